Background: an optimization exercise with open tools, aiming at a short achievable clock period and few clock cycles. Do not read the settings as production practice. At most, simulation tests tie the RTL to the original design; equivalence was not proved. The runs stand in the order in which they began. Some may have run side by side, so a run need not build on the results above it, and the first need not be the original design. The series may have gaps, and a smaller design here may also do less where the tests do not look. The RTL of runs 1, 4 and 6 was laid out without a check of its function. Power is estimated from default activity; no workload was simulated.

==> design.v <==
module riscv_top #(
  parameter PC_INIT = 32'h8000_0000
) (
  input wire clk,
  input wire rst_n,
  output wire [31:0] imem_addr,
  input wire [31:0] imem_rdata,
  output wire [31:0] dmem_addr,
  input wire [31:0] dmem_rdata,
  output wire dmem_we,
  output wire [31:0] dmem_wdata,
  output wire [31:0] reg4
);
  logic [31:0] pc_f;
  logic        d_valid;
  logic [31:0] d_ir;
  logic [31:0] d_pc;
  logic        e_valid;
  logic [31:0] e_pc;
  logic [31:0] e_a, e_b;         
  logic        e_fwd_a, e_fwd_b;  
  logic [31:0] e_sd;             
  logic        e_fwd_sd;
  logic [2:0]  e_f3;
  logic        e_sub, e_sra;
  logic        e_we;
  logic [4:0]  e_rd;
  logic        e_early;           
  logic [31:0] e_early_val;
  logic        e_alu, e_load, e_store, e_br, e_csr, e_ecall, e_csr_imm;
  logic [4:0]  e_csr_sel;         
  logic [4:0]  e_zimm;
  logic        e_pred;            
  logic [31:0] e_alt;             
  logic        e_alt_ok;          
  logic [31:0] e_addr;            
  logic        w_valid;
  logic        w_we;
  logic [4:0]  w_rd;
  logic [31:0] w_result;
  logic [31:0] dm_addr_q, dm_wdata_q;
  logic        dm_we_q;
  logic [31:0] regs [1:31];
  logic [31:0] mstatus, mtvec, mscratch, mepc, mcause;
  assign imem_addr = pc_f;
  assign dmem_addr = dm_addr_q;
  assign dmem_we = dm_we_q;
  assign dmem_wdata = dm_wdata_q;
  assign reg4 = regs[4];
  wire [6:0] d_op = d_ir[6:0];
  wire [2:0] d_f3 = d_ir[14:12];
  wire [4:0] d_rs1 = d_ir[19:15];
  wire [4:0] d_rs2 = d_ir[24:20];
  wire [4:0] d_rd = d_ir[11:7];
  wire d_lui   = d_op == 7'b0110111;
  wire d_auipc = d_op == 7'b0010111;
  wire d_jal   = d_op == 7'b1101111;
  wire d_jalr  = d_op == 7'b1100111;
  wire d_br    = d_op == 7'b1100011;
  wire d_load  = d_op == 7'b0000011;
  wire d_store = d_op == 7'b0100011;
  wire d_opimm = d_op == 7'b0010011;
  wire d_opr   = d_op == 7'b0110011;
  wire d_sys   = d_op == 7'b1110011;
  wire d_csr   = d_sys && d_f3 != 3'b000 && d_f3 != 3'b100;
  wire d_ecall = d_sys && d_f3 == 3'b000 && d_ir[31:20] == 12'h000;
  wire d_narrow = d_store && d_f3[1:0] != 2'b10;
  wire [31:0] imm_i = {{20{d_ir[31]}}, d_ir[31:20]};
  wire [31:0] imm_s = {{20{d_ir[31]}}, d_ir[31:25], d_ir[11:7]};
  wire [31:0] imm_b = {{19{d_ir[31]}}, d_ir[31], d_ir[7], d_ir[30:25], d_ir[11:8], 1'b0};
  wire [31:0] imm_j = {{11{d_ir[31]}}, d_ir[31], d_ir[19:12], d_ir[20], d_ir[30:21], 1'b0};
  wire [31:0] imm_u = {d_ir[31:12], 12'b0};
  wire w_hit1 = w_valid && w_we && w_rd == d_rs1;
  wire w_hit2 = w_valid && w_we && w_rd == d_rs2;
  wire [31:0] rf1 = d_rs1 == 5'd0 ? 32'd0 : regs[d_rs1];
  wire [31:0] rf2 = d_rs2 == 5'd0 ? 32'd0 : regs[d_rs2];
  wire [31:0] rv1 = w_hit1 ? w_result : rf1;
  wire [31:0] rv2 = w_hit2 ? w_result : rf2;
  wire e_hit1 = e_valid && e_we && e_rd == d_rs1;
  wire e_hit2 = e_valid && e_we && e_rd == d_rs2;
  wire [31:0] base = e_hit1 ? e_early_val : rv1;
  wire [31:0] agu = base + (d_store ? imm_s : imm_i);
  wire [31:0] d_pc4 = d_pc + 32'd4;
  wire [31:0] bj_target = d_pc + (d_jal ? imm_j : imm_b);
  wire [31:0] auipc_val = {d_pc[31:12] + d_ir[31:12], d_pc[11:0]};
  wire d_need_base = d_load || d_store || d_jalr;
  wire d_stall = d_valid && (
      (d_need_base && e_hit1 && !e_early) ||
      ((d_load || d_narrow) && e_valid && e_store) ||
      (d_ecall && e_valid && e_csr));
  wire d_pred = d_br && d_ir[31];
  wire d_redirect = d_valid && (d_jal || d_jalr || d_ecall || d_pred);
  wire [31:0] d_target = d_jalr ? agu : d_ecall ? mtvec : bj_target;
  wire d_we = d_rd != 5'd0 && (d_lui || d_auipc || d_jal || d_jalr || d_opimm ||
                               d_opr || d_load || d_csr);
  wire [31:0] a = e_fwd_a ? w_result : e_a;
  wire [31:0] b = e_fwd_b ? w_result : e_b;
  wire [31:0] sd = e_fwd_sd ? w_result : e_sd;
  wire [32:0] diff = {1'b0, a} - {1'b0, b};
  wire ltu = diff[32];
  wire lt = (a[31] ^ b[31]) ? a[31] : diff[32];
  wire eq = a == b;
  wire [31:0] sra_out = $signed(a) >>> b[4:0];
  logic [31:0] alu_out;
  always_comb begin
    case (e_f3)
      3'b000: alu_out = e_sub ? diff[31:0] : a + b;
      3'b001: alu_out = a << b[4:0];
      3'b010: alu_out = {31'd0, lt};
      3'b011: alu_out = {31'd0, ltu};
      3'b100: alu_out = a ^ b;
      3'b101: alu_out = e_sra ? sra_out : a >> b[4:0];
      3'b110: alu_out = a | b;
      default: alu_out = a & b;
    endcase
  end
  logic br_taken;
  always_comb begin
    case (e_f3)
      3'b000: br_taken = eq;
      3'b001: br_taken = !eq;
      3'b100: br_taken = lt;
      3'b101: br_taken = !lt;
      3'b110: br_taken = ltu;
      3'b111: br_taken = !ltu;
      default: br_taken = 1'b0;
    endcase
  end
  wire e_redirect = e_valid && e_br && (br_taken != e_pred);
  wire [31:0] csr_old = ({32{e_csr_sel[0]}} & mstatus) | ({32{e_csr_sel[1]}} & mtvec) |
                        ({32{e_csr_sel[2]}} & mscratch) | ({32{e_csr_sel[3]}} & mepc) |
                        ({32{e_csr_sel[4]}} & mcause);
  wire [31:0] csr_v = e_csr_imm ? {27'd0, e_zimm} : a;
  logic [31:0] csr_new;
  always_comb begin
    case (e_f3[1:0])
      2'b01: csr_new = csr_v;
      2'b10: csr_new = csr_old | csr_v;
      default: csr_new = csr_old & ~csr_v;
    endcase
  end
  wire csr_wr = e_valid && e_csr;
  logic [31:0] load_val;
  always_comb begin
    case (e_f3)
      3'b000: load_val = {{24{dmem_rdata[7]}}, dmem_rdata[7:0]};
      3'b001: load_val = {{16{dmem_rdata[15]}}, dmem_rdata[15:0]};
      3'b100: load_val = {24'd0, dmem_rdata[7:0]};
      3'b101: load_val = {16'd0, dmem_rdata[15:0]};
      default: load_val = dmem_rdata;
    endcase
  end
  wire [31:0] e_result = e_load ? load_val :
                         e_early ? e_early_val :
                         e_csr ? csr_old : alu_out;
  logic [31:0] st_val;
  always_comb begin
    case (e_f3[1:0])
      2'b00: st_val = {dmem_rdata[31:8], sd[7:0]};
      2'b01: st_val = {dmem_rdata[31:16], sd[15:0]};
      default: st_val = sd;
    endcase
  end
  wire d_adv = d_valid && !d_stall;
  always_ff @(posedge clk or negedge rst_n) begin
    if (!rst_n) begin
      pc_f <= PC_INIT;
      d_valid <= 1'b0;
      e_valid <= 1'b0;
      w_valid <= 1'b0;
      dm_we_q <= 1'b0;
    end else begin
      if (e_redirect) begin
        if (e_alt_ok) begin
          pc_f <= e_alt + 32'd4;
          d_valid <= 1'b1;
        end else begin
          pc_f <= e_alt;
          d_valid <= 1'b0;
        end
      end else if (d_stall) begin
      end else if (d_redirect) begin
        pc_f <= d_target;
        d_valid <= 1'b0;
      end else begin
        pc_f <= pc_f + 32'd4;
        d_valid <= 1'b1;
      end
      e_valid <= d_adv && !e_redirect;
      w_valid <= e_valid;
      dm_we_q <= e_valid && e_store;
    end
  end
  always_ff @(posedge clk) begin
    if (e_redirect) begin
      d_ir <= dmem_rdata;
      d_pc <= e_alt;
    end else if (!d_stall) begin
      d_ir <= imem_rdata;
      d_pc <= pc_f;
    end
  end
  always_ff @(posedge clk) begin
    e_pc <= d_pc;
    e_a <= rv1;
    e_fwd_a <= e_hit1 && d_rs1 != 5'd0;
    e_b <= (d_opimm) ? imm_i : rv2;
    e_fwd_b <= !d_opimm && e_hit2 && d_rs2 != 5'd0;
    e_sd <= rv2;
    e_fwd_sd <= e_hit2 && d_rs2 != 5'd0;
    e_f3 <= d_f3;
    e_sub <= d_opr && d_ir[30];
    e_sra <= d_ir[30];
    e_we <= d_we;
    e_rd <= d_rd;
    e_early <= d_lui || d_auipc || d_jal || d_jalr;
    e_early_val <= d_lui ? imm_u : d_auipc ? auipc_val : d_pc4;
    e_alu <= d_opimm || d_opr;
    e_load <= d_load;
    e_store <= d_store;
    e_br <= d_br;
    e_csr <= d_csr;
    e_ecall <= d_ecall;
    e_csr_imm <= d_f3[2];
    e_csr_sel <= {d_ir[31:20] == 12'h342, d_ir[31:20] == 12'h341, d_ir[31:20] == 12'h340,
                  d_ir[31:20] == 12'h305, d_ir[31:20] == 12'h300};
    e_zimm <= d_rs1;
    e_pred <= d_pred;
    e_alt <= d_pred ? d_pc4 : bj_target;
    e_alt_ok <= !(e_valid && e_store);
    e_addr <= agu;
  end
  always_ff @(posedge clk) begin
    if (e_valid && e_store)
      dm_addr_q <= e_addr;
    else if (d_valid && (d_load || d_narrow))
      dm_addr_q <= agu;
    else if (d_valid && d_br)
      dm_addr_q <= d_pred ? d_pc4 : bj_target;
    dm_wdata_q <= st_val;
  end
  always_ff @(posedge clk) begin
    w_we <= e_we;
    w_rd <= e_rd;
    w_result <= e_result;
  end
  always_ff @(posedge clk) begin
    if (w_valid && w_we)
      regs[w_rd] <= w_result;
  end
  always_ff @(posedge clk or negedge rst_n) begin
    if (!rst_n) begin
      mstatus <= 32'h0;
      mtvec <= 32'h0;
      mscratch <= 32'h0;
      mepc <= 32'h0;
      mcause <= 32'h0;
    end else if (e_valid) begin
      if (e_ecall) begin
        mepc <= e_pc;
        mcause <= 32'd11;
      end
      if (e_csr) begin
        if (e_csr_sel[0]) mstatus <= csr_new;
        if (e_csr_sel[1]) mtvec <= csr_new;
        if (e_csr_sel[2]) mscratch <= csr_new;
        if (e_csr_sel[3]) mepc <= csr_new;
        if (e_csr_sel[4]) mcause <= csr_new;
      end
    end
  end
endmodule
==> run.sh <==
#!/bin/bash
# synth_recipe.tcl (not shown) runs the flow's synth.tcl, then flattens the netlist and writes it again
# the make line also repeats each setting of config.mk as NAME=value (left out here)
make -C /OpenROAD-flow-scripts/flow DESIGN_CONFIG=/design/flow/config.mk WORK_HOME=/design/flow/orfs CLKGATE_MAP_FILE= SYNTH_SCRIPT=/design/flow/synth_recipe.tcl finish
==> constraint.sdc <==
create_clock -name core_clock -period 16.0 [get_ports {clk}]
set_input_delay 3.2000 -clock core_clock [delete_from_list [all_inputs] [get_ports {clk}]]
set_output_delay 3.2000 -clock core_clock [all_outputs]
set_load 0.01 [all_outputs]
==> config.mk <==
export PLATFORM = sky130hd
export DESIGN_NAME = riscv_top
export DESIGN_NICKNAME = riscv_top
export VERILOG_FILES = /design/flow/design.v
export SDC_FILE = /design/flow/constraint.sdc
export NUM_CORES = 4
export LEC_CHECK = 0
export CAP_MARGIN = 20
export CELL_PAD_IN_SITES_DETAIL_PLACEMENT = 2
export CELL_PAD_IN_SITES_GLOBAL_PLACEMENT = 2
export CORE_MARGIN = 2
export CORE_UTILIZATION = 25
export SLEW_MARGIN = 20
==> results_dict.tcl, run 1 <==
set metrics [dict create \
    htreeDepth 4 \
    gp_congestion 0.971 \
    p_switching_w 0.00483 \
    critPathCaptureType "register" \
    p_per_area_nw_per_um2 138 \
    worstPathArrival_ns 8.76 \
    rows 214 \
    dieArea_um2 346000 \
    ctsLongestPathBuffers 4 \
    rsz0062_at_grt "no" \
    hold_violations 0 \
    cts_tree "done" \
    critPathKind "register to register" \
    dr.first_iter.drc_count 6938 \
    start_kind "register" \
    tns_ns 0 \
    p_sw_share_pct 34.9 \
    start_util_pct 25.1 \
    layout_setup_ws_ns 7.82 \
    hold_path_class "register to register" \
    period_share_pct 51.1 \
    synth_area_um2 85300 \
    vias 64482 \
    p_int_w 0.00901 \
    synth-edff-count 1088 \
    tightest_slew_ns 1.44 \
    yosysWarnings 1 \
    ioPinCount 195 \
    die_h_um 588 \
    max_cap_viol_count 0 \
    max_freq_mhz 122 \
    leakagePower_nw 34.9 \
    grt_overflow_total 0 \
    drive_gt1_share_pct 17.8 \
    seq_area_frac_synth_pct 51.9 \
    cts-hold-fix-buffers 0 \
    ant_nets 0 \
    dp_hpwl_mm 281 \
    port_buffers 194 \
    crit_fanout 54 \
    power_w 0.0138 \
    post_cts_buffers 0 \
    dp_slack_ns 7.95 \
    worstPathRequired_ns 16.58 \
    drv_slew 0 \
    vdd_drop_max_uv 87.8 \
    die_x_um 588 \
    dr.pass1.iters 6 \
    skew_ns 0.108 \
    grt_max_degree 137 \
    syn2layout_area_growth_pct 17.3 \
    cts.repair.resized 0 \
    setup_viol 0 \
    slew-limit-headroom_pct 2.97 \
    n_fill_cell 35735 \
    grtUsageTotal_pct 23.0 \
    antenna_found_initial 50 \
    grt_pass1_wl_mm 565 \
    status "no timing/DRC/antenna violations" \
    cts_sinks 1619 \
    grt_pass1_vias 67495 \
    async_reset_ff_share_pct 12.1 \
    clk_pin_slew_worst_paths_ns 0.06 \
    ys_ff_latch 1619 \
    cts_inserted_buffers 190 \
    num-nets-final 7158 \
    ys_types 87 \
    viasPerCell 5.54 \
    pwr-share-seq_pct 39.9 \
    clockPowerShare_pct 34.1 \
    fin_crit_ns 8.18 \
    p_comb_share_pct 26.0 \
    core_area_um2 340000 \
    syn_avg_cell_area_um2 12.6 \
    utilization_pct 29.5 \
    root_buffer "clkbuf_16" \
    routed_wl_mm 408 \
    clk_latency_ns 0.92 \
    synthFlopType "edfxtp_1" \
    drc_errors 0 \
    synth_cells 6779 \
    routedWlPerCell_um 35.1 \
]
## sequential cells by signal, summed over array words and instances (netlist names), 31 cells and up, named ones only
register     count
d_ir            32
d_pc            32
dm_addr_q       32
dm_wdata_q      32
e_a             32
e_addr          32
e_alt           32
e_b             32
e_early_val     32
e_pc            31
e_sd            32
mcause          32
mepc            32
mscratch        32
mstatus         32
mtvec           32
pc_f            32
regs           992
w_result        32
## layout by cell type, fill, tap and decap left out, drive strengths merged, types with 76 or more instances in the layout
cell type and n:
mux2i 397, clkdlybuf4s50 193, ha 184, xnor2 90
mux4 562, o21ai 478, dfrtp 195, buf 225
nand3 97, mux2 144, nor3 76, edfxtp 1088
a211oi 120, clkbuf 253, inv 140, xor2 81
a21oi 412, dfxtp 335, nand2 611, nor2 484
## critical path: stages, from the launching register on
cell	delay, ns
dfxtp_2	0.32
buf_4	0.54
mux2i_4	0.36
clkinv_1	0.13
buf_4	0.32
ha_1	0.33
fa_1	0.46
nor3_1	0.27
a211o_1	0.22
a211oi_2	0.14
or4b_4	0.58
nand4_2	0.19
a311oi_2	0.17
a221oi_2	0.31
mux2i_1	0.11
a31oi_1	0.44
mux2i_4	0.67
buf_4	0.37
buf_4	0.54
buf_4	0.84
mux2_1	0.39
## per-layer routing
| layer | up-vias | wire [um] | global-route usage (%) |
|---|---|---|---|
| met5 | - | 42 | 0 |
| met4 | 8 | 20400 | 10.7 |
| met3 | 626 | 26200 | 3.75 |
| met2 | 2548 | 190000 | 36.9 |
| met1 | 34763 | 171000 | 30.4 |
| li1 | 26537 | - | - |
## logic make-up after synthesis
group,Yosys count,synth area share (%)
XOR/XNOR,171,1.76
AND/OR/NAND/NOR,1500,7.64
flip-flops,1619,51.9
AO/OA/AOI/OAI,1576,11.6
adder cells (fa/ha/maj),189,2.82
buffers and inverters,621,2.87
multiplexers,1103,21.4
## area by class of cell
type	count	area, um^2	area share [%]
flip-flops and latches	1619	44300	44.3
multi-input cells	4539	39100	39.0
well taps	4536	5680	5.67
inverters	135	507	0.506
diodes	56	140	0.140
repair buffers	418	3710	3.71
clock buffers	253	5410	5.40
clock inverters	91	1250	1.25
## cell usage after synthesis (43+ instances only)
cell type  instances  share of area [%]
a211oi_1         119                1.0
a21o_1            69               0.61
a21oi_1          412                2.4
a22oi_1           43               0.38
buf_1             96               0.42
clkbuf_1         356                1.6
dfrtp_1          195                5.7
dfxtp_1          335                7.9
edfxtp_1        1088                 38
ha_1             184                2.7
inv_1            128               0.56
mux2_1            84                1.1
mux2_2            60               0.79
mux2i_1          397                4.7
mux4_2           562                 15
nand2_1          611                2.7
nand3_1           97               0.57
nor2_1           484                2.1
nor3_1            76               0.45
o211ai_1          67               0.59
o21ai_0          475                2.8
xnor2_1           90               0.92
xor2_1            81               0.83
## worst paths after layout
kind	from	endpoint	slack, ns	depth (start not counted)
hold reg to reg	e_we	w_we	0.38	0
max in group asynchronous	rst_n	dm_we_q	11.43	3
hold / removal	e_we	w_we	0.38	0
setup / recovery	e_fwd_b	d_ir[19]	7.82	20
min in group asynchronous	rst_n	mstatus[14]	2.41	1
setup reg to reg	e_fwd_b	d_ir[19]	7.82	20
## per-stage QoR
| step | hold slack, ns | cells | cell area, um^2 |
|---|---|---|---|
| 2_1_floorplan | 0.331 | 6779 | 85300 |
| 3_3_place_gp | 0.374 | 11243 | 93200 |
| 3_5_place_dp | 0.375 | 11245 | 93200 |
| 4_1_cts | 0.382 | 11589 | 99900 |
| 5_1_grt | 0.387 | 11636 | 100000 |
| 6_report | 0.378 | 11647 | 100000 |
## power by group through the flow
| stage | clock network (W) | logic [W] | registers, W |
|---|---|---|---|
| CTS | 0.00480 | 0.00356 | 0.00551 |
| global route | 0.00495 | 0.00382 | 0.00554 |
| floorplan | 0 | 0.00193 | 0.00538 |
| global placement | 0 | 0.00346 | 0.00559 |
| finish | 0.00472 | 0.00361 | 0.00552 |
| detailed placement | 0 | 0.00354 | 0.00559 |
==> run 2, diff against run 1 <==
--- a/design.v
+++ b/design.v
@@ -102,3 +102,5 @@
   wire eq = a == b;
-  wire [31:0] sra_out = $signed(a) >>> b[4:0];
+  wire signed [31:0] a_s = a;
+  wire signed [31:0] sra_s = a_s >>> b[4:0];
+  wire [31:0] sra_out = sra_s;
   logic [31:0] alu_out;
==> results_dict.tcl, run 2 <==
set metrics [dict create \
    p_per_area_nw_per_um2 138 \
    dr.pass1.iters 6 \
    grt_pass1_wl_mm 565 \
    reg2reg_depth 20 \
    crit_fanout 54 \
    die_h_um 588 \
    min_from "e_we" \
    largest_reg_flops 992 \
    layout_setup_ws_ns 7.82 \
    root_buffer "clkbuf_16" \
    syn_avg_cell_area_um2 12.6 \
    gp_congestion 0.971 \
    synth-simple-area-share_pct 7.64 \
    critical_path.top_delay_family "buffers and inverters" \
    max_freq_mhz 122 \
    fin_crit_ns 8.18 \
    cpMostUsedCell "buf_4" \
    cts.repair.resized 0 \
    ant_nets 0 \
    tns_ns 0 \
    drive_gt1_share_pct 17.8 \
    slew-limit-headroom_pct 2.97 \
    yosysWarnings 1 \
    core_area_um2 340000 \
    start_util_pct 25.1 \
    routed_wl_mm 408 \
    routedWlPerCell_um 35.1 \
    synth_xor_area_share_pct 1.76 \
    rr_startpoint "e_fwd_b" \
    post-synth-top-count-cell "edfxtp_1" \
    regMostFlops "regs" \
    critPathCaptureType "register" \
    period_share_pct 51.1 \
    multi_input_area_um2 39100 \
    n_fill_cell 35735 \
    register_area_um2 44300 \
    post_cts_buffers 0 \
    num-nets-final 7158 \
    synth_top_family_by_area "multiplexers" \
    grt_pass1_vias 67495 \
    rsz0062_at_grt "no" \
    start_kind "register" \
    whs_endpoint "w_we" \
    hold_path_class "register to register" \
    final_common_cell "edfxtp_1" \
    dieArea_um2 346000 \
    worstPathRequired_ns 16.58 \
    r2r-end "d_ir[19]" \
    vdd_drop_max_uv 87.8 \
    synth_cells 6779 \
    cts-hold-fix-buffers 0 \
    cts_tree "done" \
    synthTopCellsByArea "edfxtp_1 (38%), mux4_2 (15%), dfxtp_1 (7.9%)" \
    whs_ns 0.378 \
    synthFlopType "edfxtp_1" \
    ioPinCount 195 \
    clk_pin_slew_worst_paths_ns 0.06 \
    rows 214 \
    yosysTopAreaCell "edfxtp_1" \
    ctsLongestPathBuffers 4 \
    viasPerCell 5.54 \
    crit_chain "buf_4, mux2i_4, clkinv_1, buf_4, ha_1, fa_1, nor3_1, a211o_1, a211oi_2, or4b_4, nand4_2, a311oi_2, a221oi_2, mux2i_1, a31oi_1, mux2i_4, buf_4, buf_4, buf_4, mux2_1" \
    critPathMaxStageDelay_ns 0.84 \
    synth_area_um2 85300 \
    async_reset_ff_share_pct 12.1 \
    grt_overflow_total 0 \
    synth_top_area_share_pct 38.3 \
    ys_ff_latch 1619 \
    dp_slack_ns 7.95 \
    dp_hpwl_mm 281 \
    setup_viol 0 \
    grtUsageTotal_pct 23.0 \
    dr.first_iter.drc_count 6938 \
    synthAdderAreaFrac_pct 2.82 \
    seq_area_frac_synth_pct 51.9 \
    critPathKind "register to register" \
    grt_max_degree 137 \
    synth-edff-count 1088 \
    leakagePower_nw 34.9 \
    worstPathArrival_ns 8.76 \
    drv_slew 0 \
    ys_types 87 \
    muxShareOfSynthArea_pct 21.4 \
    htreeDepth 4 \
    synth-compound-area-share_pct 11.6 \
    reg2reg_slack_ns 7.82 \
    cts_sinks 1619 \
    die_x_um 588 \
    status "no timing/DRC/antenna violations" \
    skew_ns 0.108 \
    syn2layout_area_growth_pct 17.3 \
    clk_latency_ns 0.92 \
    slowest_stage "buf_4" \
    antenna_found_initial 50 \
    max_cap_viol_count 0 \
    hold_path_depth 0 \
    drc_errors 0 \
    cts_inserted_buffers 190 \
    hold_violations 0 \
    synth_common_cells "edfxtp_1 (1,088), nand2_1 (611), mux4_2 (562), nor2_1 (484), o21ai_0 (475)" \
    tightest_slew_ns 1.44 \
    vias 64482 \
    cp_num_buf_inv 6 \
    layout_common_cells "edfxtp_1 (1,088), nand2_1 (609), mux4_2 (562)" \
    port_buffers 194 \
]
run 2: cells by family after synthesis:
family	count (synthesis)
adder cells (fa/ha/maj)	189
flip-flops	1619
buffers and inverters	621
XOR/XNOR	171
AO/OA/AOI/OAI	1576
AND/OR/NAND/NOR	1500
multiplexers	1103
run 2: routing by layer:
metal | global-route usage (%) | wire length, um | vias up | share of wire, %
li1 | - | - | 26537 | -
met1 | 30.4 | 171000 | 34763 | 42
met2 | 36.9 | 190000 | 2548 | 47
met3 | 3.75 | 26200 | 626 | 6.4
met4 | 10.7 | 20400 | 8 | 5.0
met5 | 0 | 42 | - | 0.010
run 2: layout make-up:
class,count,area share (%)
well taps,4536,5.67
repair buffers,418,3.71
multi-input cells,4539,39.0
diodes,56,0.140
clock inverters,91,1.25
inverters,135,0.506
clock buffers,253,5.40
flip-flops and latches,1619,44.3
run 2: stage by stage:
step                total power [W]  cell area [um^2]  utilization (%)  instances
detailed placement          0.00913             93200             27.4      11245
global route                 0.0143            100000             29.4      11636
floorplan                   0.00731             85300                -       6779
finish                       0.0138            100000             29.5      11647
CTS                          0.0139             99900             29.4      11589
global placement            0.00904             93200             27.4      11243
run 2: worst max-delay path by stage:
stage / end / slack, ns / cells past startpoint / startpoint
2_1_floorplan: d_ir[0] / 9.00 / 20 / w_result[0]
3_3_place_gp: pc_f[30] / 7.98 / 15 / register
3_5_place_dp: d_ir[16] / 7.95 / 20 / e_fwd_b
4_1_cts: d_pc[5] / 7.92 / 20 / e_fwd_b
5_1_grt: d_ir[16] / 7.64 / 20 / e_fwd_b
6_report: d_ir[19] / 7.82 / 20 / e_fwd_b
run 2: where the power goes:
part           switching (W)  internal, W
clock                0.00192      0.00280
combinational        0.00239      0.00122
sequential          0.000524      0.00500
total                0.00483      0.00901
Testbench counts for the RTL of run 2, summed over its fixed seeds: cycles 95,510.
==> run 3, diff against run 2 <==
--- a/design.v
+++ b/design.v
@@ -17,2 +17,3 @@
   logic [31:0] d_pc;
+  logic        d_fred;           
   logic        e_valid;
@@ -91,3 +92,3 @@
   wire d_pred = d_br && d_ir[31];
-  wire d_redirect = d_valid && (d_jal || d_jalr || d_ecall || d_pred);
+  wire d_redirect = d_valid && !d_fred && (d_jal || d_jalr || d_ecall || d_pred);
   wire [31:0] d_target = d_jalr ? agu : d_ecall ? mtvec : bj_target;
@@ -165,2 +166,17 @@
   end
+  wire [31:0] fi = imem_rdata;
+  wire [6:0] f_op = fi[6:0];
+  wire f_jal = f_op == 7'b1101111;
+  wire f_bwd = f_op == 7'b1100011 && fi[31];
+  wire f_jalr = f_op == 7'b1100111 && d_valid && d_auipc && d_rd != 5'd0 &&
+                d_rd == fi[19:15];
+  wire f_ecall = f_op == 7'b1110011 && fi[14:12] == 3'b000 && fi[31:20] == 12'h000 &&
+                 !(d_valid && d_csr) && !(e_valid && e_csr);
+  wire f_redirect = f_jal || f_bwd || f_jalr || f_ecall;
+  wire [31:0] f_imm = f_jal ? {{11{fi[31]}}, fi[31], fi[19:12], fi[20], fi[30:21], 1'b0} :
+                      f_jalr ? {{20{fi[31]}}, fi[31:20]} :
+                      {{19{fi[31]}}, fi[31], fi[7], fi[30:25], fi[11:8], 1'b0};
+  wire [31:0] f_base = f_jalr ? auipc_val : pc_f;
+  wire [31:0] f_sum = f_base + f_imm;
+  wire [31:0] f_target = f_ecall ? mtvec : f_sum;
   wire d_adv = d_valid && !d_stall;
@@ -186,2 +202,5 @@
         d_valid <= 1'b0;
+      end else if (f_redirect) begin
+        pc_f <= f_target;
+        d_valid <= 1'b1;
       end else begin
@@ -199,2 +218,3 @@
       d_pc <= e_alt;
+      d_fred <= 1'b0;
     end else if (!d_stall) begin
@@ -202,2 +222,3 @@
       d_pc <= pc_f;
+      d_fred <= f_redirect;
     end
==> flow/run.sh (new file) <==
#!/bin/bash
# Standard layout (the standard flow's own synthesis and ORFS steps), with timing repair
# aimed below the clock period: repair_timing treats paths with less than
# SETUP_SLACK_MARGIN of slack as violating. The SDC is the standard flow's, unchanged.
set -uo pipefail
bash standard.sh SETUP_SLACK_MARGIN=11.5 finish > standard_flow.log 2>&1
status=$?
cp -r orfs/logs . 2>/dev/null || true
exit $status
==> standard.sh (new file) <==
#!/bin/bash
# synth_recipe.tcl (not shown) runs the flow's synth.tcl, then flattens the netlist and writes it again
# the make line also repeats each setting of config.mk as NAME=value (left out here)
make -C /OpenROAD-flow-scripts/flow DESIGN_CONFIG=/design/flow/config.mk WORK_HOME=/design/flow/orfs CLKGATE_MAP_FILE= SYNTH_SCRIPT=/design/flow/synth_recipe.tcl "${@:-finish}"
--- a/config.mk
+++ b/config.mk
@@ -7,7 +7,8 @@
 export LEC_CHECK = 0
+export ABC_CLOCK_PERIOD_IN_PS = 4500
 export CAP_MARGIN = 20
-export CELL_PAD_IN_SITES_DETAIL_PLACEMENT = 2
-export CELL_PAD_IN_SITES_GLOBAL_PLACEMENT = 2
+export CELL_PAD_IN_SITES_DETAIL_PLACEMENT = 1
+export CELL_PAD_IN_SITES_GLOBAL_PLACEMENT = 1
 export CORE_MARGIN = 2
-export CORE_UTILIZATION = 25
+export CORE_UTILIZATION = 40
 export SLEW_MARGIN = 20
removed: run.sh
==> results_dict.tcl, run 3 <==
set metrics [dict create \
    status "no timing/DRC/antenna violations" \
    max_freq_mhz 149 \
    r2r-end "pc_f[29]" \
    rr_startpoint "d_pc[12]" \
    power_w 0.0154 \
    period_share_pct 41.8 \
    dr.pass1.iters 6 \
    dp_slack_ns 7.49 \
    clk_pin_slew_worst_paths_ns 0.06 \
    die_x_um 473 \
    worstPathArrival_ns 7.41 \
    synthTopCellsByArea "edfxtp_1 (37%), mux4_2 (14%), dfxtp_1 (7.7%)" \
    synth_top_area_share_pct 37.2 \
    viasPerCell 6.53 \
    grt_overflow_total 0 \
    drc_errors 0 \
    whs_ns 0.411 \
    p_per_area_nw_per_um2 140 \
    hold_path_depth 0 \
    start_kind "input port" \
    die_h_um 473 \
    critPathKind "input port to register" \
    cts_tree "done" \
    drv_slew 0 \
    synth_cells 7253 \
    ctsLongestPathBuffers 3 \
    drive_gt1_share_pct 31.0 \
    n_fill_cell 21919 \
    grtUsageTotal_pct 36.4 \
    syn2layout_area_growth_pct 25.8 \
    dp_hpwl_mm 270 \
    reg2reg_depth 23 \
    routed_wl_mm 419 \
    syn_avg_cell_area_um2 12.1 \
    seq_area_frac_synth_pct 50.4 \
    rsz0062_at_grt "yes" \
    skew_ns 0.0766 \
    dr.first_iter.drc_count 8688 \
    rows 172 \
    muxShareOfSynthArea_pct 20.0 \
    synth_xor_area_share_pct 2.33 \
    synth-edff-count 1088 \
    synth_area_um2 87800 \
    setup_viol 0 \
    crit_fanout 7 \
    hold_path_class "register to register" \
    clk_latency_ns 0.89 \
    hold_violations 0 \
    yosysTopAreaCell "edfxtp_1" \
    dieArea_um2 223000 \
    port_buffers 194 \
    tightest_slew_ns 1.20 \
    core_area_um2 219000 \
    yosysWarnings 1 \
    tns_ns 0 \
    final_common_cell "edfxtp_1" \
    routedWlPerCell_um 38.6 \
    cts_inserted_buffers 180 \
    cts-hold-fix-buffers 0 \
    critPathCaptureType "register" \
    reg2reg_slack_ns 9.55 \
    grt_pass1_wl_mm 571 \
    worstPathRequired_ns 16.72 \
    start_util_pct 40.1 \
    synth-simple-area-share_pct 8.62 \
    regMostFlops "regs" \
    largest_reg_flops 992 \
    cts_sinks 1620 \
    slew-limit-headroom_pct 20.0 \
    gp_congestion 0.963 \
    max_cap_viol_count 0 \
    layout_common_cells "edfxtp_1 (1,088), nand2_1 (699), mux4_2 (562)" \
    ioPinCount 195 \
    async_reset_ff_share_pct 12.1 \
    synth-compound-area-share_pct 12.5 \
    min_from "e_rd[2]" \
    multi_input_area_um2 45600 \
    root_buffer "clkbuf_16" \
    grt_pass1_vias 70178 \
    vias 70869 \
    vdd_drop_max_uv 152 \
    antenna_found_initial 33 \
    synth_common_cells "edfxtp_1 (1,088), nand2_1 (748), nor2_1 (567), mux4_2 (562), o21ai_0 (482)" \
    grt_max_degree 149 \
    layout_setup_ws_ns 9.31 \
    synthAdderAreaFrac_pct 3.24 \
    num-nets-final 8113 \
    ant_nets 0 \
    ys_ff_latch 1620 \
    leakagePower_nw 40.5 \
    post-synth-top-count-cell "edfxtp_1" \
    whs_endpoint "w_rd[2]" \
    register_area_um2 44400 \
    ys_types 89 \
    synthFlopType "edfxtp_1" \
    synth_top_family_by_area "multiplexers" \
    fin_crit_ns 6.69 \
    htreeDepth 4 \
]
run 3: worst max-delay path by stage:
stage	start	end	slack, ns	cells past startpoint
after global placement	imem_rdata[6]	pc_f[27]	7.59	19
after CTS	imem_rdata[17]	pc_f[27]	9.50	21
after global routing	imem_rdata[16]	pc_f[26]	9.20	22
final	imem_rdata[6]	pc_f[30]	9.31	19
after floorplan	imem_rdata[17]	pc_f[28]	9.17	19
after detailed placement	imem_rdata[6]	pc_f[27]	7.49	19
run 3: routing by layer:
metal	wire length (um)	vias to the layer above	GRT usage [%]
met2	188000	3694	55.8
met4	27800	10	19.2
met1	167000	37193	48.9
li1	-	29098	-
met3	36600	874	7.24
met5	62	-	0
run 3: cells by family (layout without fill, tap and decap cells):
| family | after synthesis | count (layout) |
|---|---|---|
| AOI/OAI and AO/OA | 1731 | 1732 |
| buffers and inverters | 655 | 1373 |
| xor gates and xnor gates | 233 | 233 |
| DFF | 1620 | 1620 |
| other | 0 | 13 |
| and+or+nand+nor | 1751 | 1755 |
| adders and majority gates | 224 | 224 |
| muxes | 1039 | 1039 |
run 3: where the power goes:
part / total [W] / internal (W) / switching, W
clock network: 0.00450 / 0.00260 / 0.00190
logic: 0.00541 / 0.00205 / 0.00337
registers: 0.00553 / 0.00501 / 0.000518
run 3: metrics by stage:
stage	util (%)	instances	area, um^2
after CTS	49.0	10708	107000
after detailed placement	42.9	10050	93900
final	50.4	10860	110000
after floorplan	-	7253	88600
after global routing	50.4	10849	110000
after global placement	42.9	10050	93900
run 3: critical path, stage by stage:
cell and delay (ns):
buf_2 0.33, nand4_1 0.30, nor2_2 0.25, nor4bb_4 0.31, buf_12 0.19, nor2_4 0.06
mux2_2 0.31, ha_4 0.29, a21o_1 0.15, a41oi_2 0.15, nand3_2 0.13, a31oi_4 0.11
a211o_1 0.35, a211oi_2 0.36, o21ai_2 0.13, a21oi_2 0.16, mux2i_1 0.25, o21ai_1 0.12
a31o_1 0.23
run 3: layout make-up:
type | instances | share of cell area (%)
Multi-Input combinational cell | 4983 | 41.3
Sequential cell | 1620 | 40.2
Timing Repair Buffer | 887 | 8.95
Clock buffer | 222 | 4.32
Tap cell | 2871 | 3.25
Clock inverter | 113 | 1.44
Inverter | 151 | 0.537
Antenna cell | 13 | 0.0294
run 3: what timing repair did:
action                                  in CTS  in global routing
gates resized for setup                   1431                396
pin swaps                                  161                192
cloned                                      51                 12
buffers inserted                           272                126
endpoints found under the setup margin     448                389
Testbench counts for the RTL of run 3, summed over its fixed seeds: cycles 87,197.
==> run 4, diff against run 3 <==
--- a/design.v
+++ b/design.v
@@ -14,2 +14,3 @@
   logic [31:0] pc_f;
+  logic [31:0] pc_o;             
   logic        d_valid;
@@ -18,2 +19,11 @@
   logic        d_fred;           
+  logic        d_auok;           
+  logic [31:0] d_rs1_pre;        
+  logic [31:0] d_rs2_pre;
+  logic        d_alt_ok;         
+  logic        e_res;            
+  logic        d_wsel1, d_wsel2;  
+  logic        d_ehit1, d_ehit2;  
+  logic        d_esel1, d_esel2;  
+  logic [31:0] reg4_q;
   logic        e_valid;
@@ -45,3 +55,3 @@
   logic [31:0] mstatus, mtvec, mscratch, mepc, mcause;
-  assign imem_addr = pc_f;
+  assign imem_addr = pc_o;
   assign dmem_addr = dm_addr_q;
@@ -49,3 +59,3 @@
   assign dmem_wdata = dm_wdata_q;
-  assign reg4 = regs[4];
+  assign reg4 = reg4_q;
   wire [6:0] d_op = d_ir[6:0];
@@ -73,21 +83,34 @@
   wire [31:0] imm_u = {d_ir[31:12], 12'b0};
-  wire w_hit1 = w_valid && w_we && w_rd == d_rs1;
-  wire w_hit2 = w_valid && w_we && w_rd == d_rs2;
-  wire [31:0] rf1 = d_rs1 == 5'd0 ? 32'd0 : regs[d_rs1];
-  wire [31:0] rf2 = d_rs2 == 5'd0 ? 32'd0 : regs[d_rs2];
-  wire [31:0] rv1 = w_hit1 ? w_result : rf1;
-  wire [31:0] rv2 = w_hit2 ? w_result : rf2;
-  wire e_hit1 = e_valid && e_we && e_rd == d_rs1;
-  wire e_hit2 = e_valid && e_we && e_rd == d_rs2;
-  wire [31:0] base = e_hit1 ? e_early_val : rv1;
-  wire [31:0] agu = base + (d_store ? imm_s : imm_i);
+  wire [31:0] rv1 = ({32{d_esel1}} & e_early_val) | ({32{!d_esel1 && d_wsel1}} & w_result) |
+                    ({32{!d_esel1 && !d_wsel1}} & d_rs1_pre);
+  wire [31:0] rv2 = ({32{d_esel2}} & e_early_val) | ({32{!d_esel2 && d_wsel2}} & w_result) |
+                    ({32{!d_esel2 && !d_wsel2}} & d_rs2_pre);
+  wire e_hit1 = d_ehit1 && !d_esel1;   
+  wire e_hit2 = d_ehit2 && !d_esel2;
+  wire [32:0] agu_s;
+  add_w #(32) agu_add(.a(rv1), .b(d_store ? imm_s : imm_i), .cin(1'b0), .s(agu_s));
+  wire [31:0] agu = agu_s[31:0];
   wire [31:0] d_pc4 = d_pc + 32'd4;
   wire [31:0] bj_target = d_pc + (d_jal ? imm_j : imm_b);
-  wire [31:0] auipc_val = {d_pc[31:12] + d_ir[31:12], d_pc[11:0]};
-  wire d_need_base = d_load || d_store || d_jalr;
+  wire [20:0] au_s, au_sp, au_sm;
+  add_w #(20) au_add(.a(d_pc[31:12]), .b(d_ir[31:12]), .cin(1'b0), .s(au_s));
+  add_w #(20) au_addp(.a(d_pc[31:12]), .b(d_ir[31:12]), .cin(1'b1), .s(au_sp));
+  add_w #(20) au_addm(.a(~(d_pc[31:12] ^ d_ir[31:12])),
+                      .b({d_pc[30:12] | d_ir[30:12], 1'b0}), .cin(1'b0), .s(au_sm));
+  wire [19:0] au_hi = au_s[19:0];
+  wire [31:0] auipc_val = {au_hi, d_pc[11:0]};
+  wire [19:0] au_hi_p = au_sp[19:0];
+  wire [19:0] au_hi_m = au_sm[19:0];
+  wire d_need_base = d_load || d_store || (d_jalr && !d_fred);
   wire d_stall = d_valid && (
-      (d_need_base && e_hit1 && !e_early) ||
+      (d_need_base && e_hit1) ||
       ((d_load || d_narrow) && e_valid && e_store) ||
-      (d_ecall && e_valid && e_csr));
+      (d_ecall && e_valid && e_csr && e_csr_sel[1]));
   wire d_pred = d_br && d_ir[31];
+  wire [31:0] d_alt = d_pred ? d_pc4 : bj_target;
+  wire d_res = d_valid && d_br && d_alt_ok && !e_hit1 && !e_hit2;
+  wire d_mis, d_mis_ir, d_mis_op;
+  br_dec d_dec0(.a(rv1), .b(rv2), .f3(d_f3), .pred(d_pred), .res(d_res), .mis(d_mis));
+  br_dec d_dec1(.a(rv1), .b(rv2), .f3(d_f3), .pred(d_pred), .res(d_res), .mis(d_mis_ir));
+  br_dec d_dec2(.a(rv1), .b(rv2), .f3(d_f3), .pred(d_pred), .res(d_res), .mis(d_mis_op));
   wire d_redirect = d_valid && !d_fred && (d_jal || d_jalr || d_ecall || d_pred);
@@ -96,2 +119,13 @@
                                d_opr || d_load || d_csr);
+  wire d_addi = d_opimm && d_f3 == 3'b000;
+  wire d_csr_early = d_csr && !(e_valid && e_csr);
+  wire [31:0] mepc_d = (e_valid && e_ecall) ? e_pc : mepc;
+  wire [31:0] mcause_d = (e_valid && e_ecall) ? 32'd11 : mcause;
+  wire [11:0] d_ca = d_ir[31:20];
+  wire [31:0] csr_d = ({32{d_ca == 12'h300}} & mstatus) | ({32{d_ca == 12'h305}} & mtvec) |
+                      ({32{d_ca == 12'h340}} & mscratch) | ({32{d_ca == 12'h341}} & mepc_d) |
+                      ({32{d_ca == 12'h342}} & mcause_d);
+  wire d_early = d_lui || d_auipc || d_jal || d_jalr || (d_addi && !e_hit1) || d_csr_early;
+  wire [31:0] d_early_val = d_lui ? imm_u : d_auipc ? auipc_val : (d_jal || d_jalr) ? d_pc4 :
+                            d_addi ? agu : csr_d;
   wire [31:0] a = e_fwd_a ? w_result : e_a;
@@ -102,3 +136,15 @@
   wire lt = (a[31] ^ b[31]) ? a[31] : diff[32];
-  wire eq = a == b;
+  wire eq00, lt00, ltu00, eq10, lt10, ltu10, eq01, lt01, ltu01;
+  cmp_w e_cmp00(.a(e_a), .b(e_b), .eq(eq00), .lt(lt00), .ltu(ltu00));
+  cmp_w e_cmp10(.a(w_result), .b(e_b), .eq(eq10), .lt(lt10), .ltu(ltu10));
+  cmp_w e_cmp01(.a(e_a), .b(w_result), .eq(eq01), .lt(lt01), .ltu(ltu01));
+  logic beq, blt, bltu;
+  always_comb begin
+    case ({e_fwd_a, e_fwd_b})
+      2'b00: begin beq = eq00; blt = lt00; bltu = ltu00; end
+      2'b10: begin beq = eq10; blt = lt10; bltu = ltu10; end
+      2'b01: begin beq = eq01; blt = lt01; bltu = ltu01; end
+      default: begin beq = 1'b1; blt = 1'b0; bltu = 1'b0; end
+    endcase
+  end
   wire signed [31:0] a_s = a;
@@ -122,8 +168,8 @@
     case (e_f3)
-      3'b000: br_taken = eq;
-      3'b001: br_taken = !eq;
-      3'b100: br_taken = lt;
-      3'b101: br_taken = !lt;
-      3'b110: br_taken = ltu;
-      3'b111: br_taken = !ltu;
+      3'b000: br_taken = beq;
+      3'b001: br_taken = !beq;
+      3'b100: br_taken = blt;
+      3'b101: br_taken = !blt;
+      3'b110: br_taken = bltu;
+      3'b111: br_taken = !bltu;
       default: br_taken = 1'b0;
@@ -131,3 +177,3 @@
   end
-  wire e_redirect = e_valid && e_br && (br_taken != e_pred);
+  wire e_redirect = e_valid && e_br && !e_res && (br_taken != e_pred);
   wire [31:0] csr_old = ({32{e_csr_sel[0]}} & mstatus) | ({32{e_csr_sel[1]}} & mtvec) |
@@ -173,10 +219,84 @@
   wire f_ecall = f_op == 7'b1110011 && fi[14:12] == 3'b000 && fi[31:20] == 12'h000 &&
-                 !(d_valid && d_csr) && !(e_valid && e_csr);
-  wire f_redirect = f_jal || f_bwd || f_jalr || f_ecall;
-  wire [31:0] f_imm = f_jal ? {{11{fi[31]}}, fi[31], fi[19:12], fi[20], fi[30:21], 1'b0} :
-                      f_jalr ? {{20{fi[31]}}, fi[31:20]} :
-                      {{19{fi[31]}}, fi[31], fi[7], fi[30:25], fi[11:8], 1'b0};
-  wire [31:0] f_base = f_jalr ? auipc_val : pc_f;
-  wire [31:0] f_sum = f_base + f_imm;
-  wire [31:0] f_target = f_ecall ? mtvec : f_sum;
+                 !(d_valid && d_csr && d_ir[31:20] == 12'h305) &&
+                 !(e_valid && e_csr && e_csr_sel[1]);
+  wire f_jr0 = f_op == 7'b1100111 && fi[31:20] == 12'h000 && d_valid && d_early && d_we &&
+               d_rd == fi[19:15] && !f_jalr;
+  wire f_redirect = f_jal || f_bwd || f_jalr || f_ecall || f_jr0;
+  wire [18:0] pc_hi13 = pc_f[31:13];
+  wire [18:0] pc_hi13_p = pc_f[31:13] + 19'd1;
+  wire [18:0] pc_hi13_m = pc_f[31:13] - 19'd1;
+  wire [10:0] pc_hi21 = pc_f[31:21];
+  wire [10:0] pc_hi21_p = pc_f[31:21] + 11'd1;
+  wire [10:0] pc_hi21_m = pc_f[31:21] - 11'd1;
+  wire [13:0] br_lo;
+  add_w #(13) br_add(.a(pc_f[12:0]), .b({fi[31], fi[7], fi[30:25], fi[11:8], 1'b0}), .cin(1'b0), .s(br_lo));
+  wire [18:0] br_hi;
+  hi_sel #(19) br_hs(.c(br_lo[13]), .s(fi[31]), .hi(pc_hi13), .hi_p(pc_hi13_p),
+                     .hi_m(pc_hi13_m), .out(br_hi));
+  wire [31:0] f_t_br = {br_hi, br_lo[12:0]};
+  wire [21:0] jal_lo;
+  add_w #(21) jal_add(.a(pc_f[20:0]), .b({fi[31], fi[19:12], fi[20], fi[30:21], 1'b0}), .cin(1'b0), .s(jal_lo));
+  wire [10:0] jal_hi;
+  hi_sel #(11) jal_hs(.c(jal_lo[21]), .s(fi[31]), .hi(pc_hi21), .hi_p(pc_hi21_p),
+                      .hi_m(pc_hi21_m), .out(jal_hi));
+  wire [31:0] f_t_jal = {jal_hi, jal_lo[20:0]};
+  wire [12:0] jr_lo;
+  add_w #(12) jr_add(.a(d_pc[11:0]), .b(fi[31:20]), .cin(1'b0), .s(jr_lo));
+  wire [19:0] jr_hi;
+  hi_sel #(20) jr_hs(.c(jr_lo[12]), .s(fi[31]), .hi(au_hi), .hi_p(au_hi_p),
+                     .hi_m(au_hi_m), .out(jr_hi));
+  wire [31:0] f_t_jalr = {jr_hi, jr_lo[11:0]};
+  wire [4:0] fa_idx = imem_rdata[19:15];
+  wire [4:0] fb_idx = dmem_rdata[19:15];
+  wire [4:0] fc_idx = imem_rdata[24:20];
+  wire [4:0] fd_idx = dmem_rdata[24:20];
+  wire wr_now = w_valid && w_we;
+  wire [31:0] f_rs1_main = (wr_now && w_rd == fa_idx) ? w_result : fa_idx == 5'd0 ? 32'd0 : regs[fa_idx];
+  wire [31:0] f_rs1_alt = (wr_now && w_rd == fb_idx) ? w_result : fb_idx == 5'd0 ? 32'd0 : regs[fb_idx];
+  wire [31:0] f_rs2_main = (wr_now && w_rd == fc_idx) ? w_result : fc_idx == 5'd0 ? 32'd0 : regs[fc_idx];
+  wire [31:0] f_rs2_alt = (wr_now && w_rd == fd_idx) ? w_result : fd_idx == 5'd0 ? 32'd0 : regs[fd_idx];
+  wire [31:0] rf1 = (wr_now && w_rd == d_rs1) ? w_result : d_rs1 == 5'd0 ? 32'd0 : regs[d_rs1];
+  wire [31:0] rf2 = (wr_now && w_rd == d_rs2) ? w_result : d_rs2 == 5'd0 ? 32'd0 : regs[d_rs2];
+  wire e_wr = e_valid && e_we;
+  wire f_br = f_op == 7'b1100011;
+  wire [31:0] pc_f4 = pc_f + 32'd4;
+  wire f_ok = !e_redirect && !d_stall && !d_mis && !d_redirect;
+  logic [31:0] npc_other;
+  always_comb begin
+    if (e_redirect)
+      npc_other = e_alt_ok ? e_alt + 32'd4 : e_alt;
+    else if (d_stall)
+      npc_other = pc_f;
+    else if (d_mis)
+      npc_other = d_alt + 32'd4;
+    else if (d_redirect)
+      npc_other = d_target;
+    else
+      npc_other = pc_f4;
+  end
+  wire s_jal = f_ok && f_jal;
+  wire s_br = f_ok && f_bwd;
+  wire s_jalr = f_ok && f_jalr;
+  wire s_jr0 = f_ok && f_jr0;
+  wire s_ecall = f_ok && f_ecall;
+  wire s_other = !(f_ok && f_redirect);
+  wire [31:0] pc_next, pc_next_o;
+  pc_mux pcm(.t_jal(f_t_jal), .t_br(f_t_br), .t_jalr(f_t_jalr), .t_ecall(mtvec),
+             .t_jr0(d_early_val), .s_jr0(s_jr0),
+             .t_other(npc_other), .s_jal(s_jal), .s_br(s_br), .s_jalr(s_jalr),
+             .s_ecall(s_ecall), .s_other(s_other), .out(pc_next));
+  pc_mux pcm_o(.t_jal(f_t_jal), .t_br(f_t_br), .t_jalr(f_t_jalr), .t_ecall(mtvec),
+               .t_jr0(d_early_val), .s_jr0(s_jr0),
+               .t_other(npc_other), .s_jal(s_jal), .s_br(s_br), .s_jalr(s_jalr),
+               .s_ecall(s_ecall), .s_other(s_other), .out(pc_next_o));
+  wire dm_keep_e = e_valid && e_store;
+  wire dm_agu = d_valid && (d_load || d_narrow);
+  wire dm_ealt = d_valid && d_br && !d_res;
+  wire [31:0] dm_other = dm_keep_e ? e_addr : dm_agu ? agu : d_alt;
+  wire dm_sel_f = !(dm_keep_e || dm_agu || dm_ealt);
+  wire [31:0] dm_next;
+  pc_mux dmm(.t_jal(pc_f4), .t_br(f_t_br), .t_jalr(32'd0), .t_ecall(32'd0),
+             .t_jr0(32'd0), .s_jr0(1'b0),
+             .t_other(dm_other), .s_jal(dm_sel_f && fi[31]), .s_br(dm_sel_f && !fi[31]),
+             .s_jalr(1'b0), .s_ecall(1'b0), .s_other(!dm_sel_f), .out(dm_next));
   wire d_adv = d_valid && !d_stall;
@@ -185,2 +305,3 @@
       pc_f <= PC_INIT;
+      pc_o <= PC_INIT;
       d_valid <= 1'b0;
@@ -190,21 +311,13 @@
     end else begin
-      if (e_redirect) begin
-        if (e_alt_ok) begin
-          pc_f <= e_alt + 32'd4;
-          d_valid <= 1'b1;
-        end else begin
-          pc_f <= e_alt;
-          d_valid <= 1'b0;
-        end
-      end else if (d_stall) begin
-      end else if (d_redirect) begin
-        pc_f <= d_target;
-        d_valid <= 1'b0;
-      end else if (f_redirect) begin
-        pc_f <= f_target;
+      pc_f <= pc_next;
+      pc_o <= pc_next_o;
+      if (e_redirect)
+        d_valid <= e_alt_ok;
+      else if (d_stall) begin
+      end else if (d_mis)
         d_valid <= 1'b1;
-      end else begin
-        pc_f <= pc_f + 32'd4;
+      else if (d_redirect)
+        d_valid <= 1'b0;
+      else
         d_valid <= 1'b1;
-      end
       e_valid <= d_adv && !e_redirect;
@@ -219,3 +332,10 @@
       d_fred <= 1'b0;
-    end else if (!d_stall) begin
+      d_auok <= 1'b0;
+    end else if (d_stall) begin
+    end else if (d_mis_ir) begin
+      d_ir <= dmem_rdata;
+      d_pc <= d_alt;
+      d_fred <= 1'b0;
+      d_auok <= 1'b0;
+    end else begin
       d_ir <= imem_rdata;
@@ -223,3 +343,28 @@
       d_fred <= f_redirect;
+      d_auok <= 1'b1;
     end
+    if (e_redirect || (!d_stall && d_mis_op)) begin
+      d_rs1_pre <= f_rs1_alt;
+      d_rs2_pre <= f_rs2_alt;
+      d_wsel1 <= e_wr && e_rd == fb_idx;
+      d_wsel2 <= e_wr && e_rd == fd_idx;
+    end else if (d_stall) begin
+      d_rs1_pre <= rf1;
+      d_rs2_pre <= rf2;
+      d_wsel1 <= e_wr && e_rd == d_rs1;
+      d_wsel2 <= e_wr && e_rd == d_rs2;
+    end else begin
+      d_rs1_pre <= f_rs1_main;
+      d_rs2_pre <= f_rs2_main;
+      d_wsel1 <= e_wr && e_rd == fa_idx;
+      d_wsel2 <= e_wr && e_rd == fc_idx;
+    end
+    d_ehit1 <= d_valid && !d_stall && !e_redirect && d_we && d_rd == fa_idx;
+    d_ehit2 <= d_valid && !d_stall && !e_redirect && d_we && d_rd == fc_idx;
+    d_esel1 <= d_valid && !d_stall && !e_redirect && d_we && d_early && d_rd == fa_idx;
+    d_esel2 <= d_valid && !d_stall && !e_redirect && d_we && d_early && d_rd == fc_idx;
+    d_alt_ok <= !e_redirect && !d_stall && !d_mis && f_br &&
+                !(e_valid && e_store) &&
+                !(d_valid && (d_load || d_narrow)) &&
+                !(d_valid && d_br && !d_res);
   end
@@ -238,4 +383,4 @@
     e_rd <= d_rd;
-    e_early <= d_lui || d_auipc || d_jal || d_jalr;
-    e_early_val <= d_lui ? imm_u : d_auipc ? auipc_val : d_pc4;
+    e_early <= d_early;
+    e_early_val <= d_early_val;
     e_alu <= d_opimm || d_opr;
@@ -251,3 +396,4 @@
     e_pred <= d_pred;
-    e_alt <= d_pred ? d_pc4 : bj_target;
+    e_alt <= d_alt;
+    e_res <= d_res;
     e_alt_ok <= !(e_valid && e_store);
@@ -256,8 +402,3 @@
   always_ff @(posedge clk) begin
-    if (e_valid && e_store)
-      dm_addr_q <= e_addr;
-    else if (d_valid && (d_load || d_narrow))
-      dm_addr_q <= agu;
-    else if (d_valid && d_br)
-      dm_addr_q <= d_pred ? d_pc4 : bj_target;
+    dm_addr_q <= dm_next;
     dm_wdata_q <= st_val;
@@ -272,2 +413,3 @@
       regs[w_rd] <= w_result;
+    reg4_q <= regs[4];
   end
@@ -295 +437,106 @@
 endmodule
+module pc_mux(
+  input wire [31:0] t_jal,
+  input wire [31:0] t_br,
+  input wire [31:0] t_jalr,
+  input wire [31:0] t_jr0,
+  input wire [31:0] t_ecall,
+  input wire [31:0] t_other,
+  input wire s_jal,
+  input wire s_br,
+  input wire s_jalr,
+  input wire s_jr0,
+  input wire s_ecall,
+  input wire s_other,
+  output wire [31:0] out
+);
+  assign out = ({32{s_jal}} & t_jal) | ({32{s_br}} & t_br) | ({32{s_jalr}} & t_jalr) |
+               ({32{s_jr0}} & t_jr0) |
+               ({32{s_ecall}} & t_ecall) | ({32{s_other}} & t_other);
+endmodule
+module hi_sel #(
+  parameter int W = 20
+) (
+  input wire c,
+  input wire s,
+  input wire [W-1:0] hi,
+  input wire [W-1:0] hi_p,
+  input wire [W-1:0] hi_m,
+  output wire [W-1:0] out
+);
+  wire p = c && !s;
+  wire m = !c && s;
+  assign out = ({W{p}} & hi_p) | ({W{m}} & hi_m) | ({W{!p && !m}} & hi);
+endmodule
+module add_w #(
+  parameter int W = 32
+) (
+  input wire [W-1:0] a,
+  input wire [W-1:0] b,
+  input wire cin,
+  output wire [W:0] s
+);
+  localparam int L = $clog2(W + 1);
+  logic [W:0] g [0:L];
+  logic [W:0] p [0:L];
+  always_comb begin
+    g[0][0] = cin;
+    p[0][0] = 1'b0;
+    for (int i = 0; i < W; i++) begin
+      g[0][i + 1] = a[i] & b[i];
+      p[0][i + 1] = a[i] ^ b[i];
+    end
+    for (int l = 0; l < L; l++) begin
+      for (int i = 0; i <= W; i++) begin
+        if (i >= (1 << l)) begin
+          g[l + 1][i] = g[l][i] | (p[l][i] & g[l][i - (1 << l)]);
+          p[l + 1][i] = p[l][i] & p[l][i - (1 << l)];
+        end else begin
+          g[l + 1][i] = g[l][i];
+          p[l + 1][i] = p[l][i];
+        end
+      end
+    end
+  end
+  for (genvar i = 0; i < W; i++) begin : sum
+    assign s[i] = a[i] ^ b[i] ^ g[L][i];
+  end
+  assign s[W] = g[L][W];
+endmodule
+module br_dec(
+  input wire [31:0] a,
+  input wire [31:0] b,
+  input wire [2:0] f3,
+  input wire pred,
+  input wire res,
+  output wire mis
+);
+  wire eq, lt, ltu;
+  cmp_w cmp(.a(a), .b(b), .eq(eq), .lt(lt), .ltu(ltu));
+  logic taken;
+  always_comb begin
+    case (f3)
+      3'b000: taken = eq;
+      3'b001: taken = !eq;
+      3'b100: taken = lt;
+      3'b101: taken = !lt;
+      3'b110: taken = ltu;
+      3'b111: taken = !ltu;
+      default: taken = 1'b0;
+    endcase
+  end
+  assign mis = res && (taken != pred);
+endmodule
+module cmp_w(
+  input wire [31:0] a,
+  input wire [31:0] b,
+  output wire eq,
+  output wire lt,
+  output wire ltu
+);
+  wire [32:0] d;
+  add_w #(32) sub(.a(a), .b(~b), .cin(1'b1), .s(d));
+  assign eq = a == b;
+  assign ltu = !d[32];
+  assign lt = (a[31] ^ b[31]) ? a[31] : !d[32];
+endmodule
--- a/config.mk
+++ b/config.mk
@@ -7,3 +7,2 @@
 export LEC_CHECK = 0
-export ABC_CLOCK_PERIOD_IN_PS = 4500
 export CAP_MARGIN = 20
@@ -14 +13,2 @@
 export SLEW_MARGIN = 20
+export SYNTH_HIERARCHICAL = 1
==> results_dict.tcl, run 4 <==
set metrics [dict create \
    tns_ns 0 \
    rsz0062_at_grt "yes" \
    dpl.cell_count 17466 \
    max_freq_mhz 178 \
    dr.pass1.iters 11 \
    ant_nets 0 \
    num-nets-final 14164 \
    setup_viol 0 \
    p_sw_share_pct 43.1 \
    yosysWarnings 23 \
    dp_hpwl_mm 523 \
    vdd_drop_max_uv 137 \
    period_share_pct 35.2 \
    final_cell_count_no_fill 18571 \
    layout_common_cells "mux4_2 (1,473), edfxtp_1 (1,056), nand2_1 (929)" \
    ctsLongestPathBuffers 4 \
    clockPowerShare_pct 25.3 \
    ioPinCount 195 \
    routed_wl_mm 848 \
    final_common_cell "mux4_2" \
    htreeDepth 4 \
    die_h_um 602 \
    slowest_stage "a222oi_1" \
    crit_fanout 10 \
    regMostFlops "regs" \
    skew_ns 0.121 \
    grtUsageTotal_pct 45.0 \
    critPathMaxStageDelay_ns 0.86 \
    slew-limit-headroom_pct 13.5 \
    p_per_area_nw_per_um2 123 \
    fin_crit_ns 5.63 \
    grt_max_degree 106 \
    worstPathRequired_ns 16.78 \
    crit_chain "buf_6, buf_12, buf_16, ha_4, o21a_1, and2_4, a21oi_4, a21oi_4, inv_2, ha_4, buf_12, a222oi_1, inv_1, a22oi_2, nand3_1" \
    gp_congestion 1.00 \
    hold_violations 0 \
    start_util_pct 40.2 \
    status "no timing/DRC/antenna violations" \
    drive_gt1_share_pct 30.8 \
    vias 136970 \
    cts_tree "done" \
    dr.first_iter.drc_count 20415 \
    p_switching_w 0.00921 \
    leakagePower_nw 63.9 \
    viasPerCell 7.38 \
    dp_slack_ns 8.07 \
    p_comb_share_pct 45.9 \
    start_kind "input port" \
    critPathCaptureType "register" \
    grt_pass1_vias 135075 \
    grt_pass1_wl_mm 1140 \
    cts_inserted_buffers 215 \
    critPathKind "input port to register" \
    worstPathArrival_ns 6.40 \
    port_buffers 194 \
    clk_pin_slew_worst_paths_ns 0.07 \
    drc_errors 0 \
    dieArea_um2 362000 \
    routedWlPerCell_um 45.7 \
    syn2layout_area_growth_pct 21.6 \
    rows 219 \
    hold_path_class "register to register" \
    core_area_um2 356000 \
    cts-hold-fix-buffers 0 \
    power_w 0.0214 \
    drv_slew 0 \
    tightest_slew_ns 1.30 \
    root_buffer "clkbuf_16" \
    max_cap_viol_count 0 \
    synth_cells 13136 \
    clk_latency_ns 1.03 \
    utilization_pct 48.9 \
    cts_sinks 1756 \
    p_int_w 0.0122 \
    syn_avg_cell_area_um2 10.9 \
    pwr-share-seq_pct 28.8 \
    grt_overflow_total 0 \
    antenna_found_initial 82 \
    synth_area_um2 143000 \
    die_x_um 602 \
    layout_setup_ws_ns 10.37 \
    largest_reg_flops 992 \
]
## run 4: worst paths after layout
path                                start  cells after the start  slack, ns           to
setup / recovery           imem_rdata[24]                     15      10.37     pc_o[19]
hold / removal                       e_we                      0       0.29         w_we
setup reg to reg                  d_wsel1                     27      10.46     register
hold reg to reg                      e_we                      0       0.29         w_we
max in group asynchronous           rst_n                      2      12.33  mstatus[28]
min in group asynchronous           rst_n                      1       2.20     pc_o[10]
## run 4: power groups by stage
stage	clock network (W)	logic, W	registers (W)
final	0.00541	0.00981	0.00617
after global routing	0.00557	0.0102	0.00616
after CTS	0.00540	0.00908	0.00611
after detailed placement	0	0.00804	0.00622
after global placement	0	0.00793	0.00621
after floorplan	0	0.00514	0.00586
## run 4: metrics by stage
stage | cell area, um^2 | hold WS (ns)
after floorplan | 146000 | 0.331
after detailed placement | 151000 | 0.365
after global routing | 174000 | 0.312
final | 174000 | 0.287
after global placement | 151000 | 0.367
after CTS | 170000 | 0.302
## run 4: metal layers
metal  part of all wire [%]  GRT usage (%)  vias up
met4                     11           38.9       54
met2                     42           65.7    10910
met3                     12           14.8     3373
met1                     35           53.4    69994
li1                       -              -    52639
met5                  0.051          0.119        -
## run 4: critical path, delay by kind of cell
| family | cells | cell delay, ns |
|---|---|---|
| compound gates | 5 | 1.50 |
| fa+ha+maj | 2 | 0.58 |
| buf+inv | 6 | 0.81 |
| simple gates | 2 | 0.27 |
## run 4: timing repair
| action | in CTS | in global routing |
|---|---|---|
| pin swaps | 267 | 256 |
| buffers inserted | 389 | 133 |
| resized for setup | 1909 | 438 |
| hold endpoints to repair | 0 | 0 |
| setup endpoints to repair | 545 | 490 |
| cloned | 109 | 26 |
## run 4: final cells by class
cell class	count	area, um^2
Clock buffer	281	6050
Fill cell	36620	182000
Antenna cell	44	110
Tap cell	4751	5940
Multi-Input combinational cell	9844	95700
Timing Repair inverter	1	7.51
Sequential cell	1756	47200
Inverter	521	2000
Timing Repair Buffer	1253	15400
Clock inverter	120	1500
==> run 5, diff against run 4 <==
--- a/design.v
+++ b/design.v
@@ -478,3 +478,4 @@
 );
-  localparam int L = $clog2(W + 1);
+  localparam int L = (W + 1 <= 2) ? 1 : (W + 1 <= 4) ? 2 : (W + 1 <= 8) ? 3 :
+                     (W + 1 <= 16) ? 4 : (W + 1 <= 32) ? 5 : 6;
   logic [W:0] g [0:L];
==> results_dict.tcl, run 5 <==
set metrics [dict create \
    routed_wl_mm 848 \
    fin_area_um2 174000 \
    cp_num_buf_inv 6 \
    die_x_um 602 \
    die_h_um 602 \
    dp_hpwl_mm 523 \
    cts_tree "done" \
    clk_latency_ns 1.03 \
    routedWlPerCell_um 45.7 \
    rsz0062_at_grt "yes" \
    multi_input_area_um2 95700 \
    hold_path_depth 0 \
    post_dp_cell_area_um2 151000 \
    grt_overflow_total 0 \
    syn_avg_cell_area_um2 10.9 \
    start_kind "input port" \
    syn2layout_area_growth_pct 21.6 \
    skew_ns 0.121 \
    critPathKind "input port to register" \
    register_area_um2 47200 \
    fin_crit_ns 5.63 \
    port_buffers 194 \
    ctsLongestPathBuffers 4 \
    slew-limit-headroom_pct 13.5 \
    clk_pin_slew_worst_paths_ns 0.07 \
    antenna_found_initial 82 \
    setup_viol 0 \
    drc_errors 0 \
    crit_fanout 10 \
    gp_congestion 1.00 \
    ioPinCount 195 \
    dieArea_um2 362000 \
    max_freq_mhz 178 \
    layout_common_cells "mux4_2 (1,473), edfxtp_1 (1,056), nand2_1 (929)" \
    vias 136970 \
    final_common_cell "mux4_2" \
    viasPerCell 7.38 \
    crit_chain "buf_6, buf_12, buf_16, ha_4, o21a_1, and2_4, a21oi_4, a21oi_4, inv_2, ha_4, buf_12, a222oi_1, inv_1, a22oi_2, nand3_1" \
    start_util_pct 40.2 \
    worstPathArrival_ns 6.40 \
    htreeDepth 4 \
    rows 219 \
    worstPathRequired_ns 16.78 \
    period_share_pct 35.2 \
    grtUsageTotal_pct 45.0 \
    grt_pass1_vias 135075 \
    critPathCaptureType "register" \
    tightest_slew_ns 1.30 \
    drive_gt1_share_pct 30.8 \
    num-nets-final 14164 \
    hold_violations 0 \
    max_cap_viol_count 0 \
    grt_pass1_wl_mm 1140 \
    dr.pass1.iters 11 \
    ant_nets 0 \
    core_area_um2 356000 \
    status "no timing/DRC/antenna violations" \
    yosysWarnings 23 \
    slowest_stage "a222oi_1" \
    reg2reg_depth 27 \
    leakagePower_nw 63.9 \
    vdd_drop_max_uv 137 \
    hold_path_class "register to register" \
    largest_reg_flops 992 \
    drv_slew 0 \
    root_buffer "clkbuf_16" \
    grt_max_degree 106 \
    cts-hold-fix-buffers 0 \
    worst-path-stages 15 \
    n_fill_cell 36620 \
    regMostFlops "regs" \
    critPathMaxStageDelay_ns 0.86 \
    dr.first_iter.drc_count 20415 \
    synth_area_um2 143000 \
    synth_cells 13136 \
    critical_path.top_delay_family "compound AO/OA/AOI/OAI gates" \
    cts_sinks 1756 \
    tns_ns 0 \
    whs_ns 0.287 \
    cts_inserted_buffers 215 \
    p_per_area_nw_per_um2 123 \
]
run 5: final timing paths:
path                                 from           to  slack [ns]
min in group asynchronous           rst_n     pc_o[10]        2.20
max reg2reg                       d_wsel1     register       10.46
min reg2reg                          e_we         w_we        0.29
min                                  e_we         w_we        0.29
max in group asynchronous           rst_n  mstatus[28]       12.33
max                        imem_rdata[24]     pc_o[19]       10.37
run 5: area by class of cell:
type | instances | share of cell area, %
antenna | 44 | 0.0633
multi-input combinational | 9844 | 55.0
tap | 4751 | 3.42
clock inverter | 120 | 0.862
timing repair buffer | 1253 | 8.83
timing repair inverter | 1 | 0.00432
sequential | 1756 | 27.2
inverter | 521 | 1.15
clock buffer | 281 | 3.48
run 5: what timing repair did:
item	4_1_cts	5_1_grt
cloned	109	26
endpoints found under the setup margin	545	490
endpoints found under the hold margin	0	0
pin swaps	267	256
resized for setup	1909	438
buffers inserted	389	133
run 5: metrics by stage:
| step | util (%) | worst slack (ns) | std cells | power [W] |
|---|---|---|---|---|
| after global routing | 48.8 | 10.38 | 18533 | 0.0219 |
| after detailed placement | 42.5 | 8.07 | 17466 | 0.0143 |
| after CTS | 47.8 | 10.51 | 18365 | 0.0206 |
| after floorplan | - | 10.30 | 13271 | 0.0110 |
| after global placement | 42.5 | 8.06 | 17464 | 0.0141 |
| final | 48.9 | 10.37 | 18571 | 0.0214 |
run 5: routing by layer:
metal  wire length, um  up-vias  track usage (%)  part of all wire, %
li1                  -    52639                -                    -
met1            294000    69994             53.4                   35
met2            359000    10910             65.7                   42
met5               429        -            0.119                0.051
met3            106000     3373             14.8                   12
met4             89500       54             38.9                   11
run 5: power breakdown:
part / switching, W / internal [W] / leakage, nW / total (W)
Clock: 0.00229 / 0.00312 / 3.65 / 0.00541
Combinational: 0.00611 / 0.00370 / 43.5 / 0.00981
Sequential: 0.000816 / 0.00535 / 16.7 / 0.00617
Testbench counts for the RTL of run 5, summed over its fixed seeds: cycles 80,602.
==> run 6, diff against run 5 <==
--- a/design.v
+++ b/design.v
@@ -110,7 +110,25 @@
   wire [31:0] d_alt = d_pred ? d_pc4 : bj_target;
-  wire d_res = d_valid && d_br && d_alt_ok && !e_hit1 && !e_hit2;
+  wire d_same = d_rs1 == d_rs2;
+  wire s1e = d_esel1;
+  wire s1w = !d_esel1 && d_wsel1;
+  wire s1p = !d_esel1 && !d_wsel1;
+  wire s2e = d_esel2;
+  wire s2w = !d_esel2 && d_wsel2;
+  wire s2p = !d_esel2 && !d_wsel2;
+  wire [5:0] csel = {d_same, !d_same && s1p && s2e, !d_same && s1e && s2p,
+                     !d_same && s1p && s2w, !d_same && s1w && s2p, !d_same && s1p && s2p};
+  wire [4:0] c_eq, c_lt, c_ltu;
+  cmp_w c_pp(.a(d_rs1_pre), .b(d_rs2_pre), .eq(c_eq[0]), .lt(c_lt[0]), .ltu(c_ltu[0]));
+  cmp_w c_wp(.a(w_result), .b(d_rs2_pre), .eq(c_eq[1]), .lt(c_lt[1]), .ltu(c_ltu[1]));
+  cmp_w c_pw(.a(d_rs1_pre), .b(w_result), .eq(c_eq[2]), .lt(c_lt[2]), .ltu(c_ltu[2]));
+  cmp_w c_ep(.a(e_early_val), .b(d_rs2_pre), .eq(c_eq[3]), .lt(c_lt[3]), .ltu(c_ltu[3]));
+  cmp_w c_pe(.a(d_rs1_pre), .b(e_early_val), .eq(c_eq[4]), .lt(c_lt[4]), .ltu(c_ltu[4]));
+  wire d_res = d_valid && d_br && d_alt_ok && !e_hit1 && !e_hit2 && csel != 6'd0;
   wire d_mis, d_mis_ir, d_mis_op;
-  br_dec d_dec0(.a(rv1), .b(rv2), .f3(d_f3), .pred(d_pred), .res(d_res), .mis(d_mis));
-  br_dec d_dec1(.a(rv1), .b(rv2), .f3(d_f3), .pred(d_pred), .res(d_res), .mis(d_mis_ir));
-  br_dec d_dec2(.a(rv1), .b(rv2), .f3(d_f3), .pred(d_pred), .res(d_res), .mis(d_mis_op));
+  br_dec d_dec0(.eq(c_eq), .lt(c_lt), .ltu(c_ltu), .sel(csel), .f3(d_f3), .pred(d_pred),
+                .res(d_res), .mis(d_mis));
+  br_dec d_dec1(.eq(c_eq), .lt(c_lt), .ltu(c_ltu), .sel(csel), .f3(d_f3), .pred(d_pred),
+                .res(d_res), .mis(d_mis_ir));
+  br_dec d_dec2(.eq(c_eq), .lt(c_lt), .ltu(c_ltu), .sel(csel), .f3(d_f3), .pred(d_pred),
+                .res(d_res), .mis(d_mis_op));
   wire d_redirect = d_valid && !d_fred && (d_jal || d_jalr || d_ecall || d_pred);
@@ -232,18 +250,30 @@
   add_w #(13) br_add(.a(pc_f[12:0]), .b({fi[31], fi[7], fi[30:25], fi[11:8], 1'b0}), .cin(1'b0), .s(br_lo));
-  wire [18:0] br_hi;
+  wire [18:0] br_hi, br_hi_o, br_hi_d;
   hi_sel #(19) br_hs(.c(br_lo[13]), .s(fi[31]), .hi(pc_hi13), .hi_p(pc_hi13_p),
                      .hi_m(pc_hi13_m), .out(br_hi));
+  hi_sel #(19) br_hs_o(.c(br_lo[13]), .s(fi[31]), .hi(pc_hi13), .hi_p(pc_hi13_p),
+                       .hi_m(pc_hi13_m), .out(br_hi_o));
+  hi_sel #(19) br_hs_d(.c(br_lo[13]), .s(fi[31]), .hi(pc_hi13), .hi_p(pc_hi13_p),
+                       .hi_m(pc_hi13_m), .out(br_hi_d));
   wire [31:0] f_t_br = {br_hi, br_lo[12:0]};
+  wire [31:0] f_t_br_o = {br_hi_o, br_lo[12:0]};
+  wire [31:0] f_t_br_d = {br_hi_d, br_lo[12:0]};
   wire [21:0] jal_lo;
   add_w #(21) jal_add(.a(pc_f[20:0]), .b({fi[31], fi[19:12], fi[20], fi[30:21], 1'b0}), .cin(1'b0), .s(jal_lo));
-  wire [10:0] jal_hi;
+  wire [10:0] jal_hi, jal_hi_o;
   hi_sel #(11) jal_hs(.c(jal_lo[21]), .s(fi[31]), .hi(pc_hi21), .hi_p(pc_hi21_p),
                       .hi_m(pc_hi21_m), .out(jal_hi));
+  hi_sel #(11) jal_hs_o(.c(jal_lo[21]), .s(fi[31]), .hi(pc_hi21), .hi_p(pc_hi21_p),
+                        .hi_m(pc_hi21_m), .out(jal_hi_o));
   wire [31:0] f_t_jal = {jal_hi, jal_lo[20:0]};
+  wire [31:0] f_t_jal_o = {jal_hi_o, jal_lo[20:0]};
   wire [12:0] jr_lo;
   add_w #(12) jr_add(.a(d_pc[11:0]), .b(fi[31:20]), .cin(1'b0), .s(jr_lo));
-  wire [19:0] jr_hi;
+  wire [19:0] jr_hi, jr_hi_o;
   hi_sel #(20) jr_hs(.c(jr_lo[12]), .s(fi[31]), .hi(au_hi), .hi_p(au_hi_p),
                      .hi_m(au_hi_m), .out(jr_hi));
+  hi_sel #(20) jr_hs_o(.c(jr_lo[12]), .s(fi[31]), .hi(au_hi), .hi_p(au_hi_p),
+                       .hi_m(au_hi_m), .out(jr_hi_o));
   wire [31:0] f_t_jalr = {jr_hi, jr_lo[11:0]};
+  wire [31:0] f_t_jalr_o = {jr_hi_o, jr_lo[11:0]};
   wire [4:0] fa_idx = imem_rdata[19:15];
@@ -257,4 +287,2 @@
   wire [31:0] f_rs2_alt = (wr_now && w_rd == fd_idx) ? w_result : fd_idx == 5'd0 ? 32'd0 : regs[fd_idx];
-  wire [31:0] rf1 = (wr_now && w_rd == d_rs1) ? w_result : d_rs1 == 5'd0 ? 32'd0 : regs[d_rs1];
-  wire [31:0] rf2 = (wr_now && w_rd == d_rs2) ? w_result : d_rs2 == 5'd0 ? 32'd0 : regs[d_rs2];
   wire e_wr = e_valid && e_we;
@@ -262,31 +290,14 @@
   wire [31:0] pc_f4 = pc_f + 32'd4;
-  wire f_ok = !e_redirect && !d_stall && !d_mis && !d_redirect;
-  logic [31:0] npc_other;
-  always_comb begin
-    if (e_redirect)
-      npc_other = e_alt_ok ? e_alt + 32'd4 : e_alt;
-    else if (d_stall)
-      npc_other = pc_f;
-    else if (d_mis)
-      npc_other = d_alt + 32'd4;
-    else if (d_redirect)
-      npc_other = d_target;
-    else
-      npc_other = pc_f4;
-  end
-  wire s_jal = f_ok && f_jal;
-  wire s_br = f_ok && f_bwd;
-  wire s_jalr = f_ok && f_jalr;
-  wire s_jr0 = f_ok && f_jr0;
-  wire s_ecall = f_ok && f_ecall;
-  wire s_other = !(f_ok && f_redirect);
+  wire er = e_redirect;
+  wire f_ok = !er && !d_stall && !d_mis && !d_redirect;
+  wire [9:0] pc_sel = {f_ok && !f_redirect, f_ok && f_ecall, f_ok && f_jr0, f_ok && f_jalr,
+                       f_ok && f_bwd, f_ok && f_jal, !er && !d_stall && !d_mis && d_redirect,
+                       !er && d_stall, !er && d_mis, er};
+  wire [31:0] t_e = e_alt_ok ? e_alt + 32'd4 : e_alt;
+  wire [31:0] t_dm = d_alt + 32'd4;
   wire [31:0] pc_next, pc_next_o;
-  pc_mux pcm(.t_jal(f_t_jal), .t_br(f_t_br), .t_jalr(f_t_jalr), .t_ecall(mtvec),
-             .t_jr0(d_early_val), .s_jr0(s_jr0),
-             .t_other(npc_other), .s_jal(s_jal), .s_br(s_br), .s_jalr(s_jalr),
-             .s_ecall(s_ecall), .s_other(s_other), .out(pc_next));
-  pc_mux pcm_o(.t_jal(f_t_jal), .t_br(f_t_br), .t_jalr(f_t_jalr), .t_ecall(mtvec),
-               .t_jr0(d_early_val), .s_jr0(s_jr0),
-               .t_other(npc_other), .s_jal(s_jal), .s_br(s_br), .s_jalr(s_jalr),
-               .s_ecall(s_ecall), .s_other(s_other), .out(pc_next_o));
+  oh_mux #(10) pcm(.t({pc_f4, mtvec, d_early_val, f_t_jalr, f_t_br, f_t_jal, d_target, pc_f,
+                      t_dm, t_e}), .sel(pc_sel), .out(pc_next));
+  oh_mux #(10) pcm_o(.t({pc_f4, mtvec, d_early_val, f_t_jalr_o, f_t_br_o, f_t_jal_o, d_target,
+                        pc_f, t_dm, t_e}), .sel(pc_sel), .out(pc_next_o));
   wire dm_keep_e = e_valid && e_store;
@@ -297,3 +308,3 @@
   wire [31:0] dm_next;
-  pc_mux dmm(.t_jal(pc_f4), .t_br(f_t_br), .t_jalr(32'd0), .t_ecall(32'd0),
+  pc_mux dmm(.t_jal(pc_f4), .t_br(f_t_br_d), .t_jalr(32'd0), .t_ecall(32'd0),
              .t_jr0(32'd0), .s_jr0(1'b0),
@@ -351,4 +362,4 @@
     end else if (d_stall) begin
-      d_rs1_pre <= rf1;
-      d_rs2_pre <= rf2;
+      d_rs1_pre <= rv1;
+      d_rs2_pre <= rv2;
       d_wsel1 <= e_wr && e_rd == d_rs1;
@@ -466,5 +477,29 @@
 );
-  wire p = c && !s;
-  wire m = !c && s;
-  assign out = ({W{p}} & hi_p) | ({W{m}} & hi_m) | ({W{!p && !m}} & hi);
+  wire [W-1:0] with_c, without_c;
+  sel_s #(W) by_s(.s(s), .hi(hi), .hi_p(hi_p), .hi_m(hi_m), .with_c(with_c),
+                  .without_c(without_c));
+  sel_c #(W) by_c(.c(c), .with_c(with_c), .without_c(without_c), .out(out));
+endmodule
+module sel_s #(
+  parameter int W = 20
+) (
+  input wire s,
+  input wire [W-1:0] hi,
+  input wire [W-1:0] hi_p,
+  input wire [W-1:0] hi_m,
+  output wire [W-1:0] with_c,
+  output wire [W-1:0] without_c
+);
+  assign with_c = s ? hi : hi_p;
+  assign without_c = s ? hi_m : hi;
+endmodule
+module sel_c #(
+  parameter int W = 20
+) (
+  input wire c,
+  input wire [W-1:0] with_c,
+  input wire [W-1:0] without_c,
+  output wire [W-1:0] out
+);
+  assign out = c ? with_c : without_c;
 endmodule
@@ -507,4 +542,6 @@
 module br_dec(
-  input wire [31:0] a,
-  input wire [31:0] b,
+  input wire [4:0] eq,
+  input wire [4:0] lt,
+  input wire [4:0] ltu,
+  input wire [5:0] sel,           
   input wire [2:0] f3,
@@ -514,4 +551,5 @@
 );
-  wire eq, lt, ltu;
-  cmp_w cmp(.a(a), .b(b), .eq(eq), .lt(lt), .ltu(ltu));
+  wire e = sel[5] | (|(sel[4:0] & eq));
+  wire l = !sel[5] & (|(sel[4:0] & lt));
+  wire lu = !sel[5] & (|(sel[4:0] & ltu));
   logic taken;
@@ -519,8 +557,8 @@
     case (f3)
-      3'b000: taken = eq;
-      3'b001: taken = !eq;
-      3'b100: taken = lt;
-      3'b101: taken = !lt;
-      3'b110: taken = ltu;
-      3'b111: taken = !ltu;
+      3'b000: taken = e;
+      3'b001: taken = !e;
+      3'b100: taken = l;
+      3'b101: taken = !l;
+      3'b110: taken = lu;
+      3'b111: taken = !lu;
       default: taken = 1'b0;
@@ -537,7 +575,54 @@
 );
-  wire [32:0] d;
-  add_w #(32) sub(.a(a), .b(~b), .cin(1'b1), .s(d));
-  assign eq = a == b;
-  assign ltu = !d[32];
-  assign lt = (a[31] ^ b[31]) ? a[31] : !d[32];
+  logic [30:0] l0, e0;
+  logic [15:0] l1, e1;
+  logic [7:0] l2, e2;
+  logic [3:0] l3, e3;
+  logic [1:0] l4, e4;
+  logic l5, e5;
+  always_comb begin
+    for (int i = 0; i < 31; i++) begin
+      l0[i] = !a[i] & b[i];
+      e0[i] = !(a[i] ^ b[i]);
+    end
+    for (int i = 0; i < 16; i++) begin
+      if (2 * i + 1 < 31) begin
+        l1[i] = l0[2 * i + 1] | (e0[2 * i + 1] & l0[2 * i]);
+        e1[i] = e0[2 * i + 1] & e0[2 * i];
+      end else begin
+        l1[i] = l0[2 * i];
+        e1[i] = e0[2 * i];
+      end
+    end
+    for (int i = 0; i < 8; i++) begin
+      l2[i] = l1[2 * i + 1] | (e1[2 * i + 1] & l1[2 * i]);
+      e2[i] = e1[2 * i + 1] & e1[2 * i];
+    end
+    for (int i = 0; i < 4; i++) begin
+      l3[i] = l2[2 * i + 1] | (e2[2 * i + 1] & l2[2 * i]);
+      e3[i] = e2[2 * i + 1] & e2[2 * i];
+    end
+    for (int i = 0; i < 2; i++) begin
+      l4[i] = l3[2 * i + 1] | (e3[2 * i + 1] & l3[2 * i]);
+      e4[i] = e3[2 * i + 1] & e3[2 * i];
+    end
+    l5 = l4[1] | (e4[1] & l4[0]);
+    e5 = e4[1] & e4[0];
+  end
+  wire e31 = !(a[31] ^ b[31]);
+  assign eq = e31 & e5;
+  assign ltu = (!a[31] & b[31]) | (e31 & l5);
+  assign lt = (a[31] & !b[31]) | (e31 & l5);
+endmodule
+module oh_mux #(
+  parameter int N = 2
+) (
+  input wire [32*N-1:0] t,
+  input wire [N-1:0] sel,
+  output logic [31:0] out
+);
+  always_comb begin
+    out = 32'd0;
+    for (int i = 0; i < N; i++)
+      out = out | ({32{sel[i]}} & t[32*i +: 32]);
+  end
 endmodule
==> results_dict.tcl, run 6 <==
set metrics [dict create \
    dpl.cell_count 16384 \
    dieArea_um2 336000 \
    yosysWarnings 25 \
    start_util_pct 40.1 \
    grt_overflow_total 0 \
    final_cell_count_no_fill 17652 \
    gp_congestion 1.00 \
    clk_pin_slew_worst_paths_ns 0.06 \
    grt_max_degree 125 \
    die_x_um 579 \
    root_buffer "clkbuf_16" \
    clockPowerShare_pct 22.8 \
    cts_sinks 1746 \
    skew_ns 0.128 \
    grt_pass1_wl_mm 1030 \
    drc_errors 0 \
    vdd_drop_max_uv 90.9 \
    viasPerCell 7.14 \
    htreeDepth 4 \
    crit_fanout 6 \
    p_comb_share_pct 50.0 \
    p_int_w 0.0128 \
    critPathKind "register to register" \
    ctsLongestPathBuffers 4 \
    core_area_um2 330000 \
    clk_latency_ns 1.03 \
    dr.first_iter.drc_count 18735 \
    routed_wl_mm 764 \
    vias 126098 \
    largest_reg_flops 992 \
    grtUsageTotal_pct 43.9 \
    rows 211 \
    utilization_pct 50.8 \
    reg2reg_slack_ns 10.51 \
    synth_cells 12285 \
    dp_hpwl_mm 465 \
    num-nets-final 13697 \
    tns_ns 0 \
    worstPathArrival_ns 6.27 \
    period_share_pct 34.3 \
    regMostFlops "regs" \
    layout_common_cells "edfxtp_1 (1,056), mux4_2 (1,047), nand2_1 (961)" \
    grt_pass1_vias 123409 \
    cts_inserted_buffers 213 \
    status "no timing/DRC/antenna violations" \
    max_cap_viol_count 0 \
    rsz0062_at_grt "yes" \
    dr.pass1.iters 6 \
    syn2layout_area_growth_pct 26.5 \
    n_fill_cell 34025 \
    synth_area_um2 132000 \
    routedWlPerCell_um 43.3 \
    antenna_found_initial 61 \
    slew-limit-headroom_pct 13.1 \
    cts_tree "done" \
    start_kind "register" \
    syn_avg_cell_area_um2 10.8 \
    pwr-share-seq_pct 27.2 \
    tightest_slew_ns 1.30 \
    setup_viol 0 \
    port_buffers 194 \
    fin_crit_ns 5.49 \
    hold_violations 0 \
    die_h_um 579 \
    p_sw_share_pct 43.2 \
    worstPathRequired_ns 16.77 \
    hold_path_class "register to register" \
    ioPinCount 195 \
    drv_slew 0 \
    p_per_area_nw_per_um2 135 \
    final_common_cell "edfxtp_1" \
    max_freq_mhz 182 \
    p_switching_w 0.00974 \
    ant_nets 0 \
    leakagePower_nw 63.0 \
    critPathCaptureType "register" \
    drive_gt1_share_pct 33.1 \
]
run 6: critical path, cell delays in order (launching register included):
cell and delay [ns]:
edfxtp_1 0.34, buf_6 0.14, nand2_2 0.09, or4_4 0.58, nor3b_4 0.28, buf_6 0.18, nand2_1 0.07, o21ai_2 0.11
ha_4 0.24, buf_4 0.14, a21oi_4 0.18, o31ai_4 0.12, buf_4 0.15, buf_6 0.12, a21oi_4 0.15, o31ai_4 0.09
o22a_2 0.29, a41oi_2 0.24, xnor2_1 0.11, buf_4 0.15, o211ai_1 0.58, o211ai_1 0.20, o211ai_1 0.20, o21ai_4 0.17
a221oi_2 0.27, nand4_1 0.11
run 6: path summary, 6_finish.rpt:
| check | startpoint | endpoint | cells past startpoint |
|---|---|---|---|
| max | d_ir[1] | pc_f[28] | 25 |
| min | e_rd[0] | w_rd[0] | 0 |
| max reg2reg | d_ir[1] | pc_f[28] | 25 |
| min reg2reg | e_rd[0] | w_rd[0] | 0 |
| max in group asynchronous | rst_n | mepc[20] | 3 |
| min in group asynchronous | rst_n | pc_f[30] | 1 |
run 6: timing repair:
action	CTS	global route
hold buffers	0	0
gates resized for setup	1975	624
setup buffers	422	183
gates cloned	203	18
hold endpoints to repair	0	0
pin swaps	339	336
endpoints found under the setup margin	595	524
run 6: layout make-up:
cell class / instances / area [um^2] / area share [%]
multi-input combinational: 9133 / 86100 / 51.4
sequential: 1746 / 47000 / 28.0
timing repair buffer: 1384 / 19500 / 11.7
clock buffer: 282 / 5920 / 3.53
tap: 4366 / 5460 / 3.26
inverter: 581 / 2240 / 1.33
clock inverter: 114 / 1210 / 0.720
antenna: 44 / 110 / 0.0657
timing repair inverter: 2 / 20.0 / 0.0120
run 6: power groups by stage:
| stage | sequential, W | clock (W) | combinational [W] |
|---|---|---|---|
| detailed placement | 0.00613 | 0 | 0.00890 |
| CTS | 0.00606 | 0.00514 | 0.0103 |
| finish | 0.00613 | 0.00515 | 0.0113 |
| floorplan | 0.00583 | 0 | 0.00565 |
| global route | 0.00613 | 0.00531 | 0.0116 |
| global placement | 0.00612 | 0 | 0.00868 |
run 6: metal layers:
layer	GRT usage [%]	vias to the layer above	part of all wire, %
li1	-	49110	-
met4	34.5	28	9.6
met2	63.9	9729	42
met5	0.837	-	0.074
met3	14.0	2891	13
met1	53.9	64340	35
run 6: metrics by stage:
stage          cell area [um^2]  hold WS (ns)  power (W)  setup WS [ns]
2_1_floorplan            135000         0.329     0.0115          10.28
3_3_place_gp             140000         0.401     0.0148           7.47
3_5_place_dp             141000         0.398     0.0150           7.41
4_1_cts                  163000         0.399     0.0215          10.64
5_1_grt                  167000         0.381     0.0231          10.40
6_report                 168000         0.380     0.0226          10.51
==> run 7, diff against run 6 <==
--- a/design.v
+++ b/design.v
@@ -290,14 +290,31 @@
   wire [31:0] pc_f4 = pc_f + 32'd4;
-  wire er = e_redirect;
-  wire f_ok = !er && !d_stall && !d_mis && !d_redirect;
-  wire [9:0] pc_sel = {f_ok && !f_redirect, f_ok && f_ecall, f_ok && f_jr0, f_ok && f_jalr,
-                       f_ok && f_bwd, f_ok && f_jal, !er && !d_stall && !d_mis && d_redirect,
-                       !er && d_stall, !er && d_mis, er};
-  wire [31:0] t_e = e_alt_ok ? e_alt + 32'd4 : e_alt;
-  wire [31:0] t_dm = d_alt + 32'd4;
+  wire f_ok = !e_redirect && !d_stall && !d_mis && !d_redirect;
+  logic [31:0] npc_other;
+  always_comb begin
+    if (e_redirect)
+      npc_other = e_alt_ok ? e_alt + 32'd4 : e_alt;
+    else if (d_stall)
+      npc_other = pc_f;
+    else if (d_mis)
+      npc_other = d_alt + 32'd4;
+    else if (d_redirect)
+      npc_other = d_target;
+    else
+      npc_other = pc_f4;
+  end
+  wire s_jal = f_ok && f_jal;
+  wire s_br = f_ok && f_bwd;
+  wire s_jalr = f_ok && f_jalr;
+  wire s_jr0 = f_ok && f_jr0;
+  wire s_ecall = f_ok && f_ecall;
+  wire s_other = !(f_ok && f_redirect);
   wire [31:0] pc_next, pc_next_o;
-  oh_mux #(10) pcm(.t({pc_f4, mtvec, d_early_val, f_t_jalr, f_t_br, f_t_jal, d_target, pc_f,
-                      t_dm, t_e}), .sel(pc_sel), .out(pc_next));
-  oh_mux #(10) pcm_o(.t({pc_f4, mtvec, d_early_val, f_t_jalr_o, f_t_br_o, f_t_jal_o, d_target,
-                        pc_f, t_dm, t_e}), .sel(pc_sel), .out(pc_next_o));
+  pc_mux pcm(.t_jal(f_t_jal), .t_br(f_t_br), .t_jalr(f_t_jalr), .t_ecall(mtvec),
+             .t_jr0(d_early_val), .s_jr0(s_jr0),
+             .t_other(npc_other), .s_jal(s_jal), .s_br(s_br), .s_jalr(s_jalr),
+             .s_ecall(s_ecall), .s_other(s_other), .out(pc_next));
+  pc_mux pcm_o(.t_jal(f_t_jal_o), .t_br(f_t_br_o), .t_jalr(f_t_jalr_o), .t_ecall(mtvec),
+               .t_jr0(d_early_val), .s_jr0(s_jr0),
+               .t_other(npc_other), .s_jal(s_jal), .s_br(s_br), .s_jalr(s_jalr),
+               .s_ecall(s_ecall), .s_other(s_other), .out(pc_next_o));
   wire dm_keep_e = e_valid && e_store;
@@ -477,28 +494,4 @@
 );
-  wire [W-1:0] with_c, without_c;
-  sel_s #(W) by_s(.s(s), .hi(hi), .hi_p(hi_p), .hi_m(hi_m), .with_c(with_c),
-                  .without_c(without_c));
-  sel_c #(W) by_c(.c(c), .with_c(with_c), .without_c(without_c), .out(out));
-endmodule
-module sel_s #(
-  parameter int W = 20
-) (
-  input wire s,
-  input wire [W-1:0] hi,
-  input wire [W-1:0] hi_p,
-  input wire [W-1:0] hi_m,
-  output wire [W-1:0] with_c,
-  output wire [W-1:0] without_c
-);
-  assign with_c = s ? hi : hi_p;
-  assign without_c = s ? hi_m : hi;
-endmodule
-module sel_c #(
-  parameter int W = 20
-) (
-  input wire c,
-  input wire [W-1:0] with_c,
-  input wire [W-1:0] without_c,
-  output wire [W-1:0] out
-);
+  wire [W-1:0] with_c = s ? hi : hi_p;
+  wire [W-1:0] without_c = s ? hi_m : hi;
   assign out = c ? with_c : without_c;
@@ -575,54 +568,7 @@
 );
-  logic [30:0] l0, e0;
-  logic [15:0] l1, e1;
-  logic [7:0] l2, e2;
-  logic [3:0] l3, e3;
-  logic [1:0] l4, e4;
-  logic l5, e5;
-  always_comb begin
-    for (int i = 0; i < 31; i++) begin
-      l0[i] = !a[i] & b[i];
-      e0[i] = !(a[i] ^ b[i]);
-    end
-    for (int i = 0; i < 16; i++) begin
-      if (2 * i + 1 < 31) begin
-        l1[i] = l0[2 * i + 1] | (e0[2 * i + 1] & l0[2 * i]);
-        e1[i] = e0[2 * i + 1] & e0[2 * i];
-      end else begin
-        l1[i] = l0[2 * i];
-        e1[i] = e0[2 * i];
-      end
-    end
-    for (int i = 0; i < 8; i++) begin
-      l2[i] = l1[2 * i + 1] | (e1[2 * i + 1] & l1[2 * i]);
-      e2[i] = e1[2 * i + 1] & e1[2 * i];
-    end
-    for (int i = 0; i < 4; i++) begin
-      l3[i] = l2[2 * i + 1] | (e2[2 * i + 1] & l2[2 * i]);
-      e3[i] = e2[2 * i + 1] & e2[2 * i];
-    end
-    for (int i = 0; i < 2; i++) begin
-      l4[i] = l3[2 * i + 1] | (e3[2 * i + 1] & l3[2 * i]);
-      e4[i] = e3[2 * i + 1] & e3[2 * i];
-    end
-    l5 = l4[1] | (e4[1] & l4[0]);
-    e5 = e4[1] & e4[0];
-  end
-  wire e31 = !(a[31] ^ b[31]);
-  assign eq = e31 & e5;
-  assign ltu = (!a[31] & b[31]) | (e31 & l5);
-  assign lt = (a[31] & !b[31]) | (e31 & l5);
-endmodule
-module oh_mux #(
-  parameter int N = 2
-) (
-  input wire [32*N-1:0] t,
-  input wire [N-1:0] sel,
-  output logic [31:0] out
-);
-  always_comb begin
-    out = 32'd0;
-    for (int i = 0; i < N; i++)
-      out = out | ({32{sel[i]}} & t[32*i +: 32]);
-  end
+  wire [32:0] d;
+  add_w #(32) sub(.a(a), .b(~b), .cin(1'b1), .s(d));
+  assign eq = a == b;
+  assign ltu = !d[32];
+  assign lt = (a[31] ^ b[31]) ? a[31] : !d[32];
 endmodule
==> results_dict.tcl, run 7 <==
set metrics [dict create \
    start_kind "register" \
    dp_slack_ns 7.94 \
    dr.first_iter.drc_count 19616 \
    viasPerCell 7.21 \
    start_util_pct 40.2 \
    dr_wl_met3_mm 96.0 \
    htreeDepth 4 \
    root_buffer "clkbuf_16" \
    dr.pass1.iters 6 \
    grt_max_degree 164 \
    die_x_um 583 \
    syn_avg_cell_area_um2 10.6 \
    regMostFlops "regs" \
    reg2reg_slack_ns 10.46 \
    dieArea_um2 340000 \
    p_per_area_nw_per_um2 137 \
    drc_errors 0 \
    top_layer_used "met5" \
    tns_ns 0 \
    utilization_pct 49.5 \
    antenna_found_initial 62 \
    rsz0062_at_grt "yes" \
    grt_pass1_wl_mm 1050 \
    core_area_um2 334000 \
    worstPathRequired_ns 16.80 \
    leakagePower_nw 62.4 \
    cts-hold-fix-buffers 0 \
    status "no timing/DRC/antenna violations" \
    ctsLongestPathBuffers 4 \
    rows 212 \
    ant_nets 0 \
    cts_sinks 1746 \
    hold_violations 0 \
    grt_overflow_total 0 \
    drv_slew 0 \
    gp_congestion 1.02 \
    slew-limit-headroom_pct 12.9 \
    layout_common_cells "edfxtp_1 (1,056), mux4_2 (1,046), nand2_1 (1,044)" \
    num-nets-final 13804 \
    crit_fanout 8 \
    cts_tree "done" \
    tightest_slew_ns 1.30 \
    layout_setup_ws_ns 10.46 \
    syn2layout_area_growth_pct 23.2 \
    skew_ns 0.109 \
    synth_cells 12675 \
    drive_gt1_share_pct 28.4 \
    max_cap_viol_count 0 \
    hold_path_class "register to register" \
    die_h_um 583 \
    worstPathArrival_ns 6.33 \
    grt_pass1_vias 126685 \
    final_common_cell "edfxtp_1" \
    vdd_drop_max_uv 106 \
    port_buffers 194 \
    dp_hpwl_mm 477 \
    clk_pin_slew_worst_paths_ns 0.06 \
    wl_met1_mm 275 \
    routedWlPerCell_um 43.8 \
    grtUsageTotal_pct 44.3 \
    max_freq_mhz 181 \
    vias 128135 \
    cts_inserted_buffers 213 \
    critPathCaptureType "register" \
    ioPinCount 195 \
    period_share_pct 34.6 \
    critPathKind "register to register" \
    yosysWarnings 23 \
    setup_viol 0 \
    routed_wl_mm 780 \
    dr_wl_met2_mm 330 \
    clk_latency_ns 1.00 \
    fin_crit_ns 5.54 \
    synth_area_um2 134000 \
    largest_reg_flops 992 \
]
==> run 7: power by group <==
group	total, W	internal [W]	switching, W
Clock	0.00530	0.00307	0.00223
Combinational	0.0112	0.00432	0.00684
Sequential	0.00617	0.00535	0.000824
Total	0.0226	0.0127	0.00990
==> run 7: area by class of cell <==
| class | instances | area [um^2] |
|---|---|---|
| Inverter | 567 | 2180 |
| Timing Repair inverter | 1 | 8.76 |
| Clock buffer | 283 | 5910 |
| Clock inverter | 114 | 1450 |
| Sequential cell | 1746 | 47000 |
| Multi-Input combinational cell | 9471 | 87100 |
| Fill cell | 34718 | 168000 |
| Timing Repair Buffer | 1176 | 16100 |
| Antenna cell | 37 | 92.6 |
| Tap cell | 4387 | 5490 |
==> run 7: per-stage QoR <==
step	area (um^2)	total power (W)	hold slack [ns]	instances
floorplan	137000	0.0119	0.331	12810
global placement	142000	0.0150	0.419	16728
detailed placement	142000	0.0153	0.415	16728
CTS	162000	0.0218	0.414	17603
global route	165000	0.0233	0.426	17751
finish	165000	0.0226	0.402	17782
==> run 7: what timing repair did <==
action / CTS / global route
endpoints found under the hold margin: 0 / 0
resized for setup: 1983 / 435
buffers inserted: 318 / 119
pin swaps: 242 / 194
gates cloned: 160 / 23
endpoints found under the setup margin: 518 / 459
==> run 7: layer usage <==
metal  GRT usage (%)  up-vias
met5               0        -
met1            53.6    65208
met4            36.7       40
met2            65.2    10035
met3            13.1     3039
li1                -    49813
==> run 7: final timing paths <==
kind / from / to / cells after the start
setup / recovery: d_rs1_pre[4] / pc_f[29] / 24
hold / removal: e_rd[2] / w_rd[2] / 0
setup reg to reg: d_rs1_pre[4] / pc_f[29] / 24
hold reg to reg: e_rd[2] / w_rd[2] / 0
max in group asynchronous: rst_n / e_valid / 2
min in group asynchronous: rst_n / pc_f[22] / 1
==> run 7: critical path: stages (launching register included) <==
cell,delay [ns]
dfxtp_1,0.68
ha_1,0.25
a21oi_1,0.06
o21ai_1,0.21
a21oi_2,0.07
o31ai_2,0.24
o22a_2,0.25
a41oi_2,0.19
o21ai_1,0.18
inv_1,0.08
maj3_2,0.34
a222oi_1,0.34
buf_4,0.19
nor2_2,0.04
nor3_2,0.14
o211ai_1,0.28
mux2i_4,0.30
buf_12,0.17
nor2_4,0.29
and3_4,0.31
buf_12,0.21
buf_12,0.13
nand2_8,0.12
a22oi_2,0.19
nand3_1,0.11
Testbench counts for the RTL of run 7, summed over its fixed seeds: cycles 80,602.
==> run 8, diff against run 7 <==
--- a/design.v
+++ b/design.v
@@ -53,2 +53,4 @@
   logic        dm_we_q;
+  logic        sb_v;              
+  logic [31:0] sb_a, sb_d;
   logic [31:0] regs [1:31];
@@ -106,3 +108,3 @@
       (d_need_base && e_hit1) ||
-      ((d_load || d_narrow) && e_valid && e_store) ||
+      ((d_load || d_narrow) && e_valid && e_store && sb_v) ||
       (d_ecall && e_valid && e_csr && e_csr_sel[1]));
@@ -290,35 +292,27 @@
   wire [31:0] pc_f4 = pc_f + 32'd4;
-  wire f_ok = !e_redirect && !d_stall && !d_mis && !d_redirect;
-  logic [31:0] npc_other;
-  always_comb begin
-    if (e_redirect)
-      npc_other = e_alt_ok ? e_alt + 32'd4 : e_alt;
-    else if (d_stall)
-      npc_other = pc_f;
-    else if (d_mis)
-      npc_other = d_alt + 32'd4;
-    else if (d_redirect)
-      npc_other = d_target;
-    else
-      npc_other = pc_f4;
-  end
-  wire s_jal = f_ok && f_jal;
-  wire s_br = f_ok && f_bwd;
-  wire s_jalr = f_ok && f_jalr;
-  wire s_jr0 = f_ok && f_jr0;
-  wire s_ecall = f_ok && f_ecall;
-  wire s_other = !(f_ok && f_redirect);
-  wire [31:0] pc_next, pc_next_o;
-  pc_mux pcm(.t_jal(f_t_jal), .t_br(f_t_br), .t_jalr(f_t_jalr), .t_ecall(mtvec),
-             .t_jr0(d_early_val), .s_jr0(s_jr0),
-             .t_other(npc_other), .s_jal(s_jal), .s_br(s_br), .s_jalr(s_jalr),
-             .s_ecall(s_ecall), .s_other(s_other), .out(pc_next));
-  pc_mux pcm_o(.t_jal(f_t_jal_o), .t_br(f_t_br_o), .t_jalr(f_t_jalr_o), .t_ecall(mtvec),
-               .t_jr0(d_early_val), .s_jr0(s_jr0),
-               .t_other(npc_other), .s_jal(s_jal), .s_br(s_br), .s_jalr(s_jalr),
-               .s_ecall(s_ecall), .s_other(s_other), .out(pc_next_o));
-  wire dm_keep_e = e_valid && e_store;
+  wire [32:0] ov_d;
+  add_w #(32) ov_sub(.a(e_addr), .b(~sb_a), .cin(1'b1), .s(ov_d));
+  wire ov = (ov_d[31:2] == 30'd0) || (ov_d[31:2] == {30{1'b1}} && ov_d[1:0] != 2'b00);
+  wire e_narrow = e_store && e_f3[1:0] != 2'b10;
+  wire replay = e_valid && (e_load || e_narrow) && sb_v && ov;
+  wire new_st_c = e_valid && e_store;             
+  wire new_st = new_st_c && !replay;
   wire dm_agu = d_valid && (d_load || d_narrow);
+  wire sbw = sb_v && (new_st_c || !dm_agu);       
+  wire direct = !sb_v && new_st_c && !dm_agu;     
+  wire er = e_redirect || replay;
+  wire f_ok = !er && !d_stall && !d_mis && !d_redirect;
+  wire [10:0] pc_sel = {f_ok && !f_redirect, f_ok && f_ecall, f_ok && f_jr0, f_ok && f_jalr,
+                        f_ok && f_bwd, f_ok && f_jal, !er && !d_stall && !d_mis && d_redirect,
+                        !er && d_stall, !er && d_mis, e_redirect, replay};
+  wire [31:0] t_e = e_alt_ok ? e_alt + 32'd4 : e_alt;
+  wire [31:0] t_dm = d_alt + 32'd4;
+  wire [31:0] pc_next, pc_next_o;
+  oh_mux #(11) pcm(.t({pc_f4, mtvec, d_early_val, f_t_jalr, f_t_br, f_t_jal, d_target, pc_f,
+                      t_dm, t_e, e_pc}), .sel(pc_sel), .out(pc_next));
+  oh_mux #(11) pcm_o(.t({pc_f4, mtvec, d_early_val, f_t_jalr_o, f_t_br_o, f_t_jal_o, d_target,
+                        pc_f, t_dm, t_e, e_pc}), .sel(pc_sel), .out(pc_next_o));
+  wire dm_keep_e = sbw || direct;
   wire dm_ealt = d_valid && d_br && !d_res;
-  wire [31:0] dm_other = dm_keep_e ? e_addr : dm_agu ? agu : d_alt;
+  wire [31:0] dm_other = sbw ? sb_a : direct ? e_addr : dm_agu ? agu : d_alt;
   wire dm_sel_f = !(dm_keep_e || dm_agu || dm_ealt);
@@ -338,2 +332,3 @@
       dm_we_q <= 1'b0;
+      sb_v <= 1'b0;
     end else begin
@@ -341,4 +336,4 @@
       pc_o <= pc_next_o;
-      if (e_redirect)
-        d_valid <= e_alt_ok;
+      if (er)
+        d_valid <= e_redirect && e_alt_ok;
       else if (d_stall) begin
@@ -350,5 +345,9 @@
         d_valid <= 1'b1;
-      e_valid <= d_adv && !e_redirect;
-      w_valid <= e_valid;
-      dm_we_q <= e_valid && e_store;
+      e_valid <= d_adv && !er;
+      w_valid <= e_valid && !replay;
+      dm_we_q <= sbw || (direct && !replay);
+      if (sbw)
+        sb_v <= new_st;
+      else if (new_st && !direct)
+        sb_v <= 1'b1;
     end
@@ -393,4 +392,4 @@
     d_esel2 <= d_valid && !d_stall && !e_redirect && d_we && d_early && d_rd == fc_idx;
-    d_alt_ok <= !e_redirect && !d_stall && !d_mis && f_br &&
-                !(e_valid && e_store) &&
+    d_alt_ok <= !er && !d_stall && !d_mis && f_br &&
+                !dm_keep_e &&
                 !(d_valid && (d_load || d_narrow)) &&
@@ -426,3 +425,3 @@
     e_res <= d_res;
-    e_alt_ok <= !(e_valid && e_store);
+    e_alt_ok <= !dm_keep_e;
     e_addr <= agu;
@@ -431,3 +430,7 @@
     dm_addr_q <= dm_next;
-    dm_wdata_q <= st_val;
+    dm_wdata_q <= sbw ? sb_d : st_val;
+    if (new_st_c && !direct) begin
+      sb_a <= e_addr;
+      sb_d <= st_val;
+    end
   end
@@ -494,4 +497,28 @@
 );
-  wire [W-1:0] with_c = s ? hi : hi_p;
-  wire [W-1:0] without_c = s ? hi_m : hi;
+  wire [W-1:0] with_c, without_c;
+  sel_s #(W) by_s(.s(s), .hi(hi), .hi_p(hi_p), .hi_m(hi_m), .with_c(with_c),
+                  .without_c(without_c));
+  sel_c #(W) by_c(.c(c), .with_c(with_c), .without_c(without_c), .out(out));
+endmodule
+module sel_s #(
+  parameter int W = 20
+) (
+  input wire s,
+  input wire [W-1:0] hi,
+  input wire [W-1:0] hi_p,
+  input wire [W-1:0] hi_m,
+  output wire [W-1:0] with_c,
+  output wire [W-1:0] without_c
+);
+  assign with_c = s ? hi : hi_p;
+  assign without_c = s ? hi_m : hi;
+endmodule
+module sel_c #(
+  parameter int W = 20
+) (
+  input wire c,
+  input wire [W-1:0] with_c,
+  input wire [W-1:0] without_c,
+  output wire [W-1:0] out
+);
   assign out = c ? with_c : without_c;
@@ -568,7 +595,54 @@
 );
-  wire [32:0] d;
-  add_w #(32) sub(.a(a), .b(~b), .cin(1'b1), .s(d));
-  assign eq = a == b;
-  assign ltu = !d[32];
-  assign lt = (a[31] ^ b[31]) ? a[31] : !d[32];
+  logic [30:0] l0, e0;
+  logic [15:0] l1, e1;
+  logic [7:0] l2, e2;
+  logic [3:0] l3, e3;
+  logic [1:0] l4, e4;
+  logic l5, e5;
+  always_comb begin
+    for (int i = 0; i < 31; i++) begin
+      l0[i] = !a[i] & b[i];
+      e0[i] = !(a[i] ^ b[i]);
+    end
+    for (int i = 0; i < 16; i++) begin
+      if (2 * i + 1 < 31) begin
+        l1[i] = l0[2 * i + 1] | (e0[2 * i + 1] & l0[2 * i]);
+        e1[i] = e0[2 * i + 1] & e0[2 * i];
+      end else begin
+        l1[i] = l0[2 * i];
+        e1[i] = e0[2 * i];
+      end
+    end
+    for (int i = 0; i < 8; i++) begin
+      l2[i] = l1[2 * i + 1] | (e1[2 * i + 1] & l1[2 * i]);
+      e2[i] = e1[2 * i + 1] & e1[2 * i];
+    end
+    for (int i = 0; i < 4; i++) begin
+      l3[i] = l2[2 * i + 1] | (e2[2 * i + 1] & l2[2 * i]);
+      e3[i] = e2[2 * i + 1] & e2[2 * i];
+    end
+    for (int i = 0; i < 2; i++) begin
+      l4[i] = l3[2 * i + 1] | (e3[2 * i + 1] & l3[2 * i]);
+      e4[i] = e3[2 * i + 1] & e3[2 * i];
+    end
+    l5 = l4[1] | (e4[1] & l4[0]);
+    e5 = e4[1] & e4[0];
+  end
+  wire e31 = !(a[31] ^ b[31]);
+  assign eq = e31 & e5;
+  assign ltu = (!a[31] & b[31]) | (e31 & l5);
+  assign lt = (a[31] & !b[31]) | (e31 & l5);
+endmodule
+module oh_mux #(
+  parameter int N = 2
+) (
+  input wire [32*N-1:0] t,
+  input wire [N-1:0] sel,
+  output logic [31:0] out
+);
+  always_comb begin
+    out = 32'd0;
+    for (int i = 0; i < N; i++)
+      out = out | ({32{sel[i]}} & t[32*i +: 32]);
+  end
 endmodule
==> results_dict.tcl, run 8 <==
set metrics [dict create \
    status "no timing/DRC/antenna violations" \
    ioPinCount 195 \
    use_met3_pct 13.5 \
    cts_inserted_buffers 218 \
    largest_reg_flops 992 \
    synth_cells 12743 \
    hold_violations 0 \
    vdd_drop_max_uv 92.3 \
    rows 215 \
    min_from "e_rd[4]" \
    max_freq_mhz 187 \
    utilization_pct 50.5 \
    tightest_slew_ns 1.42 \
    clk_latency_ns 1.05 \
    critical_path.top_delay_family "compound AO/OA/AOI/OAI gates" \
    hold_path_class "register to register" \
    grt_pass1_vias 127350 \
    critPathKind "input port to register" \
    dr.first_iter.drc_count 18664 \
    routed_wl_mm 790 \
    grt_pass1_wl_mm 1060 \
    worstPathRequired_ns 16.78 \
    final_cell_count_no_fill 18388 \
    grt_max_degree 86 \
    worstPathArrival_ns 6.14 \
    clk_pin_slew_worst_paths_ns 0.07 \
    antenna_found_initial 69 \
    skew_ns 0.131 \
    viasPerCell 7.11 \
    final_common_cell "edfxtp_1" \
    reg2reg_depth 20 \
    critPathCaptureType "register" \
    reg2reg_slack_ns 10.77 \
    core_area_um2 343000 \
    htreeDepth 4 \
    period_share_pct 33.5 \
    slew-limit-headroom_pct 4.27 \
    dp_slack_ns 8.02 \
    grtUsageTotal_pct 43.4 \
    p_per_area_nw_per_um2 135 \
    busiest_layer "met2" \
    whs_endpoint "w_rd[4]" \
    fin_crit_ns 5.36 \
    cp_num_buf_inv 3 \
    die_h_um 591 \
    fin_area_um2 173000 \
    leakagePower_nw 64.9 \
    start_util_pct 40.2 \
    layout_common_cells "edfxtp_1 (1,120), mux4_2 (1,040), a21oi_1 (897)" \
    tns_ns 0 \
    cpMostUsedCell "buf_16" \
    dr.pass1.iters 10 \
    rr_startpoint "d_wsel1" \
    use_met2_pct 63.9 \
    syn2layout_area_growth_pct 25.5 \
    num-nets-final 14218 \
    setup_viol 0 \
    grt_overflow_total 0 \
    port_buffers 194 \
    dieArea_um2 350000 \
    post_dp_cell_area_um2 146000 \
    ctsLongestPathBuffers 4 \
    gp_congestion 1.05 \
    cts_sinks 1811 \
    grt_use_met1_pct 53.0 \
    crit_fanout 17 \
    ant_nets 0 \
    root_buffer "clkbuf_16" \
    dpl.cell_count 17033 \
    crit_chain "buf_16, ha_2, nand2_1, a311o_1, nor2b_4, o21ai_4, buf_12, buf_16, mux2_4, a22o_1, a221oi_2, nand3_1" \
    vias 130791 \
    start_kind "input port" \
    max_cap_viol_count 0 \
    drc_errors 0 \
    layout_setup_ws_ns 10.64 \
    drv_slew 0 \
    critPathMaxStageDelay_ns 0.59 \
    slowest_stage "ha_2" \
    r2r-end "pc_f[25]" \
    dp_hpwl_mm 493 \
    routedWlPerCell_um 43.0 \
    hold_path_depth 0 \
    synth_area_um2 138000 \
    rsz0062_at_grt "yes" \
    die_x_um 591 \
    syn_avg_cell_area_um2 10.8 \
    regMostFlops "regs" \
    drive_gt1_share_pct 33.4 \
    cts_tree "done" \
    yosysWarnings 25 \
]
==> run 8: cell count changes in the layout (fill, tap and decap cells not counted), moves of 64 or more <==
cell and delta:
a221oi_2 +91, edfxtp_1 +64, buf_4 +160, mux2i_1 -355, a22o_1 +113, mux2_4 +156
nand2_1 -170, a222oi_1 +75, a22oi_1 -130, nor2_1 +159, a21oi_1 +139, xor2_1 -250
mux2_2 +245
==> run 8: power breakdown <==
| part | leakage [nW] | internal [W] | switching [W] |
|---|---|---|---|
| clock | 3.65 | 0.00309 | 0.00229 |
| combinational | 44.0 | 0.00464 | 0.00687 |
| sequential | 17.2 | 0.00553 | 0.000899 |
==> run 8: layer usage <==
metal / wire length (um) / part of all wire (%)
met5: 460 / 0.058
met4: 77000 / 9.7
met3: 96100 / 12
met2: 334000 / 42
met1: 283000 / 36
==> run 8: worst max-delay path by stage <==
stage                               from  slack, ns  depth (start not counted)            end
after floorplan           imem_rdata[12]      10.28                         13       pc_f[21]
after global placement    imem_rdata[20]       8.05                         11  d_rs2_pre[22]
after detailed placement  imem_rdata[20]       8.02                         11  d_rs2_pre[22]
after CTS                 imem_rdata[20]      10.69                         14       pc_f[27]
after global routing             d_ir[6]      10.65                         23       pc_f[28]
final                     imem_rdata[16]      10.64                         12       pc_f[27]
==> run 8: timing repair <==
| action | 4_1_cts | 5_1_grt |
|---|---|---|
| cloned | 140 | 27 |
| hold buffers | 0 | 0 |
| setup endpoints to repair | 588 | 503 |
| resized for setup | 2037 | 635 |
| buffers inserted | 443 | 237 |
| pin swaps | 272 | 279 |
==> run 8: worst reg2reg max path, stage by stage (launching register included) <==
cell      delay (ns)
dfxtp_4         0.48
buf_12          0.21
mux2i_4         0.28
o21ai_4         0.15
buf_4           0.22
ha_4            0.31
o211ai_1        0.13
buf_4           0.17
o21ai_4         0.18
o21bai_4        0.11
a21oi_4         0.20
nor3b_4         0.08
buf_6           0.12
buf_6           0.11
o31ai_4         0.28
xor2_4          0.17
o211ai_1        0.98
a31oi_4         0.23
a22o_1          0.30
a221oi_4        0.20
nand3_1         0.09
==> run 8: cell type report <==
class	count	area, um^2
Multi-Input combinational cell	9478	89900
Timing Repair Buffer	1438	18600
Inverter	600	2290
Antenna cell	95	238
Sequential cell	1811	48900
Tap cell	4557	5700
Clock buffer	290	6080
Fill cell	35398	170000
Clock inverter	119	1390
==> run 8: stage by stage <==
| step | hold WS (ns) | power, W |
|---|---|---|
| 6_report | 0.455 | 0.0233 |
| 5_1_grt | 0.450 | 0.0239 |
| 4_1_cts | 0.420 | 0.0223 |
| 3_5_place_dp | 0.400 | 0.0157 |
| 3_3_place_gp | 0.404 | 0.0155 |
| 2_1_floorplan | 0.331 | 0.0121 |
Testbench counts for the RTL of run 8, summed over its fixed seeds: cycles 79,634.
==> run 9, diff against run 8 <==
--- a/flow/run.sh
+++ b/flow/run.sh
@@ -5,3 +5,3 @@
 set -uo pipefail
-bash standard.sh SETUP_SLACK_MARGIN=11.5 finish > standard_flow.log 2>&1
+bash standard.sh SETUP_SLACK_MARGIN=12.2 finish > standard_flow.log 2>&1
 status=$?
==> results_dict.tcl, run 9 <==
set metrics [dict create \
    status "no timing/DRC/antenna violations" \
    cpMostUsedCell "buf_6" \
    p_comb_share_pct 51.9 \
    gp_congestion 1.01 \
    worstPathRequired_ns 16.78 \
    cts_tree "done" \
    critPathKind "register to register" \
    hold_violations 0 \
    drive_gt1_share_pct 37.6 \
    layout_common_cells "edfxtp_1 (1,120), mux4_2 (1,040), nor2_1 (863)" \
    synth_area_um2 138000 \
    p_switching_w 0.0108 \
    vdd_drop_max_uv 91.5 \
    skew_ns 0.149 \
    grt_pass1_wl_mm 1120 \
    dr.first_iter.drc_count 21899 \
    die_x_um 591 \
    grt_overflow_total 0 \
    start_kind "register" \
    crit_chain "buf_6, nand4bb_4, nor4_4, buf_6, o21ai_4, ha_4, nand2_4, o31ai_4, a21oi_4, o31ai_4, o22a_2, buf_4, buf_6, a31oi_4, xnor2_4, o211ai_1, a31oi_4, a22o_1, a221oi_2, nand3_1" \
    yosysWarnings 25 \
    start_util_pct 40.2 \
    critPathMaxStageDelay_ns 0.95 \
    cts_inserted_buffers 217 \
    fin_crit_ns 5.70 \
    root_buffer "clkbuf_16" \
    grtUsageTotal_pct 46.0 \
    regMostFlops "regs" \
    dp_slack_ns 7.49 \
    ctsLongestPathBuffers 4 \
    port_buffers 194 \
    clk_latency_ns 1.03 \
    critPathCaptureType "register" \
    slowest_stage "o211ai_1" \
    htreeDepth 4 \
    critical_path.top_delay_family "compound AO/OA/AOI/OAI gates" \
    core_area_um2 343000 \
    p_per_area_nw_per_um2 136 \
    setup_viol 0 \
    grt_max_degree 82 \
    slew-limit-headroom_pct 6.81 \
    grt_pass1_vias 131726 \
    pwr-share-seq_pct 26.0 \
    die_h_um 591 \
    cp_num_buf_inv 4 \
    clockPowerShare_pct 22.1 \
    synth_cells 12743 \
    num-nets-final 14515 \
    viasPerCell 7.26 \
    period_share_pct 35.6 \
    final_common_cell "edfxtp_1" \
    antenna_found_initial 98 \
    ioPinCount 195 \
    syn2layout_area_growth_pct 31.8 \
    ant_nets 0 \
    leakagePower_nw 68.3 \
    n_fill_cell 34764 \
    dr.pass1.iters 10 \
    worstPathArrival_ns 6.48 \
    tns_ns 0 \
    drv_slew 0 \
    p_sw_share_pct 43.4 \
    routedWlPerCell_um 44.8 \
    clk_pin_slew_worst_paths_ns 0.07 \
    routed_wl_mm 840 \
    hold_path_class "register to register" \
    max_freq_mhz 175 \
    crit_fanout 6 \
    largest_reg_flops 992 \
    tightest_slew_ns 1.40 \
    rows 215 \
    vias 136092 \
    syn_avg_cell_area_um2 10.8 \
    dieArea_um2 350000 \
    rsz0062_at_grt "yes" \
    p_int_w 0.0140 \
    dp_hpwl_mm 493 \
    layout_setup_ws_ns 10.30 \
    drc_errors 0 \
    cts_sinks 1811 \
    max_cap_viol_count 0 \
]
[run 9: what timing repair did]
item / in CTS / in global routing
resized for setup: 2650 / 807
hold endpoints to repair: 0 / 0
endpoints found under the setup margin: 788 / 696
cloned: 212 / 26
hold buffers: 0 / 0
pin swaps: 419 / 490
setup buffers: 637 / 286
[run 9: through the flow]
step	std cells	instance area [um^2]	utilization, %	total power (W)	hold slack, ns
2_1_floorplan	12881	142000	-	0.0122	0.331
3_5_place_dp	17019	146000	42.7	0.0158	0.421
3_3_place_gp	17009	146000	42.6	0.0156	0.435
5_1_grt	18684	182000	53.0	0.0253	0.433
4_1_cts	18274	175000	51.0	0.0233	0.433
6_report	18739	182000	53.0	0.0248	0.439
[run 9: metal layers]
| metal | share of wire, % | track usage, % |
|---|---|---|
| met3 | 13 | 16.2 |
| met2 | 41 | 66.3 |
| met4 | 11 | 40.4 |
| met1 | 34 | 54.2 |
| met5 | 0.092 | 0.514 |
[run 9: path summary, 6_finish.rpt]
check | start | endpoint | slack [ns] | cells past startpoint
max | d_ir[6] | pc_f[24] | 10.30 | 20
min | e_we | w_we | 0.44 | 0
max reg2reg | d_ir[6] | pc_f[24] | 10.30 | 20
min reg2reg | e_we | w_we | 0.44 | 0
max in group asynchronous | rst_n | mscratch[29] | 12.39 | 3
min in group asynchronous | rst_n | sb_v | 2.16 | 1
[run 9: power by group through the flow]
stage | Sequential, W | Clock [W] | Combinational [W]
after floorplan | 0.00606 | 0 | 0.00613
after global placement | 0.00648 | 0 | 0.00911
after detailed placement | 0.00651 | 0 | 0.00930
after CTS | 0.00635 | 0.00545 | 0.0115
after global routing | 0.00643 | 0.00564 | 0.0132
final | 0.00644 | 0.00549 | 0.0129
[run 9: final cells by class]
type	instances	area (um^2)	share of cell area, %
Sequential cell	1811	49000	27.0
Timing Repair inverter	3	26.3	0.0144
Multi-Input combinational cell	9484	93100	51.2
Clock inverter	137	1720	0.944
Antenna cell	151	378	0.208
Clock buffer	269	5870	3.23
Inverter	600	2400	1.32
Tap cell	4557	5700	3.14
Timing Repair Buffer	1727	23700	13.0
==> run 10, diff against run 9 <==
--- a/flow/run.sh
+++ b/flow/run.sh
@@ -5,3 +5,3 @@
 set -uo pipefail
-bash standard.sh SETUP_SLACK_MARGIN=12.2 finish > standard_flow.log 2>&1
+bash standard.sh SETUP_SLACK_MARGIN=11.5 finish > standard_flow.log 2>&1
 status=$?
--- a/config.mk
+++ b/config.mk
@@ -11,3 +11,3 @@
 export CORE_MARGIN = 2
-export CORE_UTILIZATION = 40
+export CORE_UTILIZATION = 35
 export SLEW_MARGIN = 20
==> results_dict.tcl, run 10 <==
set metrics [dict create \
    largest_reg_flops 992 \
    htreeDepth 4 \
    dr.pass1.iters 12 \
    grt_pass1_wl_mm 1100 \
    p_per_area_nw_per_um2 134 \
    layout_setup_ws_ns 10.45 \
    hold_violations 0 \
    drive_gt1_share_pct 34.9 \
    max_freq_mhz 180 \
    crit_end "pc_o[26]" \
    grtUsageTotal_pct 39.3 \
    critical_path.top_delay_family "compound AO/OA/AOI/OAI gates" \
    tightest_slew_ns 1.31 \
    clk_pin_slew_worst_paths_ns 0.06 \
    grt_pass1_vias 129912 \
    clk_latency_ns 1.07 \
    cp_num_buf_inv 1 \
    ctsLongestPathBuffers 4 \
    routedWlPerCell_um 43.2 \
    dp_slack_ns 7.56 \
    worstPathRequired_ns 16.84 \
    ant_nets 0 \
    synth_area_um2 138000 \
    drv_slew 0 \
    rows 230 \
    start_util_pct 35.1 \
    cts_inserted_buffers 218 \
    viasPerCell 6.99 \
    hold_path_depth 0 \
    status "no timing/DRC/antenna violations" \
    utilization_pct 45.2 \
    cts_sinks 1811 \
    critPathCaptureType "register" \
    layout_common_cells "edfxtp_1 (1,120), mux4_2 (1,040), nor2_1 (890)" \
    worstPathArrival_ns 6.39 \
    syn2layout_area_growth_pct 28.6 \
    routed_wl_mm 829 \
    syn_avg_cell_area_um2 10.8 \
    tns_ns 0 \
    final_common_cell "edfxtp_1" \
    regMostFlops "regs" \
    ioPinCount 195 \
    rsz0062_at_grt "yes" \
    crit_chain "bufbuf_16, mux2i_1, o21ai_1, ha_4, nand2_4, o31ai_4, a21boi_2, o31ai_4, a41oi_4, o21ai_4, xor2_4, o211ai_1, o21ai_1, nor2_2, a21oi_4, a22o_1, a221oi_4, nand3_1" \
    antenna_found_initial 80 \
    rr_startpoint "d_wsel1" \
    slew-limit-headroom_pct 10.5 \
    reg2reg_slack_ns 10.45 \
    vdd_drop_max_uv 98.2 \
    port_buffers 194 \
    skew_ns 0.108 \
    worstSetupStartpoint "d_wsel1" \
    dr.first_iter.drc_count 20875 \
    worst-path-stages 18 \
    r2r-end "pc_o[26]" \
    drc_errors 0 \
    start_kind "register" \
    slowest_stage "o211ai_1" \
    dp_hpwl_mm 493 \
    num-nets-final 14384 \
    reg2reg_depth 18 \
    setup_viol 0 \
    yosysWarnings 25 \
    crit_fanout 17 \
    critPathKind "register to register" \
    die_h_um 632 \
    die_x_um 632 \
    critPathMaxStageDelay_ns 0.81 \
    vias 134083 \
    synth_cells 12743 \
    gp_congestion 1.01 \
    max_cap_viol_count 0 \
    hold_path_class "register to register" \
    cts_tree "done" \
    period_share_pct 34.7 \
    grt_overflow_total 0 \
    leakagePower_nw 66.6 \
    core_area_um2 393000 \
    min_from "e_rd[4]" \
    root_buffer "clkbuf_16" \
    fin_crit_ns 5.55 \
    dieArea_um2 399000 \
    grt_max_degree 163 \
]
## run 10: cell type report
class                   instances  area (um^2)
well taps                    5220         6530
multi-input cells            9481        90600
clock inverters               125         1390
diodes                         67          168
inverters                     600         2320
clock buffers                 280         5980
repair buffers               1601        21400
fillers                     41121       215000
flip-flops and latches       1811        49000
## run 10: worst register-to-register path: stages (launching register included)
cell and delay (ns):
dfxtp_4 0.42, bufbuf_16 0.37, mux2i_1 0.10, o21ai_1 0.67, ha_4 0.26, nand2_4 0.06
o31ai_4 0.31, a21boi_2 0.13, o31ai_4 0.37, a41oi_4 0.24, o21ai_4 0.24, xor2_4 0.12
o211ai_1 0.81, o21ai_1 0.23, nor2_2 0.20, a21oi_4 0.10, a22o_1 0.28, a221oi_4 0.33
nand3_1 0.13
## run 10: timing repair
item	CTS	global route
pin swaps	321	334
buffers inserted	508	286
cloned	191	42
hold buffers	0	0
resized for setup	2245	658
setup endpoints to repair	578	478
## run 10: per-stage QoR
| step | hold WS (ns) | total power, W | instances | instance area (um^2) |
|---|---|---|---|---|
| 3_5_place_dp | 0.404 | 0.0157 | 17683 | 147000 |
| 6_report | 0.422 | 0.0238 | 19185 | 177000 |
| 5_1_grt | 0.434 | 0.0244 | 19146 | 177000 |
| 3_3_place_gp | 0.421 | 0.0154 | 17681 | 147000 |
| 4_1_cts | 0.419 | 0.0225 | 18787 | 171000 |
| 2_1_floorplan | 0.331 | 0.0121 | 12881 | 141000 |
## run 10: worst min path at each step
stage	end	slack, ns
floorplan	w_we	0.33
global placement	w_rd[4]	0.42
detailed placement	w_rd[4]	0.40
CTS	w_rd[4]	0.42
global route	w_rd[4]	0.43
finish	w_rd[4]	0.42
## run 10: power by group
group,internal [W],switching [W]
logic,0.00495,0.00709
registers,0.00553,0.000873
clock network,0.00299,0.00237
## run 10: per-layer routing
metal | GRT usage [%] | share of wire [%]
met3 | 13.0 | 13
met4 | 31.6 | 10
met1 | 47.5 | 35
met2 | 56.9 | 41
met5 | 0 | 0.051
==> run 11, diff against run 10 <==
--- a/flow/run.sh
+++ b/flow/run.sh
@@ -5,3 +5,3 @@
 set -uo pipefail
-bash standard.sh SETUP_SLACK_MARGIN=11.5 finish > standard_flow.log 2>&1
+bash standard.sh SETUP_SLACK_MARGIN=11.0 finish > standard_flow.log 2>&1
 status=$?
--- a/config.mk
+++ b/config.mk
@@ -11,3 +11,3 @@
 export CORE_MARGIN = 2
-export CORE_UTILIZATION = 35
+export CORE_UTILIZATION = 40
 export SLEW_MARGIN = 20
==> results_dict.tcl, run 11 <==
set metrics [dict create \
    critPathKind "register to register" \
    htreeDepth 4 \
    max_freq_mhz 174 \
    clk_latency_ns 1.05 \
    p_per_area_nw_per_um2 137 \
    cpMostUsedCell "buf_4" \
    routedWlPerCell_um 43.3 \
    setup_viol 0 \
    crit_fanout 5 \
    hold_path_class "register to register" \
    clk_pin_slew_worst_paths_ns 0.06 \
    cts_inserted_buffers 215 \
    crit_chain "nand4bb_4, nor4_4, buf_4, buf_6, buf_4, o21ai_2, ha_2, a211oi_2, o31ai_4, buf_4, a21oi_4, o31ai_4, o22a_2, a41oi_4, xnor2_4, o211ai_1, o21ai_1, nor2_2, a21oi_4, a22o_1, a221oi_4, nand3_1" \
    gp_congestion 1.02 \
    viasPerCell 7.12 \
    power_w 0.0229 \
    skew_ns 0.145 \
    dr_wl_met3_mm 96.8 \
    vias 128934 \
    start_util_pct 40.2 \
    ctsLongestPathBuffers 4 \
    grtUsageTotal_pct 42.7 \
    antenna_found_initial 79 \
    synth_area_um2 138000 \
    port_buffers 194 \
    dieArea_um2 350000 \
    worstPathRequired_ns 16.79 \
    critPathMaxStageDelay_ns 0.98 \
    fin_crit_ns 5.75 \
    reg2reg_depth 22 \
    die_x_um 591 \
    slew-limit-headroom_pct 13.0 \
    die_h_um 591 \
    regMostFlops "regs" \
    yosysWarnings 25 \
    drive_gt1_share_pct 28.2 \
    final_cell_count_no_fill 18106 \
    hold_path_depth 0 \
    synth_cells 12743 \
    layout_common_cells "edfxtp_1 (1,120), mux4_2 (1,040), a21oi_1 (951)" \
    ant_nets 0 \
    dr.pass1.iters 10 \
    tightest_slew_ns 1.30 \
    cts_tree "done" \
    worstPathArrival_ns 6.53 \
    dpl.cell_count 17028 \
    core_area_um2 343000 \
    reg2reg_slack_ns 10.25 \
    critPathCaptureType "register" \
    tns_ns 0 \
    vdd_drop_max_uv 111 \
    drv_slew 0 \
    ioPinCount 195 \
    start_kind "register" \
    dr_wl_met2_mm 333 \
    slowest_stage "o211ai_1" \
    num-nets-final 13930 \
    grt_overflow_total 0 \
    dp_hpwl_mm 489 \
    dr.first_iter.drc_count 18813 \
    cts_sinks 1811 \
    max_cap_viol_count 0 \
    routed_wl_mm 784 \
    whs_ns 0.365 \
    period_share_pct 35.9 \
    syn_avg_cell_area_um2 10.8 \
    leakagePower_nw 62.5 \
    rows 215 \
    wl_met1_mm 279 \
    hold_violations 0 \
    grt_pass1_vias 125368 \
    top_layer_used "met5" \
    rsz0062_at_grt "yes" \
    root_buffer "clkbuf_16" \
    fin_area_um2 167000 \
    largest_reg_flops 992 \
    grt_max_degree 125 \
    syn2layout_area_growth_pct 21.0 \
    drc_errors 0 \
    post_dp_cell_area_um2 146000 \
    final_common_cell "edfxtp_1" \
    status "no timing/DRC/antenna violations" \
    grt_pass1_wl_mm 1040 \
]
[run 11: final timing paths]
kind	from	endpoint
worst min-delay path	e_rd[4]	w_rd[4]
worst min register to register	e_rd[4]	w_rd[4]
min in group asynchronous	rst_n	dm_we_q
max in group asynchronous	rst_n	mscratch[25]
worst max register to register	d_ir[3]	pc_f[28]
worst max-delay path	d_ir[3]	pc_f[28]
[run 11: metrics by stage]
| step | utilization (%) | worst slack [ns] |
|---|---|---|
| floorplan | - | 10.28 |
| global placement | 42.6 | 7.30 |
| detailed placement | 42.6 | 7.42 |
| CTS | 47.4 | 10.57 |
| global route | 48.6 | 10.37 |
| finish | 48.7 | 10.25 |
[run 11: layer usage]
layer  global-route usage (%)  vias to the layer above
li1                         -                    50689
met1                     52.1                    65969
met2                     62.4                     9537
met3                     13.5                     2691
met4                     33.6                       48
met5                        0                        -
[run 11: timing repair]
item / 4_1_cts / 5_1_grt
pin swaps: 139 / 173
cloned: 97 / 55
hold endpoints to repair: 0 / 0
hold buffers: 0 / 0
gates resized for setup: 966 / 372
setup endpoints to repair: 525 / 314
buffers inserted: 279 / 140
[run 11: power by group]
group,total [W],internal [W],switching (W)
Clock,0.00537,0.00306,0.00231
Sequential,0.00638,0.00553,0.000850
Combinational,0.0112,0.00443,0.00676
[run 11: layout make-up]
| class | instances | area (um^2) |
|---|---|---|
| Timing Repair inverter | 1 | 8.76 |
| Inverter | 600 | 2300 |
| Timing Repair Buffer | 1151 | 14600 |
| Clock buffer | 270 | 5850 |
| Fill cell | 35845 | 176000 |
| Tap cell | 4557 | 5700 |
| Sequential cell | 1811 | 48900 |
| Antenna cell | 110 | 275 |
| Multi-Input combinational cell | 9479 | 87700 |
| Clock inverter | 127 | 1600 |
[run 11: critical path: cells and delay by family, from the launching register on]
| kind | cells | cell delay (ns) |
|---|---|---|
| AND/OR/NAND/NOR | 4 | 0.90 |
| adder cells (fa/ha/maj) | 1 | 0.21 |
| flip-flops | 1 | 0.45 |
| buffers and inverters | 4 | 0.60 |
| XOR/XNOR | 1 | 0.14 |
| AO/OA/AOI/OAI | 12 | 3.29 |

-- re-timing with driven ports --
No port has a modelled driver above. Below, the same layouts with a new extraction and two added sets of constraints.
Step 1 assumes that a clkbuf_16 drives the clock port and a buf_2 every other input.
Step 2 also shifts input and output timing later by t, the mid clock arrival at the registers, as if the neighbouring blocks saw the same clock.
Slacks: ideal / step 1 / step 2; pairs: ideal / step 1.
| run | t (ns) | setup WS [ns] | worst setup path after step 2 |
|---|---|---|---|
| run 1 | 0.978 | 7.818 / 7.818 / 7.818 | register to register |
| run 2 | 0.978 | 7.818 / 7.818 / 7.818 | register to register |
| run 3 | 0.948 | 9.311 / 9.385 / 8.437 | input to register |
| run 4 | 1.092 | 10.373 / 10.228 / 9.136 | input to register |
| run 5 | 1.092 | 10.373 / 10.228 / 9.136 | input to register |
| run 6 | 1.060 | 10.506 / 10.417 / 9.357 | input to register |
| run 7 | 1.062 | 10.463 / 10.463 / 9.528 | input to register |
| run 8 | 1.106 | 10.644 / 10.382 / 9.276 | input to register |
| run 9 | 1.086 | 10.301 / 10.162 / 9.076 | input to register |
| run 10 | 1.127 | 10.450 / 10.298 / 9.170 | input to register |
| run 11 | 1.075 | 10.254 / 10.254 / 9.322 | input to register |
After both steps setup and hold are still met in every run listed. For run 8, which loses most, drivers alone change the setup slack by -0.262 ns; drivers and shift together by -1.368 ns.
